From an optimization exercise on the open Yosys and OpenROAD flow, aimed at small area and a short achievable clock period; shortcuts taken in it are not production practice.
At most, simulation tests tie the RTL to the original design; equivalence was not proved.
Runs are listed by start time; runs that overlapped did not see each other's results, and the first one shown may already differ from the original design.
The series may have gaps, and a smaller design here may also do less where the tests do not look.
Only the layout flow was run in run 3; the RTL was not checked for function there.

### design/flow/design.v
module cmp_swap
(input  [7:0] a, b,
 output [7:0] lo, hi);
	wire sw = a > b;
	assign lo = sw ? b : a;
	assign hi = sw ? a : b;
endmodule
module bubble_sort
#(
parameter BW = 8,
parameter N = 16
)
(input clk, rstn,
 input [N*BW-1:0] inNum,
 output logic [N*BW-1:0] outNum);
logic [N*BW-1:0] array;
always @(posedge clk) begin
	array <= inNum;
end
wire [7:0] s1_0, s1_13;
cmp_swap u1_0_13 (.a(array[7:0]), .b(array[111:104]), .lo(s1_0), .hi(s1_13));
wire [7:0] s1_1, s1_12;
cmp_swap u1_1_12 (.a(array[15:8]), .b(array[103:96]), .lo(s1_1), .hi(s1_12));
wire [7:0] s1_2, s1_15;
cmp_swap u1_2_15 (.a(array[23:16]), .b(array[127:120]), .lo(s1_2), .hi(s1_15));
wire [7:0] s1_3, s1_14;
cmp_swap u1_3_14 (.a(array[31:24]), .b(array[119:112]), .lo(s1_3), .hi(s1_14));
wire [7:0] s1_4, s1_8;
cmp_swap u1_4_8 (.a(array[39:32]), .b(array[71:64]), .lo(s1_4), .hi(s1_8));
wire [7:0] s1_5, s1_6;
cmp_swap u1_5_6 (.a(array[47:40]), .b(array[55:48]), .lo(s1_5), .hi(s1_6));
wire [7:0] s1_7, s1_11;
cmp_swap u1_7_11 (.a(array[63:56]), .b(array[95:88]), .lo(s1_7), .hi(s1_11));
wire [7:0] s1_9, s1_10;
cmp_swap u1_9_10 (.a(array[79:72]), .b(array[87:80]), .lo(s1_9), .hi(s1_10));
wire [7:0] s2_0, s2_5;
cmp_swap u2_0_5 (.a(s1_0), .b(s1_5), .lo(s2_0), .hi(s2_5));
wire [7:0] s2_1, s2_7;
cmp_swap u2_1_7 (.a(s1_1), .b(s1_7), .lo(s2_1), .hi(s2_7));
wire [7:0] s2_2, s2_9;
cmp_swap u2_2_9 (.a(s1_2), .b(s1_9), .lo(s2_2), .hi(s2_9));
wire [7:0] s2_3, s2_4;
cmp_swap u2_3_4 (.a(s1_3), .b(s1_4), .lo(s2_3), .hi(s2_4));
wire [7:0] s2_6, s2_13;
cmp_swap u2_6_13 (.a(s1_6), .b(s1_13), .lo(s2_6), .hi(s2_13));
wire [7:0] s2_8, s2_14;
cmp_swap u2_8_14 (.a(s1_8), .b(s1_14), .lo(s2_8), .hi(s2_14));
wire [7:0] s2_10, s2_15;
cmp_swap u2_10_15 (.a(s1_10), .b(s1_15), .lo(s2_10), .hi(s2_15));
wire [7:0] s2_11, s2_12;
cmp_swap u2_11_12 (.a(s1_11), .b(s1_12), .lo(s2_11), .hi(s2_12));
wire [7:0] s3_0, s3_1;
cmp_swap u3_0_1 (.a(s2_0), .b(s2_1), .lo(s3_0), .hi(s3_1));
wire [7:0] s3_2, s3_3;
cmp_swap u3_2_3 (.a(s2_2), .b(s2_3), .lo(s3_2), .hi(s3_3));
wire [7:0] s3_4, s3_5;
cmp_swap u3_4_5 (.a(s2_4), .b(s2_5), .lo(s3_4), .hi(s3_5));
wire [7:0] s3_6, s3_8;
cmp_swap u3_6_8 (.a(s2_6), .b(s2_8), .lo(s3_6), .hi(s3_8));
wire [7:0] s3_7, s3_9;
cmp_swap u3_7_9 (.a(s2_7), .b(s2_9), .lo(s3_7), .hi(s3_9));
wire [7:0] s3_10, s3_11;
cmp_swap u3_10_11 (.a(s2_10), .b(s2_11), .lo(s3_10), .hi(s3_11));
wire [7:0] s3_12, s3_13;
cmp_swap u3_12_13 (.a(s2_12), .b(s2_13), .lo(s3_12), .hi(s3_13));
wire [7:0] s3_14, s3_15;
cmp_swap u3_14_15 (.a(s2_14), .b(s2_15), .lo(s3_14), .hi(s3_15));
wire [7:0] s4_0, s4_2;
cmp_swap u4_0_2 (.a(s3_0), .b(s3_2), .lo(s4_0), .hi(s4_2));
wire [7:0] s4_1, s4_3;
cmp_swap u4_1_3 (.a(s3_1), .b(s3_3), .lo(s4_1), .hi(s4_3));
wire [7:0] s4_4, s4_10;
cmp_swap u4_4_10 (.a(s3_4), .b(s3_10), .lo(s4_4), .hi(s4_10));
wire [7:0] s4_5, s4_11;
cmp_swap u4_5_11 (.a(s3_5), .b(s3_11), .lo(s4_5), .hi(s4_11));
wire [7:0] s4_6, s4_7;
cmp_swap u4_6_7 (.a(s3_6), .b(s3_7), .lo(s4_6), .hi(s4_7));
wire [7:0] s4_8, s4_9;
cmp_swap u4_8_9 (.a(s3_8), .b(s3_9), .lo(s4_8), .hi(s4_9));
wire [7:0] s4_12, s4_14;
cmp_swap u4_12_14 (.a(s3_12), .b(s3_14), .lo(s4_12), .hi(s4_14));
wire [7:0] s4_13, s4_15;
cmp_swap u4_13_15 (.a(s3_13), .b(s3_15), .lo(s4_13), .hi(s4_15));
wire [7:0] s5_1, s5_2;
cmp_swap u5_1_2 (.a(s4_1), .b(s4_2), .lo(s5_1), .hi(s5_2));
wire [7:0] s5_3, s5_12;
cmp_swap u5_3_12 (.a(s4_3), .b(s4_12), .lo(s5_3), .hi(s5_12));
wire [7:0] s5_4, s5_6;
cmp_swap u5_4_6 (.a(s4_4), .b(s4_6), .lo(s5_4), .hi(s5_6));
wire [7:0] s5_5, s5_7;
cmp_swap u5_5_7 (.a(s4_5), .b(s4_7), .lo(s5_5), .hi(s5_7));
wire [7:0] s5_8, s5_10;
cmp_swap u5_8_10 (.a(s4_8), .b(s4_10), .lo(s5_8), .hi(s5_10));
wire [7:0] s5_9, s5_11;
cmp_swap u5_9_11 (.a(s4_9), .b(s4_11), .lo(s5_9), .hi(s5_11));
wire [7:0] s5_13, s5_14;
cmp_swap u5_13_14 (.a(s4_13), .b(s4_14), .lo(s5_13), .hi(s5_14));
wire [7:0] s6_1, s6_4;
cmp_swap u6_1_4 (.a(s5_1), .b(s5_4), .lo(s6_1), .hi(s6_4));
wire [7:0] s6_2, s6_6;
cmp_swap u6_2_6 (.a(s5_2), .b(s5_6), .lo(s6_2), .hi(s6_6));
wire [7:0] s6_5, s6_8;
cmp_swap u6_5_8 (.a(s5_5), .b(s5_8), .lo(s6_5), .hi(s6_8));
wire [7:0] s6_7, s6_10;
cmp_swap u6_7_10 (.a(s5_7), .b(s5_10), .lo(s6_7), .hi(s6_10));
wire [7:0] s6_9, s6_13;
cmp_swap u6_9_13 (.a(s5_9), .b(s5_13), .lo(s6_9), .hi(s6_13));
wire [7:0] s6_11, s6_14;
cmp_swap u6_11_14 (.a(s5_11), .b(s5_14), .lo(s6_11), .hi(s6_14));
wire [7:0] s7_2, s7_4;
cmp_swap u7_2_4 (.a(s6_2), .b(s6_4), .lo(s7_2), .hi(s7_4));
wire [7:0] s7_3, s7_6;
cmp_swap u7_3_6 (.a(s5_3), .b(s6_6), .lo(s7_3), .hi(s7_6));
wire [7:0] s7_9, s7_12;
cmp_swap u7_9_12 (.a(s6_9), .b(s5_12), .lo(s7_9), .hi(s7_12));
wire [7:0] s7_11, s7_13;
cmp_swap u7_11_13 (.a(s6_11), .b(s6_13), .lo(s7_11), .hi(s7_13));
wire [7:0] s8_3, s8_5;
cmp_swap u8_3_5 (.a(s7_3), .b(s6_5), .lo(s8_3), .hi(s8_5));
wire [7:0] s8_6, s8_8;
cmp_swap u8_6_8 (.a(s7_6), .b(s6_8), .lo(s8_6), .hi(s8_8));
wire [7:0] s8_7, s8_9;
cmp_swap u8_7_9 (.a(s6_7), .b(s7_9), .lo(s8_7), .hi(s8_9));
wire [7:0] s8_10, s8_12;
cmp_swap u8_10_12 (.a(s6_10), .b(s7_12), .lo(s8_10), .hi(s8_12));
wire [7:0] s9_3, s9_4;
cmp_swap u9_3_4 (.a(s8_3), .b(s7_4), .lo(s9_3), .hi(s9_4));
wire [7:0] s9_5, s9_6;
cmp_swap u9_5_6 (.a(s8_5), .b(s8_6), .lo(s9_5), .hi(s9_6));
wire [7:0] s9_7, s9_8;
cmp_swap u9_7_8 (.a(s8_7), .b(s8_8), .lo(s9_7), .hi(s9_8));
wire [7:0] s9_9, s9_10;
cmp_swap u9_9_10 (.a(s8_9), .b(s8_10), .lo(s9_9), .hi(s9_10));
wire [7:0] s9_11, s9_12;
cmp_swap u9_11_12 (.a(s7_11), .b(s8_12), .lo(s9_11), .hi(s9_12));
wire [7:0] s10_6, s10_7;
cmp_swap u10_6_7 (.a(s9_6), .b(s9_7), .lo(s10_6), .hi(s10_7));
wire [7:0] s10_8, s10_9;
cmp_swap u10_8_9 (.a(s9_8), .b(s9_9), .lo(s10_8), .hi(s10_9));
always @(posedge clk) begin
	outNum <= {s4_15, s6_14, s7_13, s9_12, s9_11, s9_10, s10_9, s10_8, s10_7, s10_6, s9_5, s9_4, s9_3, s7_2, s6_1, s4_0};
end
endmodule
### design/flow/run.sh
#!/bin/bash
# synth_recipe.tcl (not shown) runs the flow's synth.tcl, then flattens the netlist and writes it again
# the make line also repeats each setting of config.mk as NAME=value (left out here)
make -C /OpenROAD-flow-scripts/flow DESIGN_CONFIG=/design/flow/config.mk WORK_HOME=/design/flow/orfs CLKGATE_MAP_FILE= SYNTH_SCRIPT=/design/flow/synth_recipe.tcl finish
### design/flow/config.mk
export PLATFORM = sky130hd
export DESIGN_NAME = bubble_sort
export DESIGN_NICKNAME = bubble_sort
export VERILOG_FILES = /design/flow/design.v
export SDC_FILE = /design/flow/constraint.sdc
export NUM_CORES = 4
export LEC_CHECK = 0
export CAP_MARGIN = 20
export CORE_MARGIN = 2
export CORE_UTILIZATION = 45
export PLACE_DENSITY = 0.6
export SLEW_MARGIN = 20
### design/flow/constraint.sdc
create_clock -name core_clock -period 70.0 [get_ports {clk}]
set_input_delay 14.0000 -clock core_clock [delete_from_list [all_inputs] [get_ports {clk}]]
set_output_delay 14.0000 -clock core_clock [all_outputs]
set_load 0.01 [all_outputs]
==> results of run 1 <==
path summary, 6_finish.rpt:
check                                from          end  slack [ps]  depth (start not counted)
worst max-delay path            array[55]   outNum[63]       45830                         87
worst min-delay path            array[96]  outNum[120]        1170                          4
worst max register to register  array[55]   outNum[63]       45830                         87
worst min register to register  array[96]  outNum[120]        1170                          4
flip-flops by register name, indices dropped and copies added, names as in the netlist:
| signal | flops |
|---|---|
| array | 128 |
| outNum | 128 |
area by class of cell:
class,count,share of cell area
clock buffer,39,0.0241
clock inverter,8,0.00208
inverter,445,0.0496
multi-input combinational,2793,0.656
sequential,256,0.152
tap,855,0.0317
timing repair buffer,292,0.0841
worst min-delay path, stage by stage, from the launching register on:
cell and delay [ps]:
dfxtp_1 360, a21oi_1 140, mux2i_1 200, mux2i_1 200
mux2i_1 220
cells by family (layout without fill, tap and decap cells):
kind of cell             Yosys count  in the layout
buffers and inverters            547            784
AO/OA/AOI/OAI                    893            893
XOR/XNOR                          29             29
multiplexers                     658            658
flip-flops                       256            256
adder cells (fa/ha/maj)          437            437
AND/OR/NAND/NOR                  776            776
Yosys cell counts (26+ instances only):
cell	count
a21o_1	105
nand4_1	40
nand3_1	82
mux2_2	73
and3_1	35
nand2b_1	35
nor2_1	231
o21a_1	39
clkbuf_1	58
nor3_1	26
mux2i_1	577
a21oi_1	277
nor2b_1	45
o21ai_0	180
and2_1	27
buf_1	28
a211oi_1	30
inv_1	445
ha_1	421
nand2_1	185
dfxtp_1	256
metal layers:
metal / vias to the layer above / global-route usage / wire (microns)
met3: 91 / 0.0296 / 4700
met1: 12200 / 0.360 / 42100
met5: - / 0 / 0
met2: 583 / 0.422 / 39200
met4: 0 / 0.0532 / 1810
li1: 13400 / - / -
metrics by stage:
stage | cells | hold WS, ps | utilization | area (sq um)
final | 4688 | 1170 | 0.523 | 33700
after global routing | 4688 | 1250 | 0.523 | 33700
after CTS | 4688 | 1190 | 0.523 | 33700
after detailed placement | 4641 | 1160 | 0.509 | 32800
after global placement | 4641 | 1170 | 0.509 | 32800
after floorplan | 3596 | 837 | - | 29300
==> summary.txt, run 1 <==
Timing
  – Setup TNS: 0 ps
  – Fmax: 41.4 MHz
  – Final Max Slew Viols: 0
  – Worst-Margin Slew: 1100 ps
  – Max-slew headroom: 0.261
  – Crit share post-route: 0.345
  – Final Setup Violations: 0
  – Endpoints failing hold: 0
  – Fin crit period: 24170 ps
  – Post-route setup slack: 45830 ps
  – RSZ-0062 raised after global routing: false
  – Layout Skew: 25.7 ps

Global routing
  – GRT Overall Usage: 0.256
  – Vias in the first global route: 24300
  – GRT overflow: 0
  – Largest net degree at the start of global routing: 38
  – First-pass GRT wire length: 136000 microns
  – Initial antenna violation count: 0

Place
  – Hpwl dp: 75300 microns
  – Gp weighted congestion: 1.01
  – Setup WS pre-CTS: 46340 ps
  – Port Buffer Count: 256

Synth
  – Synth top area share: 0.197
  – Yosys warning count: 1
  – Net Count, Synth: 4147
  – Post-synthesis sequential area ratio: 0.175
  – Synthesized cell area: 29300 sq um
  – Yosys reg bits: 256
  – Compound-Gate Fraction of Synth Area: 0.202
  – Dominant cells by area after synthesis: mux2i_1 20%, ha_1 18%, dfxtp_1 17%
  – XOR/XNOR share of the synthesized area: 0.00867
  – Synth cell types: 110
  – Async SR Flop Fraction: 0
  – Simple-Gate Fraction of Synth Area: 0.129
  – Mux cell area share after synthesis: 0.229
  – Adder-cell area share of the yosys netlist: 0.185
  – Largest family of logic cells by synthesized area: multiplexers
  – Top cell type by total area after synthesis: mux2i_1
  – Syn Inst Count: 3596
  – Synthesized area per cell: 8.15 sq um
  – Synth Flop Type: dfxtp_1
  – Post-synth EDFFs: 0

Worst setup path
  – Data required time of the worst path: 70470 ps
  – Critical Path Start Type: flip-flop
  – Most used cell, CP: mux2i_1
  – Crit-path leading delay family: compound AO/OA/AOI/OAI gates
  – Critical Path Sink Type: flip-flop
  – CP bufs+invs: 6
  – Worst Path Arrival: 24640 ps
  – Slowest CP cell: a21oi_2
  – Crit Path Class: reg2reg
  – CP peak stage delay: 810 ps
  – CP max FO: 19

Cells and area
  – Reg area: 5120 sq um
  – Footprint of the multi-input gates: 22100 sq um
  – Area Overhead vs Synth: 15.0%
  – Antenna Cells: 0
  – Fill count: 6271
  – NumNets Final: 4367
  – Share of cells above drive strength 1: 0.0592
  – Most common cell after layout, fill and taps aside: mux2i_1
  – Most frequent cells in the layout: 577 x mux2i_1, 445 x inv_1, 421 x ha_1

CTS
  – CTS max path bufs: 3
  – Clock Sinks: 256
  – Reg clk slew, reported paths: 60 ps
  – Setup bufs post-CTS: 0
  – Root buf cell: clkbuf_16
  – CTS tree: yes
  – Worst skew pair latency: 590 ps
  – Resized cells post-CTS: 0
  – CTS Hold Bufs: 0
  – Num CTS Buffers: 28
  – H-tree depth: 1

Run status
  – Outcome: no timing/DRC/antenna violations

Routing
  – Post-DR vias/cell: 5.60
  – Initial drt markers: 1802
  – Routed WL: 87800 microns
  – WL per Instance: 18.7 microns
  – Routed Antenna Nets: 0
  – Routed vias: 26300
  – DRC viols: 0
  – DRT Pass-1 Iters: 5

Floorplanning
  – Die area: 67200 sq um
  – Core Rows: 93
  – Die W: 259 microns
  – Starting Density: 0.455
  – Die Ht: 259 microns
  – I/O pins: 258
  – Core area: 64500 sq um

Worst hold path
  – Min-delay worst type: reg2reg

Flow run
  – Max-cap violations: 0
Power of run 1 is left out: the tool's default activity adds up to more than one toggle a clock period on the data nets, which glitch-free logic cannot reach.
==> run 2: changes to the inputs <==
--- a/design/flow/config.mk
+++ b/design/flow/config.mk
@@ -5,6 +5,7 @@
 export SDC_FILE = /design/flow/constraint.sdc
 export NUM_CORES = 4
 export LEC_CHECK = 0
+export ABC_AREA = 1
 export CAP_MARGIN = 20
 export CORE_MARGIN = 2
 export CORE_UTILIZATION = 45
==> run 2 against run 1 <==
Effect of this change: still clean on timing, DRC and antenna; critical path depth decreased by 10; setup slack gained 5700 ps; via count rose by 7.0%; cell count is 15% higher; area after synthesis fell by 6.6%; flip-flop and latch count unchanged; cell area down 7.3%; clock skew down 4.2 ps; routed wire length decreased by 6.3%; fmax grew 31%; register-to-register slack better by 5700 ps; utilization fell by 0.42 points.
==> summary.txt, run 2 <==
Run status
  – Outcome: no timing/DRC/antenna violations (unchanged)

Synth
  – Compound-Gate Fraction of Synth Area: 0.204 (was 0.202)
  – Most common cell in the netlist: nand2_1 (was mux2i_1)
  – Synth Flop Type: dfxtp_1 (unchanged)
  – Dominant cells by area after synthesis: nand2_1 20%, ha_1 19%, dfxtp_1 19% (was mux2i_1 20%, ha_1 18%, dfxtp_1 17%)
  – Synth cell types: 43 (was 110)
  – Synthesized area per cell: 6.16 sq um (was 8.15 sq um)
  – Adder-cell area share of the yosys netlist: 0.192 (was 0.185)
  – Syn Inst Count: 4441 (was 3596)
  – Simple-Gate Fraction of Synth Area: 0.335 (was 0.129)
  – Async SR Flop Fraction: 0 (unchanged)
  – Net Count, Synth: 4992 (was 4147)
  – XOR/XNOR share of the synthesized area: 0 (was 0.00867)
  – Yosys warning count: 1 (unchanged)
  – Top cells by count, synth: 1479 x nand2_1, 767 x o21ai_0, 421 x ha_1 (was 577 x mux2i_1, 445 x inv_1, 421 x ha_1)
  – Synth top area share: 0.203 (was 0.197)
  – Largest family of logic cells by synthesized area: simple AND/OR/NAND/NOR gates (was multiplexers)
  – Top cell type by total area after synthesis: nand2_1 (was mux2i_1)
  – Mux cell area share after synthesis: 0 (was 0.229)
  – Post-synth EDFFs: 0 (unchanged)
  – Post-synthesis sequential area ratio: 0.187 (was 0.175)
  – Yosys reg bits: 256 (unchanged)
  – Synthesized cell area: 27400 sq um (was 29300 sq um)

Timing
  – Crit share post-route: 0.263 (was 0.345)
  – Layout Skew: 21.6 ps (was 25.7 ps)
  – Max-slew headroom: 0.239 (was 0.261)
  – Setup TNS: 0 ps (unchanged)
  – Endpoints failing hold: 0 (unchanged)
  – Fmax: 54.2 MHz (was 41.4 MHz)
  – Worst-Margin Slew: 1130 ps (was 1100 ps)
  – Post-route setup slack: 51560 ps (was 45830 ps)
  – Fin crit period: 18440 ps (was 24170 ps)
  – Final Max Slew Viols: 0 (unchanged)
  – RSZ-0062 raised after global routing: false (unchanged)
  – Final Setup Violations: 0 (unchanged)

Place
  – Setup WS pre-CTS: 51770 ps (was 46340 ps)
  – Port Buffer Count: 256 (unchanged)
  – Area post-placement: 30400 sq um (was 32800 sq um)
  – Hpwl dp: 70700 microns (was 75300 microns)
  – Cell count after placement: 5352 (was 4641)
  – Gp weighted congestion: 1.02 (was 1.01)

Routing
  – Initial drt markers: 1962 (was 1802)
  – Routed Antenna Nets: 0 (unchanged)
  – Post-DR vias/cell: 5.21 (was 5.60)
  – WL per Instance: 15.2 microns (was 18.7 microns)
  – Routed WL: 82300 microns (was 87800 microns)
  – DRT Pass-1 Iters: 6 (was 5)
  – DRC viols: 0 (unchanged)
  – Routed vias: 28100 (was 26300)

CTS
  – Resized cells post-CTS: 0 (unchanged)
  – Root buf cell: clkbuf_16 (unchanged)
  – H-tree depth: 1 (unchanged)
  – Reg clk slew, reported paths: 60 ps (about the same)
  – Num CTS Buffers: 27 (was 28)
  – CTS Hold Bufs: 0 (unchanged)
  – Setup bufs post-CTS: 0 (unchanged)
  – CTS max path bufs: 3 (unchanged)
  – Worst skew pair latency: 580 ps (was 590 ps)
  – CTS tree: yes (unchanged)
  – Clock Sinks: 256 (unchanged)

Worst setup path
  – Crit-path leading delay family: compound AO/OA/AOI/OAI gates (unchanged)
  – Worst Path Arrival: 18880 ps (was 24640 ps)
  – Critical Path Sink Type: flip-flop (unchanged)
  – Crit Path Class: reg2reg (unchanged)
  – Critical Path Start Type: flip-flop (unchanged)
  – CP peak stage delay: 920 ps (was 810 ps)
  – Most used cell, CP: nand2_1 (was mux2i_1)
  – CP max FO: 31 (was 19)
  – CP bufs+invs: 9 (was 6)
  – Data required time of the worst path: 70440 ps (was 70470 ps)
  – Slowest CP cell: o21ai_0 (was a21oi_2)

Floorplanning
  – Die W: 251 microns (was 259 microns)
  – I/O pins: 258 (unchanged)
  – Core Rows: 90 (was 93)
  – Core area: 60200 sq um (was 64500 sq um)
  – Die Ht: 251 microns (was 259 microns)
  – Starting Density: 0.454 (was 0.455)
  – Die area: 62800 sq um (was 67200 sq um)

Cells and area
  – Area Overhead vs Synth: 14.1% (was 15.0%)
  – Finished Cell Area: 31200 sq um (was 33700 sq um)
  – Biggest regs: array x128, outNum x128 (unchanged)
  – Fill count: 6273 (was 6271)
  – Share of cells above drive strength 1: 0.0518 (was 0.0592)
  – Layout Cells excl Fill: 5400 (was 4688)
  – Most frequent cells in the layout: 1479 x nand2_1, 767 x o21ai_0, 421 x ha_1 (was 577 x mux2i_1, 445 x inv_1, 421 x ha_1)
  – Antenna Cells: 0 (unchanged)
  – Most common cell after layout, fill and taps aside: nand2_1 (was mux2i_1)
  – NumNets Final: 5153 (was 4367)

Global routing
  – Vias in the first global route: 25000 (was 24300)
  – Initial antenna violation count: 0 (unchanged)
  – First-pass GRT wire length: 130000 microns (was 136000 microns)
  – GRT overflow: 0 (unchanged)
  – Largest net degree at the start of global routing: 33 (was 38)
  – GRT Overall Usage: 0.257 (was 0.256)

Flow run
  – Max-cap violations: 0 (unchanged)

Worst hold path
  – Min-delay worst type: reg2reg (unchanged)
## run 2: changes by cell type after synthesis, sizes merged, moves of 37 or more
cell,before,now
a21oi,280,145
a21o,105,7
nand3,83,256
mux2i,579,0
o21a,39,2
clkbuf,58,108
nand2,187,1604
nor2b,45,0
o21ai,210,806
mux2,79,0
## run 2: worst paths after layout
path	slack, ps	from	cells after the start	end
max	51560	array[55]	77	outNum[61]
min	1050	array[18]	8	outNum[2]
max reg2reg	51560	array[55]	77	outNum[61]
min reg2reg	1050	array[18]	8	outNum[2]
## run 2: kinds of logic (layout without fill, tap and decap cells)
logic type / Yosys count / after routing
AND/OR/NAND/NOR: 2134 / 2134
AO/OA/AOI/OAI: 1052 / 1052
buffers and inverters: 578 / 755
adder cells (fa/ha/maj): 421 / 421
flip-flops: 256 / 256
## run 2: worst min-delay path, cell delays in order, from the launching register on
cell and delay, ps:
dfxtp_1 320, nand2_1 70, nand2_2 80, nand2_1 80, nand2_1 110, inv_1 90
nand2_1 70, nand2_1 70, o21ai_0 100
## run 2: cell type report
type	instances	area, sq um	area share
multi-input combinational	3607	20000	0.640
sequential	256	5120	0.164
timing repair buffer	265	2630	0.0840
inverter	445	1670	0.0535
tap	782	978	0.0313
clock buffer	34	712	0.0228
clock inverter	11	128	0.00409
## run 2: through the flow
stage	hold WS, ps	util
floorplan	811	-
detailed placement	1060	0.504
global placement	1050	0.504
finish	1050	0.519
global route	1170	0.519
CTS	1070	0.518
## run 2: layer usage
metal | track usage | wire length [microns]
met5 | 0 | 0
met4 | 0.0712 | 2400
met3 | 0.0157 | 3240
met2 | 0.463 | 39400
met1 | 0.330 | 37300
Power of run 2 is left out for the same reason.
==> run 3: changes to the inputs <==
==> design/flow/design.v (replaced) <==
module cmp_swap_w
(input  [7:0] a, b,
 output [7:0] lo, hi);
	wire [8:0] g, l;
	assign g[8] = 1'b0;
	assign l[8] = 1'b0;
	genvar i;
	for (i = 7; i >= 0; i--) begin : g_bit
		assign lo[i] = (a[i] | g[i+1]) & (b[i] | l[i+1]);
		assign hi[i] = (a[i] & ~l[i+1]) | (b[i] & ~g[i+1]);
		assign g[i] = g[i+1] | (a[i] & ~lo[i]);
		assign l[i] = l[i+1] | (b[i] & ~lo[i]);
	end
endmodule
module cmp_swap_c
(input  [7:0] a, b,
 output [7:0] lo, hi);
	wire [8:0] c;
	assign c[0] = 1'b0;
	genvar i;
	for (i = 0; i < 8; i++) begin : g_bit
		assign c[i+1] = (a[i] & ~b[i]) | (a[i] & c[i]) | (~b[i] & c[i]);
	end
	wire sw = c[8];
	assign lo = sw ? b : a;
	assign hi = sw ? a : b;
endmodule
module bubble_sort
#(
parameter BW = 8,
parameter N = 16
)
(input clk, rstn,
 input [N*BW-1:0] inNum,
 output logic [N*BW-1:0] outNum);
logic [N*BW-1:0] array;
always @(posedge clk) begin
	array <= {inNum[127:120], inNum[119:112], inNum[111:104], inNum[103:96], inNum[95:88], inNum[87:80], inNum[79:72], inNum[71:64], inNum[63:56], inNum[55:48], inNum[47:40], inNum[39:32], inNum[31:24], inNum[23:16], inNum[15:8], inNum[7:0]};
end
wire [7:0] s1_0, s1_13;
cmp_swap_w u1_0_13 (.a(array[7:0]), .b(array[111:104]), .lo(s1_0), .hi(s1_13));
wire [7:0] s1_1, s1_12;
cmp_swap_w u1_1_12 (.a(array[15:8]), .b(array[103:96]), .lo(s1_1), .hi(s1_12));
wire [7:0] s1_2, s1_15;
cmp_swap_w u1_2_15 (.a(array[23:16]), .b(array[127:120]), .lo(s1_2), .hi(s1_15));
wire [7:0] s1_3, s1_14;
cmp_swap_w u1_3_14 (.a(array[31:24]), .b(array[119:112]), .lo(s1_3), .hi(s1_14));
wire [7:0] s1_4, s1_8;
cmp_swap_w u1_4_8 (.a(array[39:32]), .b(array[71:64]), .lo(s1_4), .hi(s1_8));
wire [7:0] s1_5, s1_6;
cmp_swap_w u1_5_6 (.a(array[47:40]), .b(array[55:48]), .lo(s1_5), .hi(s1_6));
wire [7:0] s1_7, s1_11;
cmp_swap_w u1_7_11 (.a(array[63:56]), .b(array[95:88]), .lo(s1_7), .hi(s1_11));
wire [7:0] s1_9, s1_10;
cmp_swap_w u1_9_10 (.a(array[79:72]), .b(array[87:80]), .lo(s1_9), .hi(s1_10));
wire [7:0] s2_0, s2_5;
cmp_swap_w u2_0_5 (.a(s1_0), .b(s1_5), .lo(s2_0), .hi(s2_5));
wire [7:0] s2_1, s2_7;
cmp_swap_w u2_1_7 (.a(s1_1), .b(s1_7), .lo(s2_1), .hi(s2_7));
wire [7:0] s2_2, s2_9;
cmp_swap_w u2_2_9 (.a(s1_2), .b(s1_9), .lo(s2_2), .hi(s2_9));
wire [7:0] s2_3, s2_4;
cmp_swap_w u2_3_4 (.a(s1_3), .b(s1_4), .lo(s2_3), .hi(s2_4));
wire [7:0] s2_6, s2_13;
cmp_swap_w u2_6_13 (.a(s1_6), .b(s1_13), .lo(s2_6), .hi(s2_13));
wire [7:0] s2_8, s2_14;
cmp_swap_w u2_8_14 (.a(s1_8), .b(s1_14), .lo(s2_8), .hi(s2_14));
wire [7:0] s2_10, s2_15;
cmp_swap_w u2_10_15 (.a(s1_10), .b(s1_15), .lo(s2_10), .hi(s2_15));
wire [7:0] s2_11, s2_12;
cmp_swap_w u2_11_12 (.a(s1_11), .b(s1_12), .lo(s2_11), .hi(s2_12));
wire [7:0] s3_0, s3_1;
cmp_swap_w u3_0_1 (.a(s2_0), .b(s2_1), .lo(s3_0), .hi(s3_1));
wire [7:0] s3_2, s3_3;
cmp_swap_w u3_2_3 (.a(s2_2), .b(s2_3), .lo(s3_2), .hi(s3_3));
wire [7:0] s3_4, s3_5;
cmp_swap_w u3_4_5 (.a(s2_4), .b(s2_5), .lo(s3_4), .hi(s3_5));
wire [7:0] s3_6, s3_8;
cmp_swap_w u3_6_8 (.a(s2_6), .b(s2_8), .lo(s3_6), .hi(s3_8));
wire [7:0] s3_7, s3_9;
cmp_swap_w u3_7_9 (.a(s2_7), .b(s2_9), .lo(s3_7), .hi(s3_9));
wire [7:0] s3_10, s3_11;
cmp_swap_w u3_10_11 (.a(s2_10), .b(s2_11), .lo(s3_10), .hi(s3_11));
wire [7:0] s3_12, s3_13;
cmp_swap_w u3_12_13 (.a(s2_12), .b(s2_13), .lo(s3_12), .hi(s3_13));
wire [7:0] s3_14, s3_15;
cmp_swap_w u3_14_15 (.a(s2_14), .b(s2_15), .lo(s3_14), .hi(s3_15));
wire [7:0] s4_0, s4_2;
cmp_swap_w u4_0_2 (.a(s3_0), .b(s3_2), .lo(s4_0), .hi(s4_2));
wire [7:0] s4_1, s4_3;
cmp_swap_w u4_1_3 (.a(s3_1), .b(s3_3), .lo(s4_1), .hi(s4_3));
wire [7:0] s4_4, s4_10;
cmp_swap_w u4_4_10 (.a(s3_4), .b(s3_10), .lo(s4_4), .hi(s4_10));
wire [7:0] s4_5, s4_11;
cmp_swap_w u4_5_11 (.a(s3_5), .b(s3_11), .lo(s4_5), .hi(s4_11));
wire [7:0] s4_6, s4_7;
cmp_swap_w u4_6_7 (.a(s3_6), .b(s3_7), .lo(s4_6), .hi(s4_7));
wire [7:0] s4_8, s4_9;
cmp_swap_w u4_8_9 (.a(s3_8), .b(s3_9), .lo(s4_8), .hi(s4_9));
wire [7:0] s4_12, s4_14;
cmp_swap_w u4_12_14 (.a(s3_12), .b(s3_14), .lo(s4_12), .hi(s4_14));
wire [7:0] s4_13, s4_15;
cmp_swap_w u4_13_15 (.a(s3_13), .b(s3_15), .lo(s4_13), .hi(s4_15));
wire [7:0] s5_1, s5_2;
cmp_swap_w u5_1_2 (.a(s4_1), .b(s4_2), .lo(s5_1), .hi(s5_2));
wire [7:0] s5_3, s5_12;
cmp_swap_w u5_3_12 (.a(s4_3), .b(s4_12), .lo(s5_3), .hi(s5_12));
wire [7:0] s5_4, s5_6;
cmp_swap_w u5_4_6 (.a(s4_4), .b(s4_6), .lo(s5_4), .hi(s5_6));
wire [7:0] s5_5, s5_7;
cmp_swap_w u5_5_7 (.a(s4_5), .b(s4_7), .lo(s5_5), .hi(s5_7));
wire [7:0] s5_8, s5_10;
cmp_swap_w u5_8_10 (.a(s4_8), .b(s4_10), .lo(s5_8), .hi(s5_10));
wire [7:0] s5_9, s5_11;
cmp_swap_w u5_9_11 (.a(s4_9), .b(s4_11), .lo(s5_9), .hi(s5_11));
wire [7:0] s5_13, s5_14;
cmp_swap_w u5_13_14 (.a(s4_13), .b(s4_14), .lo(s5_13), .hi(s5_14));
wire [7:0] s6_1, s6_4;
cmp_swap_w u6_1_4 (.a(s5_1), .b(s5_4), .lo(s6_1), .hi(s6_4));
wire [7:0] s6_2, s6_6;
cmp_swap_w u6_2_6 (.a(s5_2), .b(s5_6), .lo(s6_2), .hi(s6_6));
wire [7:0] s6_5, s6_8;
cmp_swap_w u6_5_8 (.a(s5_5), .b(s5_8), .lo(s6_5), .hi(s6_8));
wire [7:0] s6_7, s6_10;
cmp_swap_w u6_7_10 (.a(s5_7), .b(s5_10), .lo(s6_7), .hi(s6_10));
wire [7:0] s6_9, s6_13;
cmp_swap_w u6_9_13 (.a(s5_9), .b(s5_13), .lo(s6_9), .hi(s6_13));
wire [7:0] s6_11, s6_14;
cmp_swap_w u6_11_14 (.a(s5_11), .b(s5_14), .lo(s6_11), .hi(s6_14));
wire [7:0] s7_2, s7_4;
cmp_swap_w u7_2_4 (.a(s6_2), .b(s6_4), .lo(s7_2), .hi(s7_4));
wire [7:0] s7_3, s7_6;
cmp_swap_w u7_3_6 (.a(s5_3), .b(s6_6), .lo(s7_3), .hi(s7_6));
wire [7:0] s7_9, s7_12;
cmp_swap_w u7_9_12 (.a(s6_9), .b(s5_12), .lo(s7_9), .hi(s7_12));
wire [7:0] s7_11, s7_13;
cmp_swap_w u7_11_13 (.a(s6_11), .b(s6_13), .lo(s7_11), .hi(s7_13));
wire [7:0] s8_3, s8_5;
cmp_swap_w u8_3_5 (.a(s7_3), .b(s6_5), .lo(s8_3), .hi(s8_5));
wire [7:0] s8_6, s8_8;
cmp_swap_w u8_6_8 (.a(s7_6), .b(s6_8), .lo(s8_6), .hi(s8_8));
wire [7:0] s8_7, s8_9;
cmp_swap_w u8_7_9 (.a(s6_7), .b(s7_9), .lo(s8_7), .hi(s8_9));
wire [7:0] s8_10, s8_12;
cmp_swap_w u8_10_12 (.a(s6_10), .b(s7_12), .lo(s8_10), .hi(s8_12));
wire [7:0] s9_3, s9_4;
cmp_swap_w u9_3_4 (.a(s8_3), .b(s7_4), .lo(s9_3), .hi(s9_4));
wire [7:0] s9_5, s9_6;
cmp_swap_w u9_5_6 (.a(s8_5), .b(s8_6), .lo(s9_5), .hi(s9_6));
wire [7:0] s9_7, s9_8;
cmp_swap_w u9_7_8 (.a(s8_7), .b(s8_8), .lo(s9_7), .hi(s9_8));
wire [7:0] s9_9, s9_10;
cmp_swap_w u9_9_10 (.a(s8_9), .b(s8_10), .lo(s9_9), .hi(s9_10));
wire [7:0] s9_11, s9_12;
cmp_swap_w u9_11_12 (.a(s7_11), .b(s8_12), .lo(s9_11), .hi(s9_12));
wire [7:0] s10_6, s10_7;
cmp_swap_w u10_6_7 (.a(s9_6), .b(s9_7), .lo(s10_6), .hi(s10_7));
wire [7:0] s10_8, s10_9;
cmp_swap_w u10_8_9 (.a(s9_8), .b(s9_9), .lo(s10_8), .hi(s10_9));
always @(posedge clk) begin
	outNum <= {s4_15, s6_14, s7_13, s9_12, s9_11, s9_10, s10_9, s10_8, s10_7, s10_6, s9_5, s9_4, s9_3, s7_2, s6_1, s4_0};
end
endmodule
==> design/flow/flow/run.sh (new file) <==
#!/bin/bash
# Standard ORFS layout with two changes: ABC maps with an area-recovering
# script (flow/abc.script) instead of ORFS's, and ports get sky130 buf_1 buffers.
set -euo pipefail
W=$(pwd)
# synth_recipe.tcl with every abc call's -script replaced by flow/abc.script.
{
  head -n 1 synth_recipe.tcl
  echo "proc abc {args} { set i [lsearch -exact \$args -script]; if {\$i >= 0} { lset args [expr {\$i + 1}] $W/flow/abc.script }; yosys abc {*}\$args }"
  tail -n +2 synth_recipe.tcl
} > my_synth.tcl
bash standard.sh SYNTH_SCRIPT=$W/my_synth.tcl \
  "BUFFER_PORTS_ARGS=-buffer_cell sky130_fd_sc_hd__buf_1" finish > flow.log 2>&1
==> design/flow/flow/abc.script (new file) <==
strash
dch -f
amap
topo
stime -c
==> design/flow/standard.sh (new file) <==
#!/bin/bash
# synth_recipe.tcl (not shown) runs the flow's synth.tcl, then flattens the netlist and writes it again
# the make line also repeats each setting of config.mk as NAME=value (left out here)
make -C /OpenROAD-flow-scripts/flow DESIGN_CONFIG=/design/flow/config.mk WORK_HOME=/design/flow/orfs CLKGATE_MAP_FILE= SYNTH_SCRIPT=/design/flow/synth_recipe.tcl "${@:-finish}"
--- a/design/flow/config.mk
+++ b/design/flow/config.mk
@@ -5,7 +5,6 @@
 export SDC_FILE = /design/flow/constraint.sdc
 export NUM_CORES = 4
 export LEC_CHECK = 0
-export ABC_AREA = 1
 export CAP_MARGIN = 20
 export CORE_MARGIN = 2
 export CORE_UTILIZATION = 45
removed: design/flow/run.sh
==> run 3 against run 2 <==
Effect of this change: still clean; routed wire length fell by 14%; clock skew decreased by 5.5 ps; synthesized cell count is 25% lower; global-route usage is 4.6 points higher; setup slack better by 3400 ps; cell area decreased by 29%; sequential share of layout area increased by 6.6 points; largest cell class unchanged.
==> summary.txt, run 3 <==
Worst hold path
  – Min-delay worst type: reg2reg (unchanged)
  – Worst min-delay path endpoint: outNum[127] (was outNum[2])
  – Min-Delay Path Depth: 6 (was 8)
  – Hold path startpoint: array[95] (was array[18])

Timing
  – Worst-Margin Slew: 844 ps (was 1130 ps)
  – Fin crit period: 15060 ps (was 18440 ps)
  – RSZ-0062 raised after global routing: false (unchanged)
  – Final Max Slew Viols: 0 (unchanged)
  – Layout Skew: 16.1 ps (was 21.6 ps)
  – Final Setup Violations: 0 (unchanged)
  – Setup TNS: 0 ps (unchanged)
  – Endpoints failing hold: 0 (unchanged)
  – Max-slew headroom: 0.432 (was 0.239)
  – Crit share post-route: 0.215 (was 0.263)
  – Post-route setup slack: 54940 ps (was 51560 ps)
  – Fmax: 66.4 MHz (was 54.2 MHz)

Routing
  – WL met3: 3900 microns (was 3240 microns)
  – Routed vias: 23700 (was 28100)
  – Post-DR vias/cell: 5.63 (was 5.21)
  – DRT Pass-1 Iters: 6 (unchanged)
  – Routed Antenna Nets: 0 (unchanged)
  – Routed WL: 70500 microns (was 82300 microns)
  – Met2 WL post-DR: 33100 microns (was 39400 microns)
  – DRC viols: 0 (unchanged)
  – Initial drt markers: 1517 (was 1962)
  – Max Used Layer: met4 (unchanged)
  – DRT met1 WL: 30300 microns (was 37300 microns)
  – WL per Instance: 16.7 microns (was 15.2 microns)

Cells and area
  – NumNets Final: 3741 (was 5153)
  – Most frequent cells in the layout: 761 x clkinv_1, 668 x nor2_1, 399 x o21ai_0 (was 1479 x nand2_1, 767 x o21ai_0, 421 x ha_1)
  – Most common cell after layout, fill and taps aside: clkinv_1 (was nand2_1)
  – Biggest regs: array x128, outNum x128 (unchanged)
  – Antenna Cells: 0 (unchanged)
  – Area Overhead vs Synth: 12.8% (was 14.1%)
  – Fill count: 4487 (was 6273)
  – Share of cells above drive strength 1: 0.0110 (was 0.0518)

Worst setup path
  – Critical Path Start Type: flip-flop (unchanged)
  – CP bufs+invs: 1 (was 9)
  – CP Depth: 1 (was 77)
  – Worst Path Arrival: 1060 ps (was 18880 ps)
  – Critical Path Sink Type: output port (was flip-flop)
  – CP max FO: 1 (was 31)
  – Reg2Reg Capture Point: outNum[72] (was outNum[61])
  – Crit-path leading delay family: flip-flops (was compound AO/OA/AOI/OAI gates)
  – RR Startpoint: array[63] (was array[55])
  – CP Cell Sequence: buf_1
  – Worst reg2reg setup slack: 61420 ps (was 51560 ps)
  – Slowest CP cell: dfxtp_1 (was o21ai_0)
  – Data required time of the worst path: 56000 ps (was 70440 ps)
  – CP peak stage delay: 310 ps (was 920 ps)
  – Crit Path Class: reg2out (was reg2reg)
  – Worst reg2reg path depth: 36 (was 77)

Synth
  – Async SR Flop Fraction: 0 (unchanged)
  – Synth cell types: 27 (was 43)
  – Top cell type by total area after synthesis: dfxtp_1 (was nand2_1)
  – Yosys reg bits: 256 (unchanged)
  – Most common cell in the netlist: clkinv_1 (was nand2_1)
  – Syn Inst Count: 3327 (was 4441)
  – Synth Flop Type: dfxtp_1 (unchanged)
  – Post-synthesis sequential area ratio: 0.259 (was 0.187)
  – Synthesized cell area: 19800 sq um (was 27400 sq um)
  – Yosys warning count: 1 (unchanged)
  – Synth top area share: 0.259 (was 0.203)
  – Synthesized area per cell: 5.94 sq um (was 6.16 sq um)
  – Dominant cells by area after synthesis: dfxtp_1 26%, clkinv_1 14%, nor2_1 13% (was nand2_1 20%, ha_1 19%, dfxtp_1 19%)
  – Net Count, Synth: 3457 (was 4992)
  – Post-synth EDFFs: 0 (unchanged)
  – Top cells by count, synth: 761 x clkinv_1, 668 x nor2_1, 399 x o21ai_0 (was 1479 x nand2_1, 767 x o21ai_0, 421 x ha_1)

CTS
  – Reg clk slew, reported paths: 60 ps (about the same)
  – Clock Sinks: 256 (unchanged)
  – Setup bufs post-CTS: 0 (unchanged)
  – Worst skew pair latency: 560 ps (was 580 ps)
  – Root buf cell: clkbuf_16 (unchanged)
  – H-tree depth: 1 (unchanged)
  – CTS Hold Bufs: 0 (unchanged)
  – CTS max path bufs: 3 (unchanged)
  – CTS tree: yes (unchanged)
  – Num CTS Buffers: 26 (was 27)
  – Resized cells post-CTS: 0 (unchanged)

Global routing
  – Vias in the first global route: 21100 (was 25000)
  – Largest net degree at the start of global routing: 14 (was 33)
  – GRT overflow: 0 (unchanged)
  – Initial antenna violation count: 0 (unchanged)
  – GRT Overall Usage: 0.303 (was 0.257)
  – First-pass GRT wire length: 106000 microns (was 130000 microns)

Floorplanning
  – I/O pins: 258 (unchanged)
  – Die Ht: 214 microns (was 251 microns)
  – Die W: 214 microns (was 251 microns)
  – Starting Density: 0.458 (was 0.454)
  – Core area: 43200 sq um (was 60200 sq um)
  – Core Rows: 76 (was 90)
  – Die area: 45600 sq um (was 62800 sq um)

Flow run
  – Max-cap violations: 0 (unchanged)

Place
  – Setup WS pre-CTS: 55530 ps (was 51770 ps)
  – Port Buffer Count: 256 (unchanged)
  – Hpwl dp: 61500 microns (was 70700 microns)
  – Gp weighted congestion: 0.940 (was 1.02)

Run status
  – Outcome: no timing/DRC/antenna violations (unchanged)
[run 3: final cells by class]
class / instances / area (sq um) / share of cell area
inverter: 761 / 2860 / 0.128
sequential: 256 / 5120 / 0.230
tap: 585 / 732 / 0.0328
clock buffer: 35 / 746 / 0.0335
timing repair buffer: 256 / 961 / 0.0431
clock inverter: 9 / 97.6 / 0.00438
multi-input combinational: 2310 / 11800 / 0.528
[run 3: worst max path at each step]
stage | from | end | slack (ps)
6_report | outNum[1] | outNum[1] | 54940
2_1_floorplan | outNum[0] | outNum[0] | 55670
4_1_cts | outNum[1] | outNum[1] | 54910
5_1_grt | outNum[12] | outNum[12] | 54900
3_3_place_gp | outNum[92] | outNum[92] | 55530
3_5_place_dp | outNum[115] | outNum[115] | 55530
[run 3: kinds of logic after synthesis]
family,Yosys count,synth area share
AOI/OAI and AO/OA,1360,0.400
buffers and inverters,761,0.145
DFF,256,0.259
and+or+nand+nor,950,0.196
[run 3: metrics by stage]
stage,instances,cell area (sq um),hold WS (ps),utilization
3_3_place_gp,4168,21400,742,0.497
6_report,4212,22300,790,0.516
5_1_grt,4212,22300,892,0.516
2_1_floorplan,3327,19800,670,-
3_5_place_dp,4168,21400,775,0.497
4_1_cts,4212,22300,795,0.516
[run 3: metal layers]
layer | GRT usage | vias up
li1 | - | 12000
met1 | 0.376 | 10800
met2 | 0.535 | 715
met3 | 0.0259 | 129
met4 | 0.131 | 0
met5 | 0 | -
Power of run 3 is not shown: the default activity estimate is doubtful for this run.
--- run 4: outline of the changes from run 3 ---
design/flow/design.v: 163 -> 1587 lines; modules unchanged: 0
  xm0: new, 6 lines
  xm1: new, 6 lines
  ym0: new, 6 lines
  ym1: new, 6 lines
  xl0: new, 4 lines
  xl1: new, 4 lines
  yl0: new, 4 lines
  yl1: new, 4 lines
  xh0: new, 6 lines
  xh1: new, 6 lines
  yh0: new, 6 lines
  yh1: new, 6 lines
  bubble_sort: edited, 136 -> 1523 lines, shown in part
  removed: cmp_swap_w, cmp_swap_c
==> module xm0 as of run 4 <==
module xm0 (input A, B, G, L, output F, S, GN, LN);
	assign F = ~((A | G) & (B | L));
	assign S = (A & B) | (A & F) | (B & F);
	assign GN = ~((A & F) | G);
	assign LN = ~((B & F) | L);
endmodule
==> module xm1 as of run 4 <==
module xm1 (input A, B, G, L, output F, S, GN, LN);
	assign F = ~((A | G) & (B | L));
	assign S = ~((A & B) | (A & F) | (B & F));
	assign GN = ~((A & F) | G);
	assign LN = ~((B & F) | L);
endmodule
==> module ym0 as of run 4 <==
module ym0 (input A, B, GN, LN, output F, S, G, L);
	assign F = ~((A & LN) | (B & GN));
	assign S = (A & B) | (A & F) | (B & F);
	assign G = ~((B | F) & GN);
	assign L = ~((A | F) & LN);
endmodule
==> module ym1 as of run 4 <==
module ym1 (input A, B, GN, LN, output F, S, G, L);
	assign F = ~((A & LN) | (B & GN));
	assign S = ~((A & B) | (A & F) | (B & F));
	assign G = ~((B | F) & GN);
	assign L = ~((A | F) & LN);
endmodule
==> module xl0 as of run 4 <==
module xl0 (input A, B, G, L, output F, S);
	assign F = ~((A | G) & (B | L));
	assign S = (A & B) | (A & F) | (B & F);
endmodule
==> module xl1 as of run 4 <==
module xl1 (input A, B, G, L, output F, S);
	assign F = ~((A | G) & (B | L));
	assign S = ~((A & B) | (A & F) | (B & F));
endmodule
==> module yl0 as of run 4 <==
module yl0 (input A, B, GN, LN, output F, S);
	assign F = ~((A & LN) | (B & GN));
	assign S = (A & B) | (A & F) | (B & F);
endmodule
==> module yl1 as of run 4 <==
module yl1 (input A, B, GN, LN, output F, S);
	assign F = ~((A & LN) | (B & GN));
	assign S = ~((A & B) | (A & F) | (B & F));
endmodule
==> module xh0 as of run 4 <==
module xh0 (input A, B, output F, S, GN, LN);
	assign F = ~(A & B);
	assign S = A | B;
	assign GN = ~(A & F);
	assign LN = ~(B & F);
endmodule
==> module xh1 as of run 4 <==
module xh1 (input A, B, output F, S, GN, LN);
	assign F = ~(A & B);
	assign S = ~(A | B);
	assign GN = ~(A & F);
	assign LN = ~(B & F);
endmodule
==> module yh0 as of run 4 <==
module yh0 (input A, B, output F, S, G, L);
	assign F = ~(A | B);
	assign S = A & B;
	assign G = ~(B | F);
	assign L = ~(A | F);
endmodule
==> module yh1 as of run 4 <==
module yh1 (input A, B, output F, S, G, L);
	assign F = ~(A | B);
	assign S = ~(A & B);
	assign G = ~(B | F);
	assign L = ~(A | F);
endmodule
==> module bubble_sort as of run 4, first 34 of 1523 lines <==
module bubble_sort
#(
parameter BW = 8,
parameter N = 16
)
(input clk, rstn,
 input [N*BW-1:0] inNum,
 output logic [N*BW-1:0] outNum);
logic [N*BW-1:0] array;
always @(posedge clk) begin
	array <= inNum;
end
wire c0_0_13_b7_f, c0_0_13_b7_s;
wire c0_0_13_b7_g, c0_0_13_b7_l;
xh1 c0_0_13_b7 (.A(array[7]), .B(array[111]), .F(c0_0_13_b7_f), .S(c0_0_13_b7_s), .GN(c0_0_13_b7_g), .LN(c0_0_13_b7_l));
wire c0_0_13_b6_f, c0_0_13_b6_s;
wire c0_0_13_b6_g, c0_0_13_b6_l;
ym1 c0_0_13_b6 (.A(array[6]), .B(array[110]), .F(c0_0_13_b6_f), .S(c0_0_13_b6_s), .GN(c0_0_13_b7_g), .LN(c0_0_13_b7_l), .G(c0_0_13_b6_g), .L(c0_0_13_b6_l));
wire c0_0_13_b5_f, c0_0_13_b5_s;
wire c0_0_13_b5_g, c0_0_13_b5_l;
xm0 c0_0_13_b5 (.A(array[5]), .B(array[109]), .F(c0_0_13_b5_f), .S(c0_0_13_b5_s), .G(c0_0_13_b6_g), .L(c0_0_13_b6_l), .GN(c0_0_13_b5_g), .LN(c0_0_13_b5_l));
wire c0_0_13_b4_f, c0_0_13_b4_s;
wire c0_0_13_b4_g, c0_0_13_b4_l;
ym1 c0_0_13_b4 (.A(array[4]), .B(array[108]), .F(c0_0_13_b4_f), .S(c0_0_13_b4_s), .GN(c0_0_13_b5_g), .LN(c0_0_13_b5_l), .G(c0_0_13_b4_g), .L(c0_0_13_b4_l));
wire c0_0_13_b3_f, c0_0_13_b3_s;
wire c0_0_13_b3_g, c0_0_13_b3_l;
xm0 c0_0_13_b3 (.A(array[3]), .B(array[107]), .F(c0_0_13_b3_f), .S(c0_0_13_b3_s), .G(c0_0_13_b4_g), .L(c0_0_13_b4_l), .GN(c0_0_13_b3_g), .LN(c0_0_13_b3_l));
wire c0_0_13_b2_f, c0_0_13_b2_s;
wire c0_0_13_b2_g, c0_0_13_b2_l;
ym1 c0_0_13_b2 (.A(array[2]), .B(array[106]), .F(c0_0_13_b2_f), .S(c0_0_13_b2_s), .GN(c0_0_13_b3_g), .LN(c0_0_13_b3_l), .G(c0_0_13_b2_g), .L(c0_0_13_b2_l));
wire c0_0_13_b1_f, c0_0_13_b1_s;
wire c0_0_13_b1_g, c0_0_13_b1_l;
xm0 c0_0_13_b1 (.A(array[1]), .B(array[105]), .F(c0_0_13_b1_f), .S(c0_0_13_b1_s), .G(c0_0_13_b2_g), .L(c0_0_13_b2_l), .GN(c0_0_13_b1_g), .LN(c0_0_13_b1_l));
wire c0_0_13_b0_f, c0_0_13_b0_s;
==> design/flow/flow/run.sh (replaced) <==
#!/bin/bash
# The standard layout (standard.sh) with these changes:
#  - synthesis puts flow/cells.v's gate-level modules (sky130 cells) in place of
#    the RTL's x*/y* bit-cell modules before flattening; ABC maps what is left
#    with flow/abc.script;
#  - ports get sky130 buf_1 buffers;
#  - make variables listed in flow/make_args (one per line), e.g. CTS settings.
set -euo pipefail
W=$(pwd)
MODS=$(grep -o '^module [a-z0-9_]*' flow/cells.v | awk '{print $2}' | tr '\n' ' ')
{
  head -n 1 synth_recipe.tcl
  echo "proc abc {args} { set i [lsearch -exact \$args -script]; if {\$i >= 0} { lset args [expr {\$i + 1}] $W/flow/abc.script }; yosys abc {*}\$args }"
  echo "proc hierarchy {args} {"
  echo "  if {![info exists ::cells_swapped]} {"
  echo "    set ::cells_swapped 1"
  echo "    foreach m {$MODS} { yosys delete \$m }"
  echo "    yosys read_verilog $W/flow/cells.v"
  echo "  }"
  echo "  yosys hierarchy {*}\$args"
  echo "}"
  tail -n +2 synth_recipe.tcl
} > my_synth.tcl
ARGS=()
if [[ -f flow/make_args ]]; then
  while IFS= read -r line; do [[ -n "$line" ]] && ARGS+=("$line"); done < flow/make_args
fi
bash standard.sh SYNTH_SCRIPT=$W/my_synth.tcl \
  "BUFFER_PORTS_ARGS=-buffer_cell sky130_fd_sc_hd__buf_1" "${ARGS[@]}" finish > flow.log 2>&1
==> design/flow/flow/cells.v (new file) <==
// Gate-level versions of the x*/y* modules of rtl/bubble_sort.sv, from sky130_fd_sc_hd cells.
// Generated by gen/gen.py.
module xm0 (input A, B, G, L, output F, S, GN, LN);
	sky130_fd_sc_hd__o22ai_1 u0 (.A1(A), .A2(G), .B1(B), .B2(L), .Y(F));
	sky130_fd_sc_hd__maj3_1 u1 (.A(A), .B(B), .C(F), .X(S));
	sky130_fd_sc_hd__a21oi_1 u2 (.A1(A), .A2(F), .B1(G), .Y(GN));
	sky130_fd_sc_hd__a21oi_1 u3 (.A1(B), .A2(F), .B1(L), .Y(LN));
endmodule

module xm1 (input A, B, G, L, output F, S, GN, LN);
	sky130_fd_sc_hd__o22ai_1 u0 (.A1(A), .A2(G), .B1(B), .B2(L), .Y(F));
	sky130_fd_sc_hd__a222oi_1 u1 (.A1(A), .A2(B), .B1(A), .B2(F), .C1(B), .C2(F), .Y(S));
	sky130_fd_sc_hd__a21oi_1 u2 (.A1(A), .A2(F), .B1(G), .Y(GN));
	sky130_fd_sc_hd__a21oi_1 u3 (.A1(B), .A2(F), .B1(L), .Y(LN));
endmodule

module ym0 (input A, B, GN, LN, output F, S, G, L);
	sky130_fd_sc_hd__a22oi_1 u0 (.A1(A), .A2(LN), .B1(B), .B2(GN), .Y(F));
	sky130_fd_sc_hd__maj3_1 u1 (.A(A), .B(B), .C(F), .X(S));
	sky130_fd_sc_hd__o21ai_0 u2 (.A1(B), .A2(F), .B1(GN), .Y(G));
	sky130_fd_sc_hd__o21ai_0 u3 (.A1(A), .A2(F), .B1(LN), .Y(L));
endmodule

module ym1 (input A, B, GN, LN, output F, S, G, L);
	sky130_fd_sc_hd__a22oi_1 u0 (.A1(A), .A2(LN), .B1(B), .B2(GN), .Y(F));
	sky130_fd_sc_hd__a222oi_1 u1 (.A1(A), .A2(B), .B1(A), .B2(F), .C1(B), .C2(F), .Y(S));
	sky130_fd_sc_hd__o21ai_0 u2 (.A1(B), .A2(F), .B1(GN), .Y(G));
	sky130_fd_sc_hd__o21ai_0 u3 (.A1(A), .A2(F), .B1(LN), .Y(L));
endmodule

module xl0 (input A, B, G, L, output F, S);
	sky130_fd_sc_hd__o22ai_1 u0 (.A1(A), .A2(G), .B1(B), .B2(L), .Y(F));
	sky130_fd_sc_hd__maj3_1 u1 (.A(A), .B(B), .C(F), .X(S));
endmodule

module xl1 (input A, B, G, L, output F, S);
	sky130_fd_sc_hd__o22ai_1 u0 (.A1(A), .A2(G), .B1(B), .B2(L), .Y(F));
	sky130_fd_sc_hd__a222oi_1 u1 (.A1(A), .A2(B), .B1(A), .B2(F), .C1(B), .C2(F), .Y(S));
endmodule

module yl0 (input A, B, GN, LN, output F, S);
	sky130_fd_sc_hd__a22oi_1 u0 (.A1(A), .A2(LN), .B1(B), .B2(GN), .Y(F));
	sky130_fd_sc_hd__maj3_1 u1 (.A(A), .B(B), .C(F), .X(S));
endmodule

module yl1 (input A, B, GN, LN, output F, S);
	sky130_fd_sc_hd__a22oi_1 u0 (.A1(A), .A2(LN), .B1(B), .B2(GN), .Y(F));
	sky130_fd_sc_hd__a222oi_1 u1 (.A1(A), .A2(B), .B1(A), .B2(F), .C1(B), .C2(F), .Y(S));
endmodule

module xh0 (input A, B, output F, S, GN, LN);
	sky130_fd_sc_hd__nand2_1 u0 (.A(A), .B(B), .Y(F));
	sky130_fd_sc_hd__or2_0 u1 (.A(A), .B(B), .X(S));
	sky130_fd_sc_hd__nand2_1 u2 (.A(A), .B(F), .Y(GN));
	sky130_fd_sc_hd__nand2_1 u3 (.A(B), .B(F), .Y(LN));
endmodule

module xh1 (input A, B, output F, S, GN, LN);
	sky130_fd_sc_hd__nand2_1 u0 (.A(A), .B(B), .Y(F));
	sky130_fd_sc_hd__nor2_1 u1 (.A(A), .B(B), .Y(S));
	sky130_fd_sc_hd__nand2_1 u2 (.A(A), .B(F), .Y(GN));
	sky130_fd_sc_hd__nand2_1 u3 (.A(B), .B(F), .Y(LN));
endmodule

module yh0 (input A, B, output F, S, G, L);
	sky130_fd_sc_hd__nor2_1 u0 (.A(A), .B(B), .Y(F));
	sky130_fd_sc_hd__and2_0 u1 (.A(A), .B(B), .X(S));
	sky130_fd_sc_hd__nor2_1 u2 (.A(B), .B(F), .Y(G));
	sky130_fd_sc_hd__nor2_1 u3 (.A(A), .B(F), .Y(L));
endmodule

module yh1 (input A, B, output F, S, G, L);
	sky130_fd_sc_hd__nor2_1 u0 (.A(A), .B(B), .Y(F));
	sky130_fd_sc_hd__nand2_1 u1 (.A(A), .B(B), .Y(S));
	sky130_fd_sc_hd__nor2_1 u2 (.A(B), .B(F), .Y(G));
	sky130_fd_sc_hd__nor2_1 u3 (.A(A), .B(F), .Y(L));
endmodule

==> design/flow/flow/make_args (new file) <==
CTS_ARGS=-sink_clustering_enable -repair_clock_nets -sink_clustering_size 12 -sink_clustering_max_diameter 50 -buf_list sky130_fd_sc_hd__clkbuf_8 -root_buf sky130_fd_sc_hd__clkbuf_16 -dont_use_dummy_load
--- a/design/flow/config.mk
+++ b/design/flow/config.mk
@@ -7,6 +7,6 @@
 export LEC_CHECK = 0
 export CAP_MARGIN = 20
 export CORE_MARGIN = 2
-export CORE_UTILIZATION = 45
-export PLACE_DENSITY = 0.6
+export CORE_UTILIZATION = 60
+export PLACE_DENSITY = 0.7
 export SLEW_MARGIN = 20
==> run 4 against run 3 <==
Effect of this change: non-clock buffer count unchanged; critical endpoint is now outNum[127]; critical path depth unchanged; critical path type unchanged; count of clock-buffer cells in the layout decreased by 8; register-to-register slack got worse by 3900 ps; still clean.
==> summary.txt, run 4 <==
Run status
  – Outcome: no timing/DRC/antenna violations (unchanged)

CTS
  – Num CTS Buffers: 27 (was 26)
  – Reg clk slew, reported paths: 70 ps (was 60 ps)
  – Clock Sinks: 256 (unchanged)
  – H-tree depth: 1 (unchanged)
  – CTS tree: yes (unchanged)
  – Resized cells post-CTS: 0 (unchanged)
  – Worst skew pair latency: 510 ps (was 560 ps)
  – Root buf cell: clkbuf_16 (unchanged)
  – Setup bufs post-CTS: 0 (unchanged)
  – CTS max path bufs: 3 (unchanged)
  – CTS Hold Bufs: 0 (unchanged)

Worst hold path
  – Min-delay worst type: reg2reg (unchanged)
  – Hold path startpoint: array[23] (was array[95])
  – Worst min-delay path endpoint: outNum[127] (unchanged)
  – Min-Delay Path Depth: 4 (was 6)

Worst setup path
  – Data required time of the worst path: 56000 ps (about the same)
  – Critical Path Sink Type: output port (unchanged)
  – Crit-path leading delay family: flip-flops (unchanged)
  – Critical Path Start Type: flip-flop (unchanged)
  – Crit Path Class: reg2out (unchanged)
  – Slowest CP cell: dfxtp_1 (unchanged)
  – CP Depth: 1 (unchanged)
  – Worst reg2reg setup slack: 57510 ps (was 61420 ps)
  – RR Startpoint: array[71] (was array[63])
  – Worst Path Arrival: 1020 ps (was 1060 ps)
  – Reg2Reg Capture Point: outNum[64] (was outNum[72])
  – CP max FO: 1 (unchanged)
  – CP bufs+invs: 1 (unchanged)
  – Worst reg2reg path depth: 33 (was 36)
  – CP peak stage delay: 340 ps (was 310 ps)
  – CP Cell Sequence: buf_1 (unchanged)

Synth
  – Synthesized cell area: 16800 sq um (was 19800 sq um)
  – Top cell type by total area after synthesis: dfxtp_1 (unchanged)
  – Synth top area share: 0.305 (was 0.259)
  – Yosys warning count: 1 (unchanged)
  – Async SR Flop Fraction: 0 (unchanged)
  – Top cells by count, synth: 360 x a21oi_1, 360 x o21ai_0, 257 x maj3_1 (was 761 x clkinv_1, 668 x nor2_1, 399 x o21ai_0)
  – Synth Flop Type: dfxtp_1 (unchanged)
  – Syn Inst Count: 2073 (was 3327)
  – Dominant cells by area after synthesis: dfxtp_1 31%, maj3_1 15%, a21oi_1 11% (was dfxtp_1 26%, clkinv_1 14%, nor2_1 13%)
  – Yosys reg bits: 256 (unchanged)
  – Synthesized area per cell: 8.10 sq um (was 5.94 sq um)
  – Post-synth EDFFs: 0 (unchanged)
  – Synth cell types: 12 (was 27)
  – Net Count, Synth: 2203 (was 3457)
  – Post-synthesis sequential area ratio: 0.305 (was 0.259)

Place
  – Cell count after placement: 2707 (was 4168)
  – Gp weighted congestion: 0.921 (was 0.940)
  – Port Buffer Count: 256 (unchanged)
  – Hpwl dp: 47200 microns (was 61500 microns)

Cells and area
  – Share of cells above drive strength 1: 0.0115 (was 0.0110)
  – Post-layout util: 0.673 (was 0.516)
  – Layout Cells excl Fill: 2735 (was 4212)
  – Most frequent cells in the layout: 360 x a21oi_1, 360 x o21ai_0, 257 x maj3_1 (was 761 x clkinv_1, 668 x nor2_1, 399 x o21ai_0)
  – NumNets Final: 2488 (was 3741)
  – Area Overhead vs Synth: 11.0% (was 12.8%)
  – Biggest regs: array x128, outNum x128 (unchanged)

Global routing
  – Vias in the first global route: 17000 (was 21100)
  – First-pass GRT wire length: 85400 microns (was 106000 microns)
  – GRT overflow: 0 (unchanged)
  – GRT Overall Usage: 0.374 (was 0.303)
  – Initial antenna violation count: 2 (was 0)
  – Largest net degree at the start of global routing: 14 (unchanged)

Routing
  – Routed WL: 57700 microns (was 70500 microns)
  – DRT Pass-1 Iters: 12 (was 6)
  – Initial drt markers: 2328 (was 1517)
  – Routed vias: 19600 (was 23700)
  – WL per Instance: 21.1 microns (was 16.7 microns)
  – Routed Antenna Nets: 0 (unchanged)
  – Post-DR vias/cell: 7.15 (was 5.63)
  – DRC viols: 0 (unchanged)

Floorplanning
  – Die area: 29400 sq um (was 45600 sq um)
  – Starting Density: 0.606 (was 0.458)
  – I/O pins: 258 (unchanged)
  – Die W: 171 microns (was 214 microns)
  – Die Ht: 171 microns (was 214 microns)
  – Core Rows: 61 (was 76)
  – Core area: 27700 sq um (was 43200 sq um)

Timing
  – Endpoints failing hold: 0 (unchanged)
  – Final Setup Violations: 0 (unchanged)
  – Fmax: 66.6 MHz (was 66.4 MHz)
  – Layout Skew: 32.4 ps (was 16.1 ps)
  – Worst hold slack: 761 ps (was 790 ps)
  – Max-slew headroom: 0.391 (was 0.432)
  – Worst-Margin Slew: 913 ps (was 844 ps)
  – Fin crit period: 15020 ps (was 15060 ps)
  – RSZ-0062 raised after global routing: false (unchanged)
  – Setup TNS: 0 ps (unchanged)
  – Final Max Slew Viols: 0 (unchanged)
  – Crit share post-route: 0.215 (about the same)

Flow run
  – Max-cap violations: 0 (unchanged)
## run 4: layout make-up
type / count / area [sq um]
clock buffer: 27 / 405
multi-input combinational: 1800 / 11600
fill: 2381 / 9070
sequential: 256 / 5120
timing repair buffer: 256 / 961
tap: 378 / 473
inverter: 17 / 63.8
antenna: 1 / 2.50
## run 4: cells by family after synthesis
group / Yosys count / synth area share
DFF: 256 / 0.305
adders and majority gates: 257 / 0.153
AOI/OAI and AO/OA: 1303 / 0.484
and+or+nand+nor: 240 / 0.0542
buffers and inverters: 17 / 0.00380
## run 4: worst max path at each step
stage | startpoint | endpoint | slack, ps
2_1_floorplan | outNum[0] | outNum[0] | 55670
3_3_place_gp | outNum[18] | outNum[18] | 55540
4_1_cts | outNum[10] | outNum[10] | 54970
6_report | outNum[127] | outNum[127] | 54980
3_5_place_dp | outNum[127] | outNum[127] | 55520
5_1_grt | outNum[99] | outNum[99] | 54950
## run 4: stage by stage
stage	cell area, sq um	setup slack (ps)
after global routing	18600	54950
after CTS	18600	54970
after detailed placement	18200	55520
after floorplan	16800	55670
final	18600	54980
after global placement	18200	55540
## run 4: metal layers
layer,GRT usage,vias to the layer above,share of wire,wire [microns]
met4,0.245,0,0.076,4390
met5,0,-,0,0
met1,0.448,8843,0.39,22400
met2,0.631,1101,0.45,25900
met3,0.0481,247,0.087,5000
li1,-,9366,-,-
Power of run 4 is not shown: default switching activity piles up to over one toggle a cycle in this logic, so the estimate is an artifact.
==> run 5: changes to the inputs <==
==> design/flow/flow/make_args (replaced) <==
CTS_ARGS=-sink_clustering_enable -repair_clock_nets -sink_clustering_size 10 -sink_clustering_max_diameter 40 -buf_list sky130_fd_sc_hd__clkbuf_4 -root_buf sky130_fd_sc_hd__clkbuf_16 -dont_use_dummy_load
--- a/design/flow/config.mk
+++ b/design/flow/config.mk
@@ -7,6 +7,6 @@
 export LEC_CHECK = 0
 export CAP_MARGIN = 20
 export CORE_MARGIN = 2
-export CORE_UTILIZATION = 60
-export PLACE_DENSITY = 0.7
+export CORE_UTILIZATION = 72
+export PLACE_DENSITY = 0.8
 export SLEW_MARGIN = 20
==> run 5 against run 4 <==
Effect of this change: still clean on timing, DRC and antenna; sequential share of layout area rose by 0.21 points; non-clock buffer count rose by 1; synthesized cell count did not move; cell area fell by 0.75%; die area fell by 16%; cell count fell by 2.1%; fmax barely moved; critical path depth did not move; flip-flop and latch count did not move; largest cell class unchanged; highest routed layer unchanged.
==> summary.txt, run 5 <==
Worst hold path
  – Min-Delay Path Depth: 4 (unchanged)
  – Min-delay worst type: reg2reg (unchanged)

Floorplanning
  – Core area: 22800 sq um (was 27700 sq um)
  – I/O pins: 258 (unchanged)
  – Starting Density: 0.737 (was 0.606)
  – Core Rows: 55 (was 61)
  – Die Ht: 157 microns (was 171 microns)
  – Die W: 157 microns (was 171 microns)
  – Die area: 24600 sq um (was 29400 sq um)

Synth
  – Syn Inst Count: 2073 (unchanged)
  – Post-synth EDFFs: 0 (unchanged)
  – Dominant cells by area after synthesis: dfxtp_1 31%, maj3_1 15%, a21oi_1 11% (unchanged)
  – XOR/XNOR share of the synthesized area: 0 (unchanged)
  – Largest family of logic cells by synthesized area: compound AO/OA/AOI/OAI gates (unchanged)
  – Yosys warning count: 1 (unchanged)
  – Simple-Gate Fraction of Synth Area: 0.0542 (unchanged)
  – Top cell type by total area after synthesis: dfxtp_1 (unchanged)
  – Compound-Gate Fraction of Synth Area: 0.484 (unchanged)
  – Synthesized cell area: 16800 sq um (unchanged)
  – Yosys reg bits: 256 (unchanged)
  – Synth cell types: 12 (unchanged)
  – Async SR Flop Fraction: 0 (unchanged)
  – Net Count, Synth: 2203 (unchanged)
  – Top cells by count, synth: 360 x a21oi_1, 360 x o21ai_0, 257 x maj3_1 (unchanged)
  – Post-synthesis sequential area ratio: 0.305 (unchanged)
  – Synth top area share: 0.305 (unchanged)
  – Mux cell area share after synthesis: 0 (unchanged)
  – Adder-cell area share of the yosys netlist: 0.153 (unchanged)
  – Synth Flop Type: dfxtp_1 (unchanged)
  – Synthesized area per cell: 8.10 sq um (unchanged)

Worst setup path
  – Data required time of the worst path: 56000 ps (about the same)
  – Worst Path Arrival: 1030 ps (was 1020 ps)
  – Crit Path Class: reg2out (unchanged)
  – CP Cell Sequence: buf_1 (unchanged)
  – Critical Path Sink Type: output port (unchanged)
  – Critical Path Start Type: flip-flop (unchanged)
  – CP max FO: 1 (unchanged)
  – CP peak stage delay: 370 ps (was 340 ps)
  – Worst reg2reg path depth: 33 (unchanged)
  – Crit-path leading delay family: flip-flops (unchanged)
  – Slowest CP cell: dfxtp_1 (unchanged)
  – CP Depth: 1 (unchanged)
  – CP bufs+invs: 1 (unchanged)

Timing
  – Endpoints failing hold: 0 (unchanged)
  – Final Max Slew Viols: 0 (unchanged)
  – Final Setup Violations: 0 (unchanged)
  – Fin crit period: 15030 ps (was 15020 ps)
  – Fmax: 66.5 MHz (was 66.6 MHz)
  – Worst-Margin Slew: 872 ps (was 913 ps)
  – RSZ-0062 raised after global routing: false (unchanged)
  – Setup TNS: 0 ps (unchanged)
  – Layout Skew: 57.9 ps (was 32.4 ps)
  – Max-slew headroom: 0.412 (was 0.391)
  – Crit share post-route: 0.215 (about the same)

Global routing
  – Largest net degree at the start of global routing: 11 (was 14)
  – Initial antenna violation count: 1 (was 2)
  – GRT overflow: 0 (unchanged)
  – First-pass GRT wire length: 87500 microns (was 85400 microns)
  – GRT Overall Usage: 0.449 (was 0.374)
  – Vias in the first global route: 17900 (was 17000)

CTS
  – Clock Sinks: 256 (unchanged)
  – CTS max path bufs: 3 (unchanged)
  – CTS tree: yes (unchanged)
  – Resized cells post-CTS: 0 (unchanged)
  – Worst skew pair latency: 510 ps (about the same)
  – CTS Hold Bufs: 0 (unchanged)
  – Setup bufs post-CTS: 0 (unchanged)
  – Num CTS Buffers: 34 (was 27)
  – H-tree depth: 2 (was 1)
  – Root buf cell: clkbuf_16 (unchanged)
  – Reg clk slew, reported paths: 110 ps (was 70 ps)

Routing
  – DRC viols: 0 (unchanged)
  – Routed WL: 57300 microns (was 57700 microns)
  – WL per Instance: 21.4 microns (was 21.1 microns)
  – Post-DR vias/cell: 7.62 (was 7.15)
  – Initial drt markers: 3422 (was 2328)
  – Routed Antenna Nets: 0 (unchanged)
  – DRT Pass-1 Iters: 17 (was 12)
  – Routed vias: 20400 (was 19600)

Flow run
  – Max-cap violations: 0 (unchanged)

Cells and area
  – Biggest regs: array x128, outNum x128 (unchanged)
  – Most frequent cells in the layout: 360 x a21oi_1, 360 x o21ai_0, 257 x maj3_1 (unchanged)
  – Area Overhead vs Synth: 10.1% (was 11.0%)
  – Antenna Cells: 0 (was 1)
  – NumNets Final: 2496 (was 2488)
  – Share of cells above drive strength 1: 0.0148 (was 0.0115)

Run status
  – Outcome: no timing/DRC/antenna violations (unchanged)

Place
  – Gp weighted congestion: 1.04 (was 0.921)
  – Hpwl dp: 45200 microns (was 47200 microns)
  – Port Buffer Count: 256 (unchanged)
[run 5: cell counts after synthesis]
Identical to the previous run, type by type.
[run 5: final cells by class]
type                       instances  area [sq um]
inverter                          17          63.8
clock buffer                      34           343
tap                              313           392
multi-input combinational       1800         11600
fill                            1553          4280
sequential                       256          5120
timing repair buffer             257           968
[run 5: path summary, 6_finish.rpt]
check / startpoint / endpoint / slack [ps]
worst max-delay path: outNum[91] / outNum[91] / 54970
worst min-delay path: array[7] / outNum[7] / 790
worst max register to register: array[39] / outNum[56] / 57210
worst min register to register: array[7] / outNum[7] / 790
[run 5: metrics by stage]
step / setup slack, ps / utilization / hold WS, ps / instances / cell area, sq um
3_5_place_dp: 55510 / 0.797 / 776 / 2643 / 18200
4_1_cts: 54990 / 0.812 / 776 / 2677 / 18500
2_1_floorplan: 55670 / - / 636 / 2073 / 16800
3_3_place_gp: 55540 / 0.797 / 748 / 2643 / 18200
5_1_grt: 54920 / 0.812 / 881 / 2677 / 18500
6_report: 54970 / 0.812 / 791 / 2677 / 18500
[run 5: cells by family after synthesis]
kind of cell,Yosys count
buffers and inverters,17
AND/OR/NAND/NOR,240
adder cells (fa/ha/maj),257
AO/OA/AOI/OAI,1303
flip-flops,256
[run 5: layer usage]
metal,wire (microns),share of wire,vias to the layer above,global-route usage
li1,-,-,9374,-
met1,20300,0.36,8960,0.530
met2,25100,0.44,1632,0.728
met3,6680,0.12,422,0.0786
met4,5190,0.091,0,0.340
met5,0,0,-,0
Power of run 5 is left out for the same reason.
==> run 6: changes to the inputs <==
==> design/flow/flow/make_args (replaced) <==
CTS_ARGS=-sink_clustering_enable -repair_clock_nets -sink_clustering_size 16 -sink_clustering_max_diameter 60 -buf_list sky130_fd_sc_hd__clkbuf_8 -root_buf sky130_fd_sc_hd__clkbuf_16 -dont_use_dummy_load
--- a/design/flow/config.mk
+++ b/design/flow/config.mk
@@ -7,6 +7,6 @@
 export LEC_CHECK = 0
 export CAP_MARGIN = 20
 export CORE_MARGIN = 2
-export CORE_UTILIZATION = 72
-export PLACE_DENSITY = 0.8
+export CORE_UTILIZATION = 66
+export PLACE_DENSITY = 0.75
 export SLEW_MARGIN = 20
==> run 6 against run 5 <==
Effect of this change: still clean on timing, DRC and antenna; critical path depth did not move; utilization fell by 7.6 points; global-route usage fell by 2.6 points; area after synthesis did not move; setup slack got worse by 24 ps; worst hold slack got worse by 6.1 ps; fmax fell by 0.16%; critical endpoint is now outNum[94]; largest cell class unchanged.
==> summary.txt, run 6 <==
Run status
  – Outcome: no timing/DRC/antenna violations (unchanged)

Synth
  – Top cells by count, synth: 360 x a21oi_1, 360 x o21ai_0, 257 x maj3_1 (unchanged)
  – Synthesized cell area: 16800 sq um (unchanged)
  – Synth top area share: 0.305 (unchanged)
  – Dominant cells by area after synthesis: dfxtp_1 31%, maj3_1 15%, a21oi_1 11% (unchanged)
  – Post-synthesis sequential area ratio: 0.305 (unchanged)
  – Async SR Flop Fraction: 0 (unchanged)
  – Synthesized area per cell: 8.10 sq um (unchanged)
  – Synth cell types: 12 (unchanged)
  – Yosys warning count: 1 (unchanged)
  – Top cell type by total area after synthesis: dfxtp_1 (unchanged)
  – Net Count, Synth: 2203 (unchanged)
  – Post-synth EDFFs: 0 (unchanged)
  – Syn Inst Count: 2073 (unchanged)
  – Synth Flop Type: dfxtp_1 (unchanged)
  – Yosys reg bits: 256 (unchanged)

Cells and area
  – Reg area: 5120 sq um (unchanged)
  – Most frequent cells in the layout: 360 x a21oi_1, 360 x o21ai_0, 257 x maj3_1 (unchanged)
  – Share of cells above drive strength 1: 0.00894 (was 0.0148)
  – Area Overhead vs Synth: 10.1% (about the same)
  – Biggest regs: array x128, outNum x128 (unchanged)
  – Footprint of the multi-input gates: 11600 sq um (unchanged)
  – Fill count: 1962 (was 1553)
  – Antenna Cells: 0 (unchanged)
  – NumNets Final: 2482 (was 2496)

Worst setup path
  – CP Depth: 1 (unchanged)
  – Setup crit start: outNum[94] (was outNum[91])
  – Crit-path leading delay family: flip-flops (unchanged)
  – Worst reg2reg path depth: 33 (unchanged)
  – CP Cell Sequence: buf_1 (unchanged)
  – Reg2Reg Capture Point: outNum[56] (unchanged)
  – Worst Path Arrival: 1050 ps (was 1030 ps)
  – CP peak stage delay: 360 ps (was 370 ps)
  – Worst Setup EP: outNum[94] (was outNum[91])
  – RR Startpoint: array[23] (was array[39])
  – Worst reg2reg setup slack: 57230 ps (was 57210 ps)
  – Slowest CP cell: dfxtp_1 (unchanged)
  – CP max FO: 1 (unchanged)
  – Crit Path Class: reg2out (unchanged)
  – CP bufs+invs: 1 (unchanged)
  – Critical Path Start Type: flip-flop (unchanged)
  – Data required time of the worst path: 56000 ps (about the same)
  – Critical Path Sink Type: output port (unchanged)

Routing
  – DRC viols: 0 (unchanged)
  – WL met3: 5950 microns (was 6680 microns)
  – Routed Antenna Nets: 0 (unchanged)
  – WL per Instance: 22.0 microns (was 21.4 microns)
  – Met2 WL post-DR: 26800 microns (was 25100 microns)
  – Initial drt markers: 3090 (was 3422)
  – DRT Pass-1 Iters: 14 (was 17)
  – Max Used Layer: met4 (unchanged)
  – Post-DR vias/cell: 7.46 (was 7.62)
  – Routed WL: 59000 microns (was 57300 microns)
  – Routed vias: 20000 (was 20400)
  – DRT met1 WL: 22200 microns (was 20300 microns)

Global routing
  – GRT overflow: 0 (unchanged)
  – Initial antenna violation count: 0 (was 1)
  – Largest net degree at the start of global routing: 17 (was 11)
  – GRT Overall Usage: 0.423 (was 0.449)
  – Vias in the first global route: 17600 (was 17900)
  – First-pass GRT wire length: 89000 microns (was 87500 microns)

Timing
  – Fmax: 66.4 MHz (was 66.5 MHz)
  – Final Max Slew Viols: 0 (unchanged)
  – Worst-Margin Slew: 919 ps (was 872 ps)
  – Final Setup Violations: 0 (unchanged)
  – Post-route setup slack: 54950 ps (was 54970 ps)
  – Fin crit period: 15050 ps (was 15030 ps)
  – Setup TNS: 0 ps (unchanged)
  – RSZ-0062 raised after global routing: false (unchanged)
  – Crit share post-route: 0.215 (about the same)
  – Max-slew headroom: 0.388 (was 0.412)
  – Layout Skew: 37.2 ps (was 57.9 ps)
  – Endpoints failing hold: 0 (unchanged)

CTS
  – H-tree depth: 1 (was 2)
  – Reg clk slew, reported paths: 100 ps (was 110 ps)
  – CTS max path bufs: 3 (unchanged)
  – Root buf cell: clkbuf_16 (unchanged)
  – Worst skew pair latency: 520 ps (was 510 ps)
  – Clock Sinks: 256 (unchanged)
  – Resized cells post-CTS: 0 (unchanged)
  – Setup bufs post-CTS: 0 (unchanged)
  – Num CTS Buffers: 21 (was 34)
  – CTS tree: yes (unchanged)
  – CTS Hold Bufs: 0 (unchanged)

Floorplanning
  – Core Rows: 58 (was 55)
  – Starting Density: 0.669 (was 0.737)
  – Core area: 25100 sq um (was 22800 sq um)
  – I/O pins: 258 (unchanged)
  – Die W: 164 microns (was 157 microns)
  – Die Ht: 164 microns (was 157 microns)
  – Die area: 26700 sq um (was 24600 sq um)

Place
  – Setup WS pre-CTS: 55530 ps (was 55510 ps)
  – Hpwl dp: 47200 microns (was 45200 microns)
  – Port Buffer Count: 256 (unchanged)
  – Gp weighted congestion: 0.953 (was 1.04)

Worst hold path
  – Min-delay worst type: reg2reg (unchanged)

Flow run
  – Max-cap violations: 0 (unchanged)
## run 6: cell counts after synthesis
No cell type changed its count.
## run 6: per-layer routing
metal,vias to the layer above,track usage
li1,9342,-
met5,-,0
met3,292,0.0648
met2,1391,0.715
met4,0,0.244
met1,8961,0.512
## run 6: final cells by class
class	instances	share of cell area
Clock buffer	21	0.0175
Inverter	17	0.00345
Multi-Input combinational cell	1800	0.628
Sequential cell	256	0.277
Tap cell	330	0.0223
Timing Repair Buffer	256	0.0520
## run 6: through the flow
stage                     instances  utilization  cell area (sq um)  hold slack, ps
after floorplan                2073            -              16800             636
after global placement         2659        0.724              18200             737
after detailed placement       2659        0.724              18200             751
after CTS                      2680        0.737              18500             763
after global routing           2680        0.737              18500             823
final                          2680        0.737              18500             785
## run 6: worst min-delay path by stage
stage              start     endpoint  cells after the start
2_1_floorplan  array[55]  outNum[127]                      4
3_3_place_gp    array[7]    outNum[7]                      4
3_5_place_dp   array[63]  outNum[127]                      4
4_1_cts        array[87]  outNum[127]                      4
5_1_grt        array[87]  outNum[127]                      4
6_report       array[87]  outNum[127]                      4
## run 6: cells by family (layout without fill, tap and decap cells)
logic type               Yosys count  after routing  share of synthesized area
AO/OA/AOI/OAI                   1303           1303                      0.484
adder cells (fa/ha/maj)          257            257                      0.153
buffers and inverters             17            294                    0.00380
flip-flops                       256            256                      0.305
AND/OR/NAND/NOR                  240            240                     0.0542
Power of run 6 is left out for the same reason.
==> run 7: too many edits to list; what changed since run 6 <==
design/flow/design.v: 1587 -> 1587 lines; modules unchanged: 8
  xm0: edited, 6 -> 6 lines
  xm1: edited, 6 -> 6 lines
  ym0: edited, 6 -> 6 lines
  ym1: edited, 6 -> 6 lines
  bubble_sort: edited, 1523 -> 1523 lines, shown in part
==> module xm0 as of run 7 <==
module xm0 (input A, B, G, L, output F, S, GN, LN);
	assign F = ~((A | G) & (B | L));
	assign GN = ~((A & F) | G);
	assign LN = ~((B & F) | L);
	assign S = (A & LN) | (B & GN);
endmodule
==> module xm1 as of run 7 <==
module xm1 (input A, B, G, L, output F, S, GN, LN);
	assign F = ~((A | G) & (B | L));
	assign GN = ~((A & F) | G);
	assign LN = ~((B & F) | L);
	assign S = ~((A & LN) | (B & GN));
endmodule
==> module ym0 as of run 7 <==
module ym0 (input A, B, GN, LN, output F, S, G, L);
	assign F = ~((A & LN) | (B & GN));
	assign G = ~((B | F) & GN);
	assign L = ~((A | F) & LN);
	assign S = (A | G) & (B | L);
endmodule
==> module ym1 as of run 7 <==
module ym1 (input A, B, GN, LN, output F, S, G, L);
	assign F = ~((A & LN) | (B & GN));
	assign G = ~((B | F) & GN);
	assign L = ~((A | F) & LN);
	assign S = ~((A | G) & (B | L));
endmodule
==> module bubble_sort, changes in run 7, first 21 of 1973 lines <==
@@ -12,27 +12,27 @@
 end
 wire c0_0_13_b7_f, c0_0_13_b7_s;
 wire c0_0_13_b7_g, c0_0_13_b7_l;
-xh1 c0_0_13_b7 (.A(array[7]), .B(array[111]), .F(c0_0_13_b7_f), .S(c0_0_13_b7_s), .GN(c0_0_13_b7_g), .LN(c0_0_13_b7_l));
+yh1 c0_0_13_b7 (.A(array[7]), .B(array[111]), .F(c0_0_13_b7_f), .S(c0_0_13_b7_s), .G(c0_0_13_b7_g), .L(c0_0_13_b7_l));
 wire c0_0_13_b6_f, c0_0_13_b6_s;
 wire c0_0_13_b6_g, c0_0_13_b6_l;
-ym1 c0_0_13_b6 (.A(array[6]), .B(array[110]), .F(c0_0_13_b6_f), .S(c0_0_13_b6_s), .GN(c0_0_13_b7_g), .LN(c0_0_13_b7_l), .G(c0_0_13_b6_g), .L(c0_0_13_b6_l));
+xm1 c0_0_13_b6 (.A(array[6]), .B(array[110]), .F(c0_0_13_b6_f), .S(c0_0_13_b6_s), .G(c0_0_13_b7_g), .L(c0_0_13_b7_l), .GN(c0_0_13_b6_g), .LN(c0_0_13_b6_l));
 wire c0_0_13_b5_f, c0_0_13_b5_s;
 wire c0_0_13_b5_g, c0_0_13_b5_l;
-xm0 c0_0_13_b5 (.A(array[5]), .B(array[109]), .F(c0_0_13_b5_f), .S(c0_0_13_b5_s), .G(c0_0_13_b6_g), .L(c0_0_13_b6_l), .GN(c0_0_13_b5_g), .LN(c0_0_13_b5_l));
+ym1 c0_0_13_b5 (.A(array[5]), .B(array[109]), .F(c0_0_13_b5_f), .S(c0_0_13_b5_s), .GN(c0_0_13_b6_g), .LN(c0_0_13_b6_l), .G(c0_0_13_b5_g), .L(c0_0_13_b5_l));
 wire c0_0_13_b4_f, c0_0_13_b4_s;
 wire c0_0_13_b4_g, c0_0_13_b4_l;
-ym1 c0_0_13_b4 (.A(array[4]), .B(array[108]), .F(c0_0_13_b4_f), .S(c0_0_13_b4_s), .GN(c0_0_13_b5_g), .LN(c0_0_13_b5_l), .G(c0_0_13_b4_g), .L(c0_0_13_b4_l));
+xm1 c0_0_13_b4 (.A(array[4]), .B(array[108]), .F(c0_0_13_b4_f), .S(c0_0_13_b4_s), .G(c0_0_13_b5_g), .L(c0_0_13_b5_l), .GN(c0_0_13_b4_g), .LN(c0_0_13_b4_l));
 wire c0_0_13_b3_f, c0_0_13_b3_s;
 wire c0_0_13_b3_g, c0_0_13_b3_l;
-xm0 c0_0_13_b3 (.A(array[3]), .B(array[107]), .F(c0_0_13_b3_f), .S(c0_0_13_b3_s), .G(c0_0_13_b4_g), .L(c0_0_13_b4_l), .GN(c0_0_13_b3_g), .LN(c0_0_13_b3_l));
--- a/design/flow/flow/cells.v
+++ b/design/flow/flow/cells.v
@@ -2,28 +2,28 @@
 // Generated by gen/gen.py.
 module xm0 (input A, B, G, L, output F, S, GN, LN);
 	sky130_fd_sc_hd__o22ai_1 u0 (.A1(A), .A2(G), .B1(B), .B2(L), .Y(F));
-	sky130_fd_sc_hd__maj3_1 u1 (.A(A), .B(B), .C(F), .X(S));
+	sky130_fd_sc_hd__a22o_1 u1 (.A1(A), .A2(LN), .B1(B), .B2(GN), .X(S));
 	sky130_fd_sc_hd__a21oi_1 u2 (.A1(A), .A2(F), .B1(G), .Y(GN));
 	sky130_fd_sc_hd__a21oi_1 u3 (.A1(B), .A2(F), .B1(L), .Y(LN));
 endmodule
 
 module xm1 (input A, B, G, L, output F, S, GN, LN);
 	sky130_fd_sc_hd__o22ai_1 u0 (.A1(A), .A2(G), .B1(B), .B2(L), .Y(F));
-	sky130_fd_sc_hd__a222oi_1 u1 (.A1(A), .A2(B), .B1(A), .B2(F), .C1(B), .C2(F), .Y(S));
+	sky130_fd_sc_hd__a22oi_1 u1 (.A1(A), .A2(LN), .B1(B), .B2(GN), .Y(S));
 	sky130_fd_sc_hd__a21oi_1 u2 (.A1(A), .A2(F), .B1(G), .Y(GN));
 	sky130_fd_sc_hd__a21oi_1 u3 (.A1(B), .A2(F), .B1(L), .Y(LN));
 endmodule
 
 module ym0 (input A, B, GN, LN, output F, S, G, L);
 	sky130_fd_sc_hd__a22oi_1 u0 (.A1(A), .A2(LN), .B1(B), .B2(GN), .Y(F));
-	sky130_fd_sc_hd__maj3_1 u1 (.A(A), .B(B), .C(F), .X(S));
+	sky130_fd_sc_hd__o22a_1 u1 (.A1(A), .A2(G), .B1(B), .B2(L), .X(S));
 	sky130_fd_sc_hd__o21ai_0 u2 (.A1(B), .A2(F), .B1(GN), .Y(G));
 	sky130_fd_sc_hd__o21ai_0 u3 (.A1(A), .A2(F), .B1(LN), .Y(L));
 endmodule
 
 module ym1 (input A, B, GN, LN, output F, S, G, L);
 	sky130_fd_sc_hd__a22oi_1 u0 (.A1(A), .A2(LN), .B1(B), .B2(GN), .Y(F));
-	sky130_fd_sc_hd__a222oi_1 u1 (.A1(A), .A2(B), .B1(A), .B2(F), .C1(B), .C2(F), .Y(S));
+	sky130_fd_sc_hd__o22ai_1 u1 (.A1(A), .A2(G), .B1(B), .B2(L), .Y(S));
 	sky130_fd_sc_hd__o21ai_0 u2 (.A1(B), .A2(F), .B1(GN), .Y(G));
 	sky130_fd_sc_hd__o21ai_0 u3 (.A1(A), .A2(F), .B1(LN), .Y(L));
 endmodule
==> run 7 against run 6 <==
Effect of this change: via count is 4.6% higher; die area is 6.1% lower; routed wire length is 1.2% lower; count of clock-buffer cells in the layout decreased by 1; flip-flop and latch count did not move; sequential share of layout area rose by 1.7 points; area after synthesis is 6.3% lower; setup slack improved by 33 ps; highest routed layer unchanged.
==> summary.txt, run 7 <==
Floorplanning
  – Starting Density: 0.671 (was 0.669)
  – Die area: 25100 sq um (was 26700 sq um)
  – Core Rows: 56 (was 58)
  – Core area: 23500 sq um (was 25100 sq um)
  – Die W: 158 microns (was 164 microns)
  – I/O pins: 258 (unchanged)
  – Die Ht: 158 microns (was 164 microns)

Synth
  – Post-synthesis sequential area ratio: 0.326 (was 0.305)
  – Synth Flop Type: dfxtp_1 (unchanged)
  – Dominant cells by area after synthesis: dfxtp_1 33%, a22oi_1 17%, o22ai_1 15% (was dfxtp_1 31%, maj3_1 15%, a21oi_1 11%)
  – Synth top area share: 0.326 (was 0.305)
  – Net Count, Synth: 2207 (was 2203)
  – Syn Inst Count: 2077 (was 2073)
  – Mux cell area share after synthesis: 0 (unchanged)
  – Synth cell types: 14 (was 12)
  – Async SR Flop Fraction: 0 (unchanged)
  – Synthesized area per cell: 7.58 sq um (was 8.10 sq um)
  – Adder-cell area share of the yosys netlist: 0.0121 (was 0.153)
  – Top cells by count, synth: 382 x o22ai_1, 362 x a22oi_1, 360 x a21oi_1, 360 x o21ai_0, 256 x dfxtp_1 (was 360 x a21oi_1, 360 x o21ai_0, 257 x maj3_1)
  – Post-synth EDFFs: 0 (unchanged)
  – Yosys reg bits: 256 (unchanged)
  – Simple-Gate Fraction of Synth Area: 0.0579 (was 0.0542)
  – Yosys warning count: 1 (unchanged)
  – Synthesized cell area: 15700 sq um (was 16800 sq um)
  – Compound-Gate Fraction of Synth Area: 0.599 (was 0.484)
  – Top cell type by total area after synthesis: dfxtp_1 (unchanged)
  – Largest family of logic cells by synthesized area: compound AO/OA/AOI/OAI gates (unchanged)
  – XOR/XNOR share of the synthesized area: 0 (unchanged)
  – Most common cell in the netlist: o22ai_1

Timing
  – Crit share post-route: 0.215 (about the same)
  – Setup TNS: 0 ps (unchanged)
  – Layout Skew: 40.4 ps (was 37.2 ps)
  – RSZ-0062 raised after global routing: false (unchanged)
  – Fmax: 66.6 MHz (was 66.4 MHz)
  – Endpoints failing hold: 0 (unchanged)
  – Max-slew headroom: 0.433 (was 0.388)
  – Final Setup Violations: 0 (unchanged)
  – Worst-Margin Slew: 850 ps (was 919 ps)
  – Fin crit period: 15020 ps (was 15050 ps)
  – Final Max Slew Viols: 0 (unchanged)

CTS
  – CTS Hold Bufs: 0 (unchanged)
  – Reg clk slew, reported paths: 110 ps (was 100 ps)
  – Num CTS Buffers: 20 (was 21)
  – Clock Sinks: 256 (unchanged)
  – Root buf cell: clkbuf_16 (unchanged)
  – Resized cells post-CTS: 0 (unchanged)
  – Worst skew pair latency: 510 ps (was 520 ps)
  – H-tree depth: 1 (unchanged)
  – CTS max path bufs: 3 (unchanged)
  – CTS tree: yes (unchanged)
  – Setup bufs post-CTS: 0 (unchanged)

Cells and area
  – Share of cells above drive strength 1: 0.00850 (was 0.00894)
  – NumNets Final: 2485 (was 2482)
  – Biggest regs: array x128, outNum x128 (unchanged)
  – Most frequent cells in the layout: 382 x o22ai_1, 362 x a22oi_1, 360 x o21ai_0, 360 x a21oi_1 (was 360 x a21oi_1, 360 x o21ai_0, 257 x maj3_1)
  – Most common cell after layout, fill and taps aside: o22ai_1
  – Area Overhead vs Synth: 10.6% (was 10.1%)
  – Antenna Cells: 0 (unchanged)

Worst setup path
  – CP bufs+invs: 1 (unchanged)
  – CP peak stage delay: 360 ps (about the same)
  – Worst reg2reg setup slack: 56390 ps (was 57230 ps)
  – CP max FO: 1 (unchanged)
  – Data required time of the worst path: 56000 ps (about the same)
  – Slowest CP cell: dfxtp_1 (unchanged)
  – Critical Path Sink Type: output port (unchanged)
  – Crit Path Class: reg2out (unchanged)
  – Critical Path Start Type: flip-flop (unchanged)
  – Crit-path leading delay family: flip-flops (unchanged)
  – CP Cell Sequence: buf_1 (unchanged)
  – Worst Path Arrival: 1020 ps (was 1050 ps)

Global routing
  – GRT overflow: 0 (unchanged)
  – First-pass GRT wire length: 87100 microns (was 89000 microns)
  – GRT Overall Usage: 0.438 (was 0.423)
  – Vias in the first global route: 18100 (was 17600)
  – Initial antenna violation count: 0 (unchanged)
  – Largest net degree at the start of global routing: 17 (unchanged)

Run status
  – Outcome: no timing/DRC/antenna violations (unchanged)

Routing
  – Routed WL: 58300 microns (was 59000 microns)
  – DRC viols: 0 (unchanged)
  – WL met3: 7150 microns (was 5950 microns)
  – Post-DR vias/cell: 7.82 (was 7.46)
  – DRT Pass-1 Iters: 21 (was 14)
  – Routed vias: 20900 (was 20000)
  – Initial drt markers: 3750 (was 3090)
  – Max Used Layer: met4 (unchanged)
  – DRT met1 WL: 20400 microns (was 22200 microns)
  – WL per Instance: 21.8 microns (was 22.0 microns)
  – Routed Antenna Nets: 0 (unchanged)
  – Met2 WL post-DR: 26200 microns (was 26800 microns)

Place
  – Gp weighted congestion: 1.03 (was 0.953)
  – Port Buffer Count: 256 (unchanged)
  – Hpwl dp: 46600 microns (was 47200 microns)

Worst hold path
  – Min-delay worst type: reg2reg (unchanged)

Flow run
  – Max-cap violations: 0 (unchanged)
-- run 7: cell count changes after synthesis, moves of 4 or more --
| cell | change |
|---|---|
| o22a_1 | +12 |
| nor2_1 | +9 |
| o22ai_1 | +172 |
| a222oi_1 | -122 |
| a22oi_1 | +152 |
| maj3_1 | -238 |
| clkinv_1 | +4 |
| a22o_1 | +24 |
| nand2_1 | -9 |
-- run 7: layout make-up --
class / instances / area, sq um
clock buffers: 20 / 309
fillers: 1832 / 6060
inverters: 21 / 78.8
multi-input cells: 1800 / 10500
flip-flops and latches: 256 / 5120
well taps: 319 / 399
repair buffers: 256 / 961
-- run 7: kinds of logic after synthesis --
| logic type | after synthesis |
|---|---|
| compound gates | 1541 |
| flops | 256 |
| simple gates | 240 |
| buf+inv | 21 |
| fa+ha+maj | 19 |
-- run 7: per-layer routing --
metal,track usage,up-vias
met4,0.275,0
met1,0.523,9430
met5,0,-
met3,0.0694,393
met2,0.739,1731
li1,-,9345
-- run 7: final timing paths --
kind              start         end  cells after the start
max          outNum[29]  outNum[29]                      1
min           array[39]   outNum[7]                      4
max reg2reg   array[95]  outNum[72]                     41
min reg2reg   array[39]   outNum[7]                      4
-- run 7: through the flow --
| step | hold WS (ps) | std cells | area [sq um] | setup WS [ps] | utilization |
|---|---|---|---|---|---|
| finish | 824 | 2672 | 17400 | 54980 | 0.742 |
| global route | 875 | 2672 | 17400 | 54950 | 0.742 |
| CTS | 780 | 2672 | 17400 | 54990 | 0.742 |
| detailed placement | 765 | 2652 | 17100 | 55520 | 0.729 |
| global placement | 748 | 2652 | 17100 | 55540 | 0.729 |
| floorplan | 641 | 2077 | 15700 | 55670 | - |
Power of run 7 is left out for the same reason.

-- separate check: timing with driven ports --
In the flow no input, the clock included, has a driving cell. The finished layouts below were timed again as built, in two steps. Step 1: set_driving_cell puts a clkbuf_16 on clk and a buf_2 on each other input, an assumption about the parent block. Step 2 moves the port delays by t, midway between the first and last clock arrival at a register: inputs arrive t later, outputs are due t later. That takes back most of the time a late clock gives input paths. Slacks: ideal ports / drivers / drivers and shift; pairs: ideal ports / drivers.
| run | t (ns) | setup slack, ns | clock arrival spread, ns | worst data-port slew with drivers (ns) | pins driven straight from the clock port |
|---|---|---|---|---|---|
| run 1 | 0.637 | 45.829 / 45.829 / 45.829 | 0.030 / 0.029 | 0.05 | 1 |
| run 2 | 0.627 | 51.563 / 51.563 / 51.563 | 0.021 / 0.022 | 0.05 | 1 |
| run 3 | 0.619 | 54.942 / 54.880 / 55.499 | 0.016 / 0.016 | 0.04 | 1 |
| run 4 | 0.546 | 54.985 / 54.932 / 55.479 | 0.035 / 0.035 | 0.04 | 1 |
| run 5 | 0.533 | 54.971 / 54.916 / 55.449 | 0.060 / 0.061 | 0.04 | 1 |
| run 6 | 0.547 | 54.947 / 54.897 / 55.444 | 0.037 / 0.037 | 0.05 | 1 |
| run 7 | 0.543 | 54.980 / 54.929 / 55.472 | 0.040 / 0.040 | 0.04 | 1 |
After both steps every run listed still meets setup and hold.
